This is an optimization exercise on Yosys and OpenROAD, whose aim is small area and a short achievable clock period, not a production implementation. Function was checked by simulation only, so behaviour that the tests miss may differ from the original. The runs stand in the order in which they began. Some may have run side by side, so a run need not build on the results above it, and the first need not be the original design. Some runs may be left out. An edit can pass the tests and still lose a function that they never use.

`design.v`:
```
module programcounter(
    input reset,
    input select,
    input [4:0] jumpingaddress,
    output [4:0] nextaddress,
    input stall,
    input clk,
    output reg [4:0] currentaddress
);
reg [4:0] counter;
always @(posedge clk) begin
    if (reset) begin
        counter <= 0;
    end else if (!stall) begin
        counter <= nextaddress;
    end
end
always@(*)
begin
if(select)
  currentaddress=jumpingaddress;
else
  currentaddress=counter;
end
assign nextaddress[4:0]= (currentaddress[4:0] + 1) ;
endmodule
module instructionreg(input [4:0] currentaddin,nxtaddin,input [31:0] datain,input stall,input clk,input reset,input rst,output reg [31:0] dataout,output reg [4:0] currentadd,nxtadd);
always@(posedge clk or posedge reset)
begin
 if(reset)
  begin
   dataout<=32'd0;
  end
 else if(rst)
  begin
   dataout<=32'd0;
   currentadd<=5'd0;
   nxtadd<=5'd0;
  end
 else if(!stall)
  begin
   dataout<=datain;
   currentadd<=currentaddin;
   nxtadd<=nxtaddin;
  end
end
endmodule
module instructionfetch(
    input stall,
    input reset,
    input clk,
    input [4:0] branching,jumping,
    output [31:0] dataout,
    input  branch,jump,
    input clr,
    output [4:0] nextaddressoutput,
    output  [4:0] addressoutput,
    input  [31:0] datain,
    output [4:0] address
);
    wire [4:0] nextaddress,addressskip;
    wire decidejump;
    assign decidejump=branch|| jump;
    assign addressskip = branch ?  branching:jumping ;
    programcounter    programcounter_inst(.reset(reset),
                                          .select(decidejump),
                                          .jumpingaddress(addressskip),
                                          .nextaddress(nextaddress),
                                          .stall(stall),
                                          .clk(clk),
                                          .currentaddress(address));
    instructionreg instructionreg_inst(
        .currentaddin(address),
        .nxtaddin(nextaddress),
        .datain(datain),
        .stall(stall),
        .clk(clk),
        .reset(clr),
        .rst(reset),
        .dataout(dataout),
        .currentadd(addressoutput),
        .nxtadd(nextaddressoutput)
    );
endmodule
module GPR(clk,reset,Radd1,Radd2,RaddD,wen,Dwrite,Rs1,Rs2);
input clk,reset,wen;   
input [4:0]Radd1,Radd2,RaddD;  
input [31:0]Dwrite;
output  [31:0] Rs1,Rs2;
reg [31:0]Register[31:0];  
integer i;
always@(negedge clk)
begin
if(reset)
  begin
  for(i=0;i<32;i=i+1)
  Register[i]<=0;
  end
 else if(wen) 
     begin
	  Register[RaddD] <= Dwrite;
	  end
end
assign Rs1 = Register[Radd1];
assign  Rs2 = Register[Radd2];
endmodule
module maindec(
    input [6:0] op,
    output [1:0] ResultSrc,
    output MemWrite,
    output Branch,
    output ALUSrc,
    output RegWrite,
    output Jump,
    output [1:0] ImmSrc,
    output [1:0] ALUOp
);
    reg [10:0] controls;
    assign {RegWrite, ImmSrc, ALUSrc, MemWrite, ResultSrc, Branch, ALUOp, Jump} = controls;
    always @*
        case(op)
            7'b0000011: controls = 11'b1_00_1_0_01_0_00_0;  
            7'b0100011: controls = 11'b0_01_1_1_01_0_00_0;  
            7'b0110011: controls = 11'b1_00_0_0_00_0_10_0;  
            7'b1100011: controls = 11'b0_00_0_0_00_1_01_0;  
            7'b0010011: controls = 11'b1_10_1_0_00_0_10_0;  
            7'b1101111: controls = 11'b1_00_0_0_10_0_00_1;  
				7'b0110111: controls = 11'b1_00_0_0_11_0_00_0;  
            default: controls = 11'b0_00_0_0_00_0_00_0;  
        endcase
endmodule
module aludec(
    input opb5,opb4,
    input [2:0] funct3,
    input funct7b5,
    input [1:0] ALUOp,
    output reg [3:0] ALUControl
);
    wire RtypeSub;
    assign RtypeSub = funct7b5 & (opb5||opb4);  
    always @(* )begin
        case(ALUOp)
            2'b00: ALUControl = 4'b0000;  
            2'b01: ALUControl = 4'b0001;  
            default: begin  
                case(funct3)
                    3'b000: if (RtypeSub)
                                ALUControl = 4'b0001;  
                            else
                                ALUControl = 4'b0000;  
						  3'b100: ALUControl = 4'b0100;  
					     3'b101: if (RtypeSub)
						          ALUControl = 4'b0110; 
						          else
							       ALUControl = 4'b0111;	 
                    3'b010: ALUControl = 4'b0101;  
                    3'b110: ALUControl = 4'b0011;  
                    3'b111: ALUControl = 4'b0010;  
                    default: ALUControl = 4'b0000;  
                endcase
            end
        endcase
    end
endmodule
module controller(
    input [6:0] op,
    input [2:0] funct3,
    input funct7b5,
    output [1:0] ResultSrc,
    output MemWrite,
    output ALUSrc,
    output RegWrite,
    output Jump,
    output [1:0] ImmSrc,
    output [3:0] ALUControl,
	 output Branch
);
    wire [1:0] ALUOp;
    maindec md(op, ResultSrc, MemWrite, Branch, ALUSrc, RegWrite, Jump, ImmSrc, ALUOp);
    aludec ad(op[5],op[4], funct3, funct7b5, ALUOp, ALUControl);
endmodule
module extend(
    input [31:7] instr,
    input [1:0] immsrc,
    output reg [31:0] immext
);
    always @* begin
        case(immsrc)
            2'b00: immext = {{20{instr[31]}}, instr[31:20]};
            2'b01: immext = {{20{instr[31]}}, instr[31:25], instr[11:7]};
           2'b10: immext ={{22{instr[31]}}, instr[29:20]};
            default: immext = 32'd0;  
        endcase
    end
endmodule
module instructiondecode(
input clk,clrebranch,
                        input reset,stall,
       input [31:0] ins,
          input [4:0] currentaddress,nxtadd,
			  input [4:0] regadd,
			  input wen,
	 input [31:0] Dwrite,
	 output [1:0] ResultSrc,  
    output MemWrite,
    output ALUSrc,
    output RegWrite,
    output Jump,
    output [1:0] ImmSrc,
    output [3:0] ALUControl,
	 output [31:0] RD1E, RD2E,  
	 output [31:0] immext,
	output branch ,
	output [4:0] currentaddressout,nxtaddout,RS1E,RS2E,RDE,
	output [2:0] fun3o
	 );
	 wire [1:0] ResultSrcinp;  
    wire MemWriteinp;
    wire ALUSrcinp;
    wire RegWriteinp;
    wire [3:0] ALUControlinp;
	 wire [4:0]  Rs1ainp,Rs2ainp,Rsadinp;
	 wire [31:0] RD1, RD2;  
	 wire [31:0] immextinp ;
	  wire branchinp;
	   controller inst_controller (
        .op(ins[6:0]),
        .funct3(ins[14:12]),
        .funct7b5(ins[30]), 
        .ResultSrc(ResultSrcinp),
        .MemWrite(MemWriteinp),
        .ALUSrc(ALUSrcinp),
        .RegWrite(RegWriteinp),
        .Jump(Jump),
        .ImmSrc(ImmSrc),
        .ALUControl(ALUControlinp),
		.Branch(branchinp)
    );
	GPR m1 (
        .clk(clk),
        .reset(reset),
        .Radd1(ins[19:15]),
        .Radd2(ins[24:20]),
        .RaddD(regadd),
        .wen(wen),
        .Dwrite(Dwrite),
        .Rs1(RD1),
        .Rs2(RD2)
    );
			extend inst_extend (
        .instr(ins[31:7]),
        .immsrc(ImmSrc),
        .immext(immextinp)
    );
 instructionreg2 inst (
        .reset(clrebranch),
        .rst(reset),
        .clk(clk),
		  .stall(stall),
        .Rd1(RD1),
        .Rd2(RD2),
        .RS1d(ins[19:15]),
        .RS2d(ins[24:20]),
        .RDd(ins[11:7]),
        .ResultSrc(ResultSrcinp),
        .MemWrite(MemWriteinp),
        .ALUSrc(ALUSrcinp),
        .RegWrite(RegWriteinp),
        .branch(branchinp),
        .ImmSrc(ImmSrc),
        .ALUControl(ALUControlinp),
        .immExt(immextinp),
        .currentadd(currentaddress),
        .nxtadd(nxtadd),
        .ResultSrcE(ResultSrc),
        .MemWriteE(MemWrite),
        .ALUSrcE(ALUSrc),
        .RegWriteE(RegWrite),
        .branchE(branch),
        .ALUControlE(ALUControl),
        .RD1E(RD1E),
        .RD2E(RD2E),
        .immExtE(immext),
        .RS1E(RS1E),
        .RS2E(RS2E),
        .RDE(RDE),
        .currentaddE(currentaddressout),
        .nxtaddE(nxtaddout),
		  .fun3i(ins[14:12]),  
		  .fun3o(fun3o)
		  );
endmodule
module instructionreg2(
    input reset,
    input rst,
	 input clk,
	 input stall,
    input [31:0] Rd1,Rd2,
	 input [4:0] RS1d, RS2d, RDd,
	 input [1:0] ResultSrc,  
    input MemWrite,
    input ALUSrc,
    input RegWrite,
	 input branch,
    input [1:0] ImmSrc,
    input [3:0] ALUControl,
	 input [31:0] immExt,     
	 input [4:0] currentadd,nxtadd,
	 output reg [1:0] ResultSrcE,  
    output reg MemWriteE,
    output reg ALUSrcE,
    output reg RegWriteE,
	 output reg branchE,
    output reg  [1:0] ImmSrcE,
    output  reg [3:0] ALUControlE,
	 output reg [31:0] RD1E, RD2E,  
	 output  reg [31:0] immExtE,     
	 output  reg [4:0]  RS1E, RS2E, RDE,
output reg [4:0] currentaddE,nxtaddE,
input [2:0] fun3i,
output reg [2:0] fun3o
);
always@(posedge clk or posedge reset)
begin
 if(reset)
  begin
   ResultSrcE<=0;  
    MemWriteE<=0;
    ALUSrcE<=0;
    RegWriteE<=0;
	 branchE<=0;
     ImmSrcE<=0;
     ALUControlE<=0;
	  RD1E<=0;
	  RD2E<=0;  
	 immExtE<=0;
	 RS1E<=0; 
	 RS2E<=0; 
	 RDE<=0;
	currentaddE<=0;
	nxtaddE<=0;
	fun3o<=0;
  end
 else if(rst)
  begin
   ResultSrcE<=0;
   MemWriteE<=0;
   ALUSrcE<=0;
   RegWriteE<=0;
   branchE<=0;
   ImmSrcE<=0;
   ALUControlE<=0;
   RD1E<=0;
   RD2E<=0;
   immExtE<=0;
   RS1E<=0;
   RS2E<=0;
   RDE<=0;
   currentaddE<=0;
   nxtaddE<=0;
   fun3o<=0;
  end
 else if(!stall)
  begin
  currentaddE<=currentadd;
  nxtaddE<=nxtadd;
  ResultSrcE<=ResultSrc;  
  MemWriteE<=MemWrite;
  ALUSrcE<=ALUSrc;
  RegWriteE<=RegWrite;
  branchE<=branch;
  ImmSrcE<=ImmSrc;
  ALUControlE<=ALUControl;
  RD1E<=Rd1;
  RD2E<=Rd2;  
  immExtE<=immExt;
  RS1E<=RS1d; 
  RS2E<=RS2d; 
  RDE<=RDd;
  fun3o<=fun3i;
  end
end
endmodule
module execute(
input RegWrite,
input [1:0] ResultSrc,  
input MemWrite,
input Jump,
input branch ,
input [3:0] ALUControl,
input ALUSrc,
input [31:0] RD1E, RD2E,  
input [31:0] immext,
input [4:0] currentaddress,nxtadd,Rde,
input clk,reset,
input rst,
output branchchoice,
output regwitem,
output memwritem,
output [1:0] resultsrcm,
output [31:0] solm,regdatam,
output [4:0] nxtaddoutm,Rdm,jumping,
output [31:0] regdata,
output zero_flag, Neg_flag,
input [1:0] ForwardAE, ForwardBE,
input [31:0] Memoeyregvalue,Writeregvalue,
output [31:0] Bout,Aout
);
 wire [31:0] Bin,sol,solfinal;
 wire optionsel;
assign optionsel=ResultSrc[0]&ResultSrc[1];
mux2to1 m3(RD2E,immext,ALUSrc,Bin);
mux3to1  m4(RD1E,Memoeyregvalue,Writeregvalue,ForwardAE,Aout);
mux3to1  m5(Bin,Memoeyregvalue,Writeregvalue,ForwardBE,Bout);
ALU m6(ALUControl,Aout,Bout,sol,zero_flag, Neg_flag);
mux2to1 m9(sol,immext,optionsel,solfinal);
assign branchchoice= branch;
instructionreg3 m8(clk,reset,rst,
immext,
 RegWrite,
   ResultSrc,  
 MemWrite,
 Rde,nxtadd,
solfinal,RD2E,	 
 nxtaddoutm,Rdm,
 solm,regdatam,	 
 regwitem,
 resultsrcm,  
 memwritem,
 regdata);
endmodule
module mux3to1(
    input [31:0] A,
    input [31:0] B,
    input [31:0] C,
    input [1:0] choice,
    output reg [31:0] data
);
always @(*)
begin
    case (choice)
        2'b00: data = A;
        2'b01: data = B;
        2'b10: data = C;
        default: data = A;
    endcase
end
endmodule
module mux2to1(
    input [31:0] A,
    input [31:0] B,
    input choice,
    output reg [31:0] data
);
always @(*)
begin
    if (!choice)
        data = A;
    else
        data = B;
end
endmodule
module instructionreg3(
input clk,reset,
input rst,
input [31:0] immext,
input RegWrite,
 input [1:0] ResultSrc,  
 input MemWrite,
input [4:0] Rde,nxtadd,
input [31:0] sol,regdata,	 
output reg[4:0] nxtaddout,Rdm,
output reg [31:0] solm,regdatam,	 
output reg RegWritem,
 output reg [1:0] ResultSrcm,  
 output reg MemWritem,
 output reg [31:0] regdatawrite
);
always@(posedge clk or posedge reset)
begin
if (reset)
begin
nxtaddout<=0;
Rdm<=0;
solm<=0;
regdatam <=  0;
RegWritem <= 0;
ResultSrcm <= 0;
MemWritem <= 0;
regdatawrite<=0;
end
else if (rst)
begin
nxtaddout<=0;
Rdm<=0;
solm<=0;
regdatam <=  0;
RegWritem <= 0;
ResultSrcm <= 0;
MemWritem <= 0;
regdatawrite<=0;
end
else
begin
nxtaddout<=nxtadd;
Rdm<=Rde;
solm<=sol;
regdatam <=  regdata;
RegWritem <= RegWrite;
ResultSrcm <= ResultSrc;
MemWritem <= MemWrite;
regdatawrite<=immext;
end
end
endmodule
module ALU(
input [3:0] ALUcontrol,
input [31:0] A,B,
output reg [31:0] sol,
output reg zero_flag,Neg_flag
);
always@(*)
begin
case(ALUcontrol)
4'b0000:sol=A+B;
4'b0001:sol=A-B;
4'b0010:sol=A&B;
4'b0011:sol=A|B;
4'b0100:sol=A^B;
4'b0101:sol=A<B;
4'b0110:sol=A>>>B;
4'b0111:sol=A>>B;
default:sol=0;
endcase
zero_flag = (sol == 32'b00000000_00000000_00000000_00000000)?1:0;
Neg_flag = (sol[31]==1)?1:0;
end
endmodule
module ALUREG(
input [31:0] data,
input clk,
output reg [31:0] dataout
);
always@(posedge clk)
begin
dataout<=data;
end
endmodule
module programaddr(input [4:0] PC,input [31:0] exc,output [4:0] jumping);
wire [4:0] w;
assign w= exc[4:0];
assign jumping=w+PC;
endmodule
module storeStage(
input clk,
input reset,
input RegWrite,
input [1:0] ResultSrc,  
input MemWrite,
input [4:0] Rdm,nxtadd,
input [31:0] ALUResultm,regdata,	 
input [31:0] immext,
output  [4:0]nxtaddout,Rdw,
output  RegWritew,
output  [1:0] ResultSrcw,  
output [31:0] ResultW
);
wire [31:0]  readDataw;
wire MemWritew;
wire [31:0] ALUResultw;
wire [31:0] readData;
wire [31:0] immextw;
 DataMemory data_memory_inst (
        .clk(clk),                 
        .reset(reset),             
        .addr(ALUResultm),               
        .writeData(regdata),     
        .memWrite(MemWrite),       
        .readData(readData)        
    );
	 storeStagePipelineReg store_stage_pipeline_reg_inst (
        .clk(clk),                   
        .reset(reset),
        .RegWrite(RegWrite),         
        .ResultSrc(ResultSrc),       
        .MemWrite(MemWrite),         
        .Rdm(Rdm),                   
        .nxtadd(nxtadd),             
        .ALUResultm(ALUResultm),     
		  .readData(readData),
		  .immextm(immext), 
        .nxtaddout(nxtaddout),       
        .Rdw(Rdw),                   
        .ALUResultw(ALUResultw),     
        .RegWritew(RegWritew),       
        .ResultSrcw(ResultSrcw),     
        .MemWritew(MemWritew),
		  .readDataw(readDataw),
		  .immextw(immextw) 
    );
	 mux3choito1 mux1(.A(ALUResultw),
	                  .B (readDataw),
	                 .C(nxtaddout),
						  .D(immextw),
	                  .choice(ResultSrcw),
	                  .data(ResultW));
endmodule
module mux3choito1(
    input [31:0] A,
    input [31:0] B,
   input [4:0] C,
	input [31:0] D,
    input [1:0] choice,
    output reg [31:0] data
);
always @(*)
begin
    case (choice)
        2'b00: data = A;
        2'b01: data = B;
        2'b10:data = {27'd0, C};
		  default:data=D;
    endcase
end
endmodule
module DataMemory(
    input clk,             
    input reset,           
    input [31:0] addr,     
    input [31:0] writeData,  
    input memWrite,        
    output [31:0] readData  
);
parameter MEM_DEPTH = 32;  
parameter MEM_WIDTH = 32;  
integer i;
reg [31:0] memory [31:0];
wire inrange = (addr[31:5] == 27'd0);
always @(posedge clk) begin
    if (reset) begin
        for ( i = 0; i < 32; i = i + 1) begin
            memory[i] <= 0;
        end
    end
    else if (memWrite == 1 && inrange)
        begin
            memory[addr[4:0]] <= writeData;
        end
end
assign readData = inrange ? memory[addr[4:0]] : 32'd0;
endmodule
module storeStagePipelineReg(
input clk,
input reset,
input RegWrite,
input [1:0] ResultSrc,  
input MemWrite,
input [4:0] Rdm,nxtadd,
input [31:0] ALUResultm,regdata,	 
input [31:0]readData,
input [31:0] immextm,
output reg [31:0]nxtaddout,Rdw,
output reg [31:0] ALUResultw,	 
output reg RegWritew,
output reg [1:0] ResultSrcw,  
output reg MemWritew,
output reg [31:0]readDataw,
 output reg [31:0] immextw
);
always@(posedge clk)
begin
 if (reset)
 begin
	nxtaddout<=0;
	Rdw<=0;
	ALUResultw<=0;
	RegWritew<=0;
	ResultSrcw<=0;
	MemWritew<=0;
	readDataw<=0;
	immextw<=0;
 end
 else
 begin
	nxtaddout<=nxtadd;
	Rdw<=Rdm;
	ALUResultw<=ALUResultm;
	RegWritew<= RegWrite;
	ResultSrcw <= ResultSrc;
	MemWritew <= MemWrite;
	readDataw <= readData;
	immextw<=immextm;
 end
end
endmodule
module hazardunit( 
    input [4:0] Rs1E, Rs2E,
    input [4:0] RdE, RdM, RdW,
    input branch, RegWriteW,
    output reg [1:0] ForwardAE, ForwardBE
);
reg condition;
always @(*) 
begin
    ForwardAE = 2'b00;
    ForwardBE = 2'b00;
	 condition=RegWriteW|| branch;
    if ((Rs1E == RdM) & (condition) & (Rs1E != 0))  
        ForwardAE = 2'b01; 
    else if ((Rs1E == RdW) & (condition) & (Rs1E != 0))
        ForwardAE = 2'b10;  
    if ((Rs2E == RdM) & (condition) & (Rs2E != 0))
        ForwardBE = 2'b01;  
    else if ((Rs2E == RdW) & condition & (Rs2E != 0))
        ForwardBE = 2'b10;  
end
endmodule
module sevensegment (
input [3:0] a,
output reg [6:0] s
);
always @(*) 
case(a)
4'h0:s= 7'b1000000;
4'h1:s= 7'b1111001;
4'h2:s= 7'b0100100;
4'h3:s= 7'b0110000;
4'h4:s= 7'b0011001;
4'h5:s= 7'b0010010;
4'h6:s= 7'b0000010;
4'h7:s= 7'b1111000;
4'h8:s= 7'b0000000;
4'h9:s= 7'b0011000;
4'hA:s= 7'b0001000;
4'hB:s= 7'b0000011;
4'hC:s= 7'b1000110;
4'hD:s= 7'b0100001;
4'hE:s= 7'b0000110;
4'hF:s= 7'b0001110;
default:s=7'b0000000; 
endcase
endmodule
module or3gate(input a,b,c,output reg d);
always@(*)
begin
if((a==1) || (b==1) || (c==1))
begin
d=1;
end
else
begin
d=0;
end
end
endmodule
module branchpredictor(input [6:0] ins,
input clk,
input rst,
input [4:0]currentadd,
additionadd,
input branch,
input flag,
output reg reset,
output reg branchop,
output  [4:0] add,
output reg  [2:0] count,
output reg  [ 4:0] currentreg,addreg);
reg [6:0] instemp;
reg [7:0] branching;    
always@(negedge clk)
begin
if (rst)
begin
instemp<=0;
branchop<=0;
count<=0;
currentreg<=0;
addreg<=0;
end
else if(ins[6:0]!=7'b1100011)
begin
instemp<=ins;
branchop<=0;
end
else
begin
currentreg<=currentadd+additionadd;
addreg<=currentadd+1;
case(instemp)
7'b0000011:  begin 
branchop<=branching[0];
count<=0;
end
7'b0010011 :  begin 
branchop<=branching[1];
count<=1;
end
7'b0100011:  begin 
branchop<=branching[2];
count<=1;
end
7'b0110011:  begin 
branchop<=branching[3];
count<=2;
end
7'b0110111 :  begin 
branchop<=branching[4];
count<=3;
end
7'b1101111:  begin  
branchop<=branching[5];
count<=4;
end
default:
begin
branchop<=0;
count<=6;
end
endcase
end
end
always@(negedge clk)
begin
if (rst)
begin
branching<=8'hff;
reset<=0;
end
else if(branch)
begin
if(flag!=branching[count])
begin
branching[count]<=~branching[count];
reset<=1;
end
else
begin
reset<=0;
end
end
else
begin
reset<=0;
end
end
assign add=(branching[count])?(currentreg):(addreg);
endmodule
module RISCV_2(
input clk,
input reset,
input [31:0] instr,           
output [4:0] imem_addr,       
output [3:0] data4bitpart1,data4bitpart2,
output [6:0]sout_1,sout_2,
output wb_en,                 
output [4:0] wb_rd,
output [31:0] wb_data
);
    wire [4:0] addressoutput;
    wire [4:0] addressTowhichToBranch;
    wire [31:0] instuctionfetchdata32;
    wire [4:0] addressinsfetchcurrent;
    wire [2:0] count;
    wire branchoperand;
    wire [4:0] currentregbranch, addregbranch;
    wire flag, branchOrOut;
    wire [1:0] ForwardAE, ForwardBE;
    wire [31:0] Aout, Bout;
    wire [31:0] solm;
    wire [31:0] regdatam;
wire [31:0] dataout;
wire [3:0] ALUControl;
reg [31:0]ResultW;
wire  [31:0] RD1E,RD2E;
wire ALUSrc;
wire [4:0]nextaddressoutput;
wire [1:0]ResultSrc;
wire MemWrite;
wire RegWrite;
wire Jump;
wire [1:0]ImmSrc;
wire [31:0] immext;
wire branchout;
wire [4:0] currentaddressout,nxtaddout,RS1E,RS2E,RDE;
wire [31:0] Dwrite;
wire wen;
wire branchchoice;
wire regwitem;
wire memwritem;
wire [1:0] resultsrcm;
wire [4:0] nxtaddoutm,Rdm,jumpingout;
wire [4:0] Rdw;
wire [4:0] nxtaddoutw;
wire [31:0]regdata;
wire [2:0] fun3o;
wire zero_flag, Neg_flag;
wire branchReset;
assign instuctionfetchdata32 = instr;
assign imem_addr = addressinsfetchcurrent;
mux2to1Forbranch m1(zero_flag, Neg_flag, fun3o, flag);
 instructionfetch instructionfetch_inst (
        .stall(1'b0),
        .reset(reset),
        .clk(clk),
        .branching(addressTowhichToBranch),
        .jumping(dataout[24:20]),
        .dataout(dataout),
        .branch(branchOrOut),
        .jump(1'b0),
        .clr(branchReset),
        .nextaddressoutput(nextaddressoutput),
        .addressoutput(addressoutput),
        .datain(instuctionfetchdata32),
        .address(addressinsfetchcurrent)
    );
 instructiondecode instructiondecode_inst (  
        .clk(clk),
        .clrebranch(branchReset),
        .reset(reset),
        .stall(1'b0),
        .ins(dataout),
        .currentaddress(addressoutput),
        .nxtadd(nextaddressoutput),
        .regadd(Rdw),
        .wen(wen),
        .Dwrite(Dwrite),
        .ResultSrc(ResultSrc),
        .MemWrite(MemWrite),
        .ALUSrc(ALUSrc),
        .RegWrite(RegWrite),
        .Jump(Jump),
        .ImmSrc(ImmSrc),
        .ALUControl(ALUControl),
        .RD1E(RD1E),
        .RD2E(RD2E),
        .immext(immext),
        .branch(branchout),
        .currentaddressout(currentaddressout),
        .nxtaddout(nxtaddout),
        .RS1E(RS1E),
        .RS2E(RS2E),
        .RDE(RDE),
        .fun3o(fun3o)
    );
 execute execute_inst (  
        .RegWrite(RegWrite),
        .ResultSrc(ResultSrc),
        .MemWrite(MemWrite),
        .Jump(Jump),
        .branch(branchout),
        .ALUControl(ALUControl),
        .ALUSrc(ALUSrc),
        .RD1E(RD1E),
        .RD2E(RD2E),
        .immext(immext),
        .currentaddress(currentaddressout),
        .nxtadd(nxtaddout),
        .Rde(RDE),
        .clk(clk), .reset(branchReset), .rst(reset),
        .branchchoice(branchchoice),
        .regwitem(regwitem),
        .memwritem(memwritem),
        .resultsrcm(resultsrcm),
        .solm(solm),
        .regdatam(regdatam),
        .nxtaddoutm(nxtaddoutm),
        .Rdm(Rdm),
        .jumping(jumpingout),
        .regdata(regdata),
        .zero_flag(zero_flag),
        .Neg_flag(Neg_flag),
        .ForwardAE(ForwardAE),
        .ForwardBE(ForwardBE),
        .Memoeyregvalue(solm),
        .Writeregvalue(Dwrite),
        .Bout(Bout),
        .Aout(Aout)
    );
 storeStage storeStage_inst (  
        .clk(clk),
        .reset(reset),
        .RegWrite(regwitem),
        .ResultSrc(resultsrcm),
        .MemWrite(memwritem),
        .Rdm(Rdm),
        .nxtadd(nxtaddoutm),
        .ALUResultm(solm),
        .regdata(regdatam),
        .immext(regdata),
        .nxtaddout(nxtaddoutw),
        .Rdw(Rdw),
        .RegWritew(wen),
        .ResultW(Dwrite)
    );
 branchpredictor b1(.ins(dataout[6:0]),
        .clk(clk),
        .rst(reset),
        .currentadd(addressoutput),
        .additionadd(dataout[11:7]),
        .branch(branchchoice),
        .flag(flag),
        .reset(branchReset),
        .branchop(branchoperand),
        .add(addressTowhichToBranch),
        .count(count),
        .currentreg(currentregbranch),
        .addreg(addregbranch)
        );
 hazardunit uut (
        .Rs1E(RS1E),
        .Rs2E(RS2E),
        .RdE(RDE),
        .RdM(Rdm),
        .RdW(Rdw),
        .branch(branchout),
        .RegWriteW(RegWrite),
        .ForwardAE(ForwardAE),
        .ForwardBE(ForwardBE)
    );
 or3gate   grs(branchReset, Jump,branchoperand,branchOrOut);
 always@(posedge clk)
 begin
  if (reset)
   ResultW<=0;
  else
   ResultW<=Dwrite;
 end
assign data4bitpart1=RD1E[3:0];
assign data4bitpart2=RD2E[3:0];
assign wb_en=wen;
assign wb_rd=Rdw;
assign wb_data=Dwrite;
sevensegment sg(ResultW[3:0], sout_1[6:0]);
sevensegment sg_2(ResultW[7:4], sout_2[6:0]);
endmodule
module mux2to1Forbranch(
input A,  
input B,  
input [2:0]choice,
output reg data
);
always @(*)
begin
    if ((choice==3'b000))
        data = A;
    else if((choice==3'b001))
        data = ~A;
    else if((choice==3'b010))
        data = B;
    else if((choice==3'b011))
        data = ~B;
    else
        data = 1'b0;
end
endmodule
```
`run.sh`:
```
#!/bin/bash
# synth_recipe.tcl (not shown) runs the flow's synth.tcl, then flattens the netlist and writes it again
# the make line also repeats each setting of config.mk as NAME=value (left out here)
make -C /OpenROAD-flow-scripts/flow DESIGN_CONFIG=/design/flow/config.mk WORK_HOME=/design/flow/orfs CLKGATE_MAP_FILE= SYNTH_SCRIPT=/design/flow/synth_recipe.tcl finish
```
`config.mk`:
```
export PLATFORM = sky130hd
export DESIGN_NAME = RISCV_2
export DESIGN_NICKNAME = RISCV_2
export VERILOG_FILES = /design/flow/design.v
export SDC_FILE = /design/flow/constraint.sdc
export NUM_CORES = 4
export LEC_CHECK = 0
export CAP_MARGIN = 20
export CORE_MARGIN = 2
export CORE_UTILIZATION = 40
export SLEW_MARGIN = 20
```
`constraint.sdc`:
```
create_clock -name core_clock -period 16.0 [get_ports {clk}]
set_input_delay 3.2000 -clock core_clock [delete_from_list [all_inputs] [get_ports {clk}]]
set_output_delay 3.2000 -clock core_clock [all_outputs]
set_load 0.01 [all_outputs]
```
==> run_results.csv, run 1 <==
group,metric,value,unit
sta,fin_setup_tns,0,ns
synth,syn-num-nets,8848,
setup_path,crit_arrival,8.33,ns
synth,synth_top_family_by_area,"multiplexers",
final_layout,final_cells,13800,
detailed_routing,met2_length,211000,um
synth,synth-main-ff-cell,"edfxtp_1",
detailed_routing,viasPerCell,5.99,
setup_path,path_max_fanout,17,
detailed_routing,top_layer_used,"met5",
final_layout,utilization,46.5,%
synth,synth_top_area_cell,"edfxtp_1",
detailed_routing,routedWlPerCell,31.5,um
placement,gp_congestion,0.948,
global_route,grt_max_degree,143,
floorplan,dieArea,305000,um^2
synth,synth_edf_count,2058,
detailed_routing,drt-met1-wl,161000,um
global_route,grt_overflow,0,
final_layout,multiInputGateArea,46400,um^2
final_layout,layout-drive-gt1-share,19.3,%
synth,avgSynthCellArea,13.8,um^2
setup_path,endpoint_kind,"register",
detailed_routing,drtAntennaViolNets,0,
sta,hold_viol,0,
detailed_routing,vias,82800,
synth,synthAdderAreaFrac,1.29,%
synth,synth_xor_xnor_area_share,0.321,%
synth,synthMuxAreaShare,18.8,%
synth,ys_types,89,
floorplan,ios,99,
clock_tree,clk_path_buf_depth,4,
sta,worstMarginPinSlew,1.22,ns
final_layout,nNetsFinal,9800,
detailed_routing,drtIter0Drc,10700,
flow_run,cap_violations,0,
worst_hold_path,hold_path.class,"reg2reg",
clock_tree,cts_buffers,280,
sta,holdWs,0.448,ns
synth,yosysSeqAreaShare,58.6,%
sta,finalSetupViolations,0,
final_layout,regArea,70400,um^2
placement,io_buffers,98,
synth,yosysMostFrequentCell,"edfxtp_1",
final_layout,fillers,26600,
synth,async_reset_ff_share,9.48,%
clock_tree,cts_setup_buffers,0,
synth,synth_compound_area_share,4.73,%
placement,place_inst,12300,
sta,max_slew_margin,18.7,%
global_route,grt_pass1_wl,614000,um
synth,netlist_area,120000,um^2
placement,hpwl,269000,um
clock_tree,clock-sinks,2426,
clock_tree,cts_tree,"built",
clock_tree,clockRootBuffer,"clkbuf_16",
synth,yosys_warnings,22,
sta,rsz0062_at_grt,"no",
synth,synthSimpleGateAreaFrac,13.1,%
detailed_routing,drcViolationCount,0,
detailed_routing,routed_wl,436000,um
synth,ys_seq_elements,2426,
global_route,grt_pass1_vias,85300,
clock_tree,clk_pin_slew_worst_paths,0.06,ns
setup_path,ff2ff_setup_slack,0.45,ns
detailed_routing,firstDrtPassIters,6,
floorplan,die_h,552,um
floorplan,initial_core_util,40.1,%
synth,synth_common_cells,"edfxtp_1 (2058), nor2_1 (1337), and2_1 (1032)",
clock_tree,htreeDepth,5,
setup_path,start_kind,"register",
global_route,grt_usage,28.4,%
global_route,antenna_found_initial,20,
sta,fin_worst_skew,0.0588,ns
synth,synth_area_leaders,"edfxtp_1 (51%), mux4_2 (17%), and2_1 (5.4%)",
floorplan,die_w,552,um
setup_path,cp.required,8.78,ns
run_status,status,"timing/DRC/antenna clean",
detailed_routing,wl_met3,41200,um
floorplan,coreArea,299000,um^2
sta,drv_slew,0,
synth,yosysTopAreaCellShare,51.5,%
setup_path,crit_type,"reg2reg",
clock_tree,clock_latency,0.92,ns
final_layout,syn_to_final_growth,16.0,%
synth,synthCells,8692,
floorplan,rows,201,
## placed cells by master (no fill, tap or decap), types with 136 or more instances in the layout
| cell | Yosys | final |
|---|---|---|
| a21oi_1 | 194 | 194 |
| clkbuf_16 | 0 | 289 |
| dfrtp_1 | 230 | 211 |
| nand2_1 | 204 | 172 |
| mux2i_1 | 194 | 194 |
| dfxtp_1 | 138 | 136 |
| mux4_2 | 904 | 904 |
| inv_1 | 155 | 1228 |
| nor2b_1 | 189 | 189 |
| nor2_1 | 1337 | 1297 |
| buf_4 | 9 | 345 |
| and2_1 | 1032 | 1032 |
| edfxtp_1 | 2058 | 2058 |
## final cells by class
type | count | share of cell area, %
timing repair buffer | 460 | 2.80
tap | 3958 | 3.56
clock inverter | 1209 | 3.99
antenna | 7 | 0.0126
multi-input combinational | 5261 | 33.3
clock buffer | 339 | 5.40
sequential | 2426 | 50.5
inverter | 161 | 0.439
## registers in the layout, summed over array words and instances, names as in the netlist, 7 cells and up
name / flops
execute_inst.m8.solm: 32
sout_1: 7
storeStage_inst.data_memory_inst.memory: 1024
execute_inst.m8.regdatam: 32
instructiondecode_inst.m1.Register: 1024
instructionfetch_inst.instructionreg_inst.dataout: 32
sout_2: 7
storeStage_inst.store_stage_pipeline_reg_inst.immextw: 12
instructiondecode_inst.inst.RD2E: 32
instructiondecode_inst.inst.immExtE: 12
execute_inst.m8.regdatawrite: 12
instructiondecode_inst.inst.RD1E: 32
b1.branching: 8
b1.instemp: 7
storeStage_inst.store_stage_pipeline_reg_inst.ALUResultw: 32
storeStage_inst.store_stage_pipeline_reg_inst.readDataw: 32
## cells by family (layout without fill, tap and decap cells)
group,after synthesis,after routing
AND/OR/NAND/NOR,3144,3144
adder cells (fa/ha/maj),122,122
AO/OA/AOI/OAI,835,835
buffers and inverters,1005,2169
other,0,7
flip-flops,2426,2426
XOR/XNOR,44,44
multiplexers,1116,1116
## path summary, 6_finish.rpt
| kind | cells past startpoint | start | end |
|---|---|---|---|
| worst max-delay path | 27 | instructiondecode_inst.inst.RS2E[1] | b1.branching[0] |
| worst min-delay path | 1 | execute_inst.m8.ResultSrcm[0] | register |
| worst max register to register | 27 | instructiondecode_inst.inst.RS2E[1] | b1.branching[0] |
| worst min register to register | 1 | execute_inst.m8.ResultSrcm[0] | register |
| max in group asynchronous | 2 | b1.reset | asynchronous set/reset pin |
| min in group asynchronous | 1 | b1.reset | instructiondecode_inst.inst.ALUControlE[2] |
## stage by stage
stage                     worst slack, ns  area (um^2)
after global routing              0.00497       139000
after CTS                           0.236       139000
after floorplan                      1.13       120000
after global placement             0.0427       126000
final                               0.453       139000
after detailed placement            0.290       126000
## layer usage
layer / up-vias / GRT usage, %
met5: - / 0
met4: 10 / 14.5
met3: 939 / 6.25
met2: 4747 / 46.5
met1: 42800 / 35.5
li1: 34300 / -
## worst max-delay path, cell delays in order (launching register included)
cell and delay [ns]:
dfrtp_1 0.41, or4_4 0.56, o22a_1 0.30, and3_4 0.28, o31a_1 0.36, clkinv_1 0.10
ha_1 0.18, inv_1 0.07, fa_1 0.49, a211oi_1 0.34, o21ai_0 0.18, a21oi_1 0.35
o21ai_1 0.24, o21ai_1 0.30, o221ai_1 0.16, a221oi_1 0.40, o221ai_1 0.22, nor4b_1 0.32
nand4_1 0.12, nor4_1 0.21, buf_4 0.18, nand4_1 0.18, o41ai_4 0.45, buf_12 0.19
mux2_4 0.37, buf_4 0.18, o22ai_1 0.16, nand2b_1 0.07
## what timing repair did
item / 4_1_cts / 5_1_grt
gates resized for setup: 0 / 11
hold buffers: 0 / 0
endpoints found under the setup margin: 0 / 9
Power of run 1 is not shown: the default activity estimate is doubtful for this run.
==> run 2, diff against run 1 <==
==> design.v (replaced) <==
module RISCV_2(
input clk,
input reset,
input [31:0] instr,           
output [4:0] imem_addr,       
output [3:0] data4bitpart1,data4bitpart2,
output [6:0]sout_1,sout_2,
output wb_en,                 
output [4:0] wb_rd,
output [31:0] wb_data
);
    reg  [4:0]  pc;                      
    reg  [31:0] d_ins;                   
    reg  [4:0]  d_ca, d_na;
    reg         e_rw, e_mw, e_br, e_asrc, e_sub, e_ldu;    
    reg  [1:0]  e_rsrc;
    reg  [2:0]  e_op;                    
    reg  [31:0] e_rd1, e_rd2;
    reg  [11:0] e_imm;
    reg  [4:0]  e_rd, e_na;
    reg  [2:0]  e_f3;
    reg  [1:0]  e_fa, e_fb;              
    reg         m_rw, m_mw;              
    reg  [1:0]  m_rsrc;
    reg  [4:0]  m_rd, m_na;
    reg  [31:0] m_sol, m_sd;
    reg         w_en;                    
    reg  [4:0]  w_rd;
    reg  [31:0] w_data;
    reg  [7:0]  res_w;                   
    reg  [2:0]  bp_cls;                  
    reg  [2:0]  bp_cnt;                  
    reg  [4:0]  bp_cr, bp_ar;            
    reg  [4:0]  bp_b;                    
    reg         bp_b6;                   
    reg  [31:0] rf [0:31];
    reg  [31:0] rf_v;
    reg  [31:0] dm [0:31];
    reg  [31:0] dm_v;
    wire [6:0] op = d_ins[6:0];
    wire is_lw  = (op == 7'b0000011);
    wire is_sw  = (op == 7'b0100011);
    wire is_r   = (op == 7'b0110011);
    wire is_br  = (op == 7'b1100011);
    wire is_i   = (op == 7'b0010011);
    wire is_jal = (op == 7'b1101111);
    wire is_ldu = (op == 7'b0110111);
    wire [2:0] f3 = d_ins[14:12];
    wire [4:0] rs1 = d_ins[19:15];
    wire [4:0] rs2 = d_ins[24:20];
    wire dc_rw   = is_lw | is_r | is_i | is_jal | is_ldu;
    wire dc_asrc = is_lw | is_sw | is_i;
    wire [1:0] dc_rsrc = {is_jal | is_ldu, is_lw | is_sw | is_ldu};
    wire alu_f  = is_r | is_i;
    wire dc_sub = is_br | (alu_f & (f3 == 3'b000) & d_ins[30]);
    reg  [2:0] dc_op;
    always @(*) begin
        dc_op = 3'd0;
        if (alu_f)
            case (f3)
                3'b100: dc_op = 3'd3;
                3'b101: dc_op = 3'd5;
                3'b010: dc_op = 3'd4;
                3'b110: dc_op = 3'd2;
                3'b111: dc_op = 3'd1;
                default: dc_op = 3'd0;
            endcase
    end
    wire [11:0] dc_imm = is_sw ? {d_ins[31:25], d_ins[11:7]} :
                         is_i  ? {d_ins[31], d_ins[31], d_ins[29:20]} :
                                 d_ins[31:20];
    wire [31:0] rd1 = (w_en && w_rd == rs1) ? w_data : (rf_v[rs1] ? rf[rs1] : 32'd0);
    wire [31:0] rd2 = (w_en && w_rd == rs2) ? w_data : (rf_v[rs2] ? rf[rs2] : 32'd0);
    wire fwd_c = dc_rw | is_br;
    wire [1:0] dc_fa = (fwd_c && rs1 != 5'd0) ?
                       ((rs1 == e_rd) ? 2'b01 : (rs1 == m_rd) ? 2'b10 : 2'b00) : 2'b00;
    wire [1:0] dc_fb = (fwd_c && rs2 != 5'd0) ?
                       ((rs2 == e_rd) ? 2'b01 : (rs2 == m_rd) ? 2'b10 : 2'b00) : 2'b00;
    wire [31:0] immx = {{20{e_imm[11]}}, e_imm};
    wire [31:0] bin  = e_asrc ? immx : e_rd2;
    wire [31:0] A = e_fa[0] ? m_sol : e_fa[1] ? w_data : e_rd1;
    wire [31:0] B = e_fb[0] ? m_sol : e_fb[1] ? w_data : bin;
    wire [32:0] sum = {1'b0, A} + {1'b0, e_sub ? ~B : B} + {32'd0, e_sub};
    wire [31:0] diff = A - B;
    wire [31:0] srl = (|B[31:5]) ? 32'd0 : (A >> B[4:0]);
    reg  [31:0] sol;
    always @(*) begin
        case (e_op)
            3'd0: sol = sum[31:0];
            3'd1: sol = A & B;
            3'd2: sol = A | B;
            3'd3: sol = A ^ B;
            3'd4: sol = {31'd0, A < B};
            default: sol = srl;
        endcase
    end
    wire [31:0] solf = e_ldu ? immx : sol;
    wire eq = (A == B);
    reg  flag;
    always @(*) begin
        case (e_f3)
            3'b000: flag = eq;
            3'b001: flag = ~eq;
            3'b010: flag = diff[31];
            3'b011: flag = ~diff[31];
            default: flag = 1'b0;
        endcase
    end
    wire [7:0] bits = {1'b1, bp_b6, 1'b1, bp_b};
    wire pbit = bits[bp_cnt];
    wire mis  = ~reset & e_br & (flag ^ pbit);
    wire inr = (m_sol[31:5] == 27'd0);
    wire [4:0] ma = m_sol[4:0];
    wire [31:0] rdata = (inr & dm_v[ma]) ? dm[ma] : 32'd0;
    reg  [31:0] wb_next;
    always @(*) begin
        case (m_rsrc)
            2'b01: wb_next = rdata;
            2'b10: wb_next = {27'd0, m_na};
            default: wb_next = m_sol;
        endcase
    end
    reg [2:0] cls_of;        
    always @(*) begin
        case (op)
            7'b0000011: cls_of = 3'd0;
            7'b0010011: cls_of = 3'd1;
            7'b0100011: cls_of = 3'd2;
            7'b0110011: cls_of = 3'd3;
            7'b0110111: cls_of = 3'd4;
            7'b1101111: cls_of = 3'd5;
            default:    cls_of = 3'd6;
        endcase
    end
    reg [2:0] cnt_of;        
    reg       pred;          
    always @(*) begin
        case (bp_cls)
            3'd0: begin cnt_of = 3'd0; pred = bp_b[0]; end
            3'd1: begin cnt_of = 3'd1; pred = bp_b[1]; end
            3'd2: begin cnt_of = 3'd1; pred = bp_b[2]; end
            3'd3: begin cnt_of = 3'd2; pred = bp_b[3]; end
            3'd4: begin cnt_of = 3'd3; pred = bp_b[4]; end
            3'd5: begin cnt_of = 3'd4; pred = 1'b1;    end
            default: begin cnt_of = 3'd6; pred = 1'b0; end
        endcase
    end
    wire [2:0] cnt_n = reset ? 3'd0 : is_br ? cnt_of : bp_cnt;
    wire [4:0] cr_n  = reset ? 5'd0 : is_br ? d_ca + d_ins[11:7] : bp_cr;
    wire [4:0] ar_n  = reset ? 5'd0 : is_br ? d_ca + 5'd1 : bp_ar;
    wire [2:0] cls_n = reset ? 3'd6 : is_br ? bp_cls : cls_of;
    wire [7:0] bits_m = bits ^ (8'd1 << bp_cnt);
    wire sel_n = is_jal | (~reset & is_br & pred);
    wire [4:0] add_n = bits[cnt_n]   ? cr_n : ar_n;
    wire [4:0] add_m = bits_m[cnt_n] ? cr_n : ar_n;
    assign imem_addr = mis ? add_m : sel_n ? add_n : pc;
    integer i;
    always @(posedge clk) begin
        pc <= reset ? 5'd0 : imem_addr + 5'd1;
        if (mis) begin
            d_ins <= 32'd0;
        end else if (reset) begin
            d_ins <= 32'd0; d_ca <= 5'd0; d_na <= 5'd0;
        end else begin
            d_ins <= instr; d_ca <= imem_addr; d_na <= imem_addr + 5'd1;
        end
        if (reset | mis) begin
            e_rw <= 1'b0; e_mw <= 1'b0; e_br <= 1'b0; e_asrc <= 1'b0; e_sub <= 1'b0;
            e_ldu <= 1'b0; e_rsrc <= 2'd0; e_op <= 3'd0; e_rd1 <= 32'd0; e_rd2 <= 32'd0;
            e_imm <= 12'd0; e_rd <= 5'd0; e_na <= 5'd0; e_f3 <= 3'd0;
            e_fa <= 2'd0; e_fb <= 2'd0;
        end else begin
            e_rw <= dc_rw; e_mw <= is_sw; e_br <= is_br; e_asrc <= dc_asrc; e_sub <= dc_sub;
            e_ldu <= is_ldu; e_rsrc <= dc_rsrc; e_op <= dc_op; e_rd1 <= rd1; e_rd2 <= rd2;
            e_imm <= dc_imm; e_rd <= d_ins[11:7]; e_na <= d_na; e_f3 <= f3;
            e_fa <= dc_fa; e_fb <= dc_fb;
        end
        if (reset | mis) begin
            m_rw <= 1'b0; m_mw <= 1'b0; m_rsrc <= 2'd0; m_rd <= 5'd0; m_na <= 5'd0;
            m_sol <= 32'd0; m_sd <= 32'd0;
        end else begin
            m_rw <= e_rw; m_mw <= e_mw; m_rsrc <= e_rsrc; m_rd <= e_rd; m_na <= e_na;
            m_sol <= solf; m_sd <= e_rd2;
        end
        if (reset | mis) begin
            w_en <= 1'b0; w_rd <= 5'd0; w_data <= 32'd0;
        end else begin
            w_en <= m_rw; w_rd <= m_rd; w_data <= wb_next;
        end
        res_w <= reset ? 8'd0 : w_data[7:0];
        bp_cnt <= cnt_n;
        bp_cr  <= cr_n;
        bp_ar  <= ar_n;
        bp_cls <= cls_n;
        if (reset) begin
            bp_b <= 5'h1f; bp_b6 <= 1'b1;
        end else if (mis) begin
            bp_b <= bits_m[4:0]; bp_b6 <= bits_m[6];
        end
        if (reset)
            rf_v <= 32'd0;
        else if (w_en)
            rf_v[w_rd] <= 1'b1;
        if (reset)
            dm_v <= 32'd0;
        else if (m_mw & ~mis & inr)
            dm_v[ma] <= 1'b1;
    end
    always @(posedge clk) begin
        if (~reset & w_en)
            rf[w_rd] <= w_data;
        if (~reset & m_mw & ~mis & inr)
            dm[ma] <= m_sd;
    end
    assign data4bitpart1 = mis ? 4'd0 : e_rd1[3:0];
    assign data4bitpart2 = mis ? 4'd0 : e_rd2[3:0];
    assign wb_en   = w_en;
    assign wb_rd   = w_rd;
    assign wb_data = w_data;
    sevensegment sg  (res_w[3:0], sout_1);
    sevensegment sg_2(res_w[7:4], sout_2);
endmodule
module sevensegment (
input [3:0] a,
output reg [6:0] s
);
always @(*)
case(a)
4'h0:s= 7'b1000000;
4'h1:s= 7'b1111001;
4'h2:s= 7'b0100100;
4'h3:s= 7'b0110000;
4'h4:s= 7'b0011001;
4'h5:s= 7'b0010010;
4'h6:s= 7'b0000010;
4'h7:s= 7'b1111000;
4'h8:s= 7'b0000000;
4'h9:s= 7'b0011000;
4'hA:s= 7'b0001000;
4'hB:s= 7'b0000011;
4'hC:s= 7'b1000110;
4'hD:s= 7'b0100001;
4'hE:s= 7'b0000110;
4'hF:s= 7'b0001110;
default:s=7'b0000000;
endcase
endmodule
==> run 2 against run 1 <==
Net effect: non-clock buffer count down 174; area after synthesis is 10% lower; flip-flop and latch count decreased by 11; via count down 24%; global-route usage fell by 4.0 points; register-to-register slack gained 7.2 ns; critical path depth down 10; synthesized cell count is 28% lower; largest cell class unchanged; highest routed layer unchanged.
==> run_results.csv, run 2 <==
group,metric,value,unit
sta,rsz0062_at_grt,"no",
synth,syn-num-nets,6425,
global_route,grt_pass1_wl,476000,um
synth,synthCells,6236,
placement,hpwl,203000,um
flow_run,cap_violations,0,
global_route,grt_pass1_vias,62400,
setup_path,start_kind,"register",
final_layout,layout-drive-gt1-share,25.7,%
sta,hold_viol,0,
floorplan,rows,190,
final_layout,syn_to_final_growth,13.1,%
detailed_routing,routed_wl,337000,um
sta,fin_worst_skew,0.0611,ns
synth,ys_types,83,
setup_path,endpoint_kind,"output pin",
sta,timing.fmax,0.0925,GHz
setup_path,crit_type,"reg2out",
global_route,antenna_found_initial,16,
worst_hold_path,whs_path_depth,1,
synth,synth_top_area_cell,"edfxtp_1",
floorplan,coreArea,268000,um^2
final_layout,most-common-layout-cells,"edfxtp_1 (2058), mux4_2 (928), nor2_1 (404)",
setup_path,crit_arrival,7.61,ns
sta,max_slew_margin,19.9,%
clock_tree,clk_path_buf_depth,4,
synth,yosysSeqAreaShare,64.1,%
sta,fin_ws,5.19,ns
setup_path,path_max_fanout,35,
synth,synth_edf_count,2058,
setup_path,max_stage_delay,0.69,ns
synth,yosysMostFrequentCell,"edfxtp_1",
floorplan,initial_core_util,40.2,%
synth,async_reset_ff_share,0,%
floorplan,die_w,523,um
setup_path,path_cells,"nand2_1 > buf_4 > a21oi_1 > a21oi_1 > nor2_1 > a21oi_1 > ha_1 > nand4_1 > or2_2 > or4_1 > mux2i_1 > o211a_1 > nand3b_1 > mux2i_4 > buf_4 > nor2b_1 > clkdlybuf4s50_1",
clock_tree,cts_tree,"built",
final_layout,final_common_cell,"edfxtp_1",
global_route,grt_usage,24.4,%
clock_tree,cts_setup_buffers,0,
synth,avgSynthCellArea,17.3,um^2
floorplan,ios,99,
placement,place_inst,9645,
setup_path,crit_slowest_cell,"clkdlybuf4s50_1",
placement,io_buffers,98,
final_layout,reg_top3,"dm (1024), rf (1024)",
setup_path,ff2ff_setup_slack,7.65,ns
final_layout,final_cells,10100,
synth,netlist_area,108000,um^2
synth,synth-main-ff-cell,"edfxtp_1",
detailed_routing,drtIter0Drc,7887,
setup_path,r2r_start,"e_asrc",
synth,yosysTopAreaCellShare,57.4,%
detailed_routing,drcViolationCount,0,
detailed_routing,vias,62700,
setup_path,r2r-end,"dm[29][30]",
floorplan,dieArea,273000,um^2
worst_hold_path,min_to,"e_imm[9]",
clock_tree,clock_latency,0.92,ns
floorplan,die_h,523,um
clock_tree,clk_pin_slew_worst_paths,0.06,ns
detailed_routing,drtAntennaViolNets,0,
clock_tree,ctsResizeCount,0,
synth,yosys_warnings,2,
run_status,status,"timing/DRC/antenna clean",
clock_tree,clockRootBuffer,"clkbuf_16",
detailed_routing,routedWlPerCell,33.4,um
sta,fin_setup_tns,0,ns
detailed_routing,viasPerCell,6.20,
global_route,grt_overflow,0,
final_layout,fillers,22800,
clock_tree,htreeDepth,4,
synth,ys_seq_elements,2415,
worst_hold_path,hold_path.class,"reg2reg",
synth,synth_area_leaders,"edfxtp_1 (57%), mux4_2 (19%), dfxtp_1 (6.6%)",
final_layout,nNetsFinal,6532,
clock_tree,clock-sinks,2415,
placement,gp_congestion,0.930,
placement,dpl_worst_slack,5.65,ns
sta,finalSetupViolations,0,
setup_path,cp.required,12.80,ns
clock_tree,cts_hold_buf,0,
sta,worstMarginPinSlew,1.20,ns
worst_hold_path,holdCritStartpoint,"d_ins[29]",
sta,drv_slew,0,
detailed_routing,firstDrtPassIters,6,
global_route,grt_max_degree,125,
sta,fin_crit_sh,67.5,%
setup_path,crit_top_cell,"a21oi_1",
setup_path,reg2regPathDepth,19,
sta,period_minus_slack,10.81,ns
synth,synth_common_cells,"edfxtp_1 (2058), mux4_2 (928), nor2_1 (462)",
final_layout,utilization,45.4,%
clock_tree,cts_buffers,248,
[run 2: changes by cell type after synthesis, sizes merged, moves of 69 or more]
cell	delta
nor2	-875
dfxtp	+219
nand2	-69
dfrtp	-230
clkbuf	-416
nor2b	-159
a21oi	+122
and2	-919
[run 2: per-layer routing]
metal | vias to the layer above | track usage (%) | wire length, um
li1 | 25500 | - | -
met1 | 33700 | 34.9 | 140000
met2 | 3010 | 38.0 | 157000
met3 | 529 | 4.08 | 27600
met4 | 12 | 8.39 | 12300
met5 | - | 0 | 88
[run 2: worst max-delay path by stage]
stage | to | from
floorplan | imem_addr[0] | reset
global placement | imem_addr[0] | reset
detailed placement | imem_addr[0] | reset
CTS | data4bitpart2[0] | e_asrc
global route | data4bitpart2[0] | e_asrc
finish | data4bitpart2[0] | e_asrc
[run 2: kinds of logic after synthesis]
group                    share of synthesized area (%)
AO/OA/AOI/OAI                                     4.39
XOR/XNOR                                         0.863
adder cells (fa/ha/maj)                           1.82
buffers and inverters                             1.97
flip-flops                                        64.1
multiplexers                                      22.3
AND/OR/NAND/NOR                                   4.57
[run 2: cell type report]
type | instances | area (um^2) | area share, %
inverter | 113 | 424 | 0.348
antenna | 9 | 22.5 | 0.0185
clock inverter | 124 | 1340 | 1.10
multi-input combinational | 3279 | 37100 | 30.5
clock buffer | 329 | 6900 | 5.66
sequential | 2415 | 69000 | 56.7
timing repair buffer | 286 | 2440 | 2.00
tap | 3552 | 4440 | 3.65
[run 2: worst max-delay path: cells and delay by family (launching register included)]
family,cells,cell delay [ns]
AND/OR/NAND/NOR,7,2.56
buffers and inverters,3,1.34
AO/OA/AOI/OAI,4,1.32
multiplexers,2,0.60
flip-flops,1,0.58
adder cells (fa/ha/maj),1,0.27
[run 2: stage by stage]
step                hold WS [ns]  area, um^2
CTS                        0.424      122000
global placement           0.410      113000
finish                     0.423      122000
global route               0.443      122000
floorplan                  0.406      108000
detailed placement         0.410      113000
Power of run 2 is not shown: the default activity estimate is doubtful for this run.
==> run 3, diff against run 2 <==
==> design.v (replaced) <==
module RISCV_2(
input clk,
input reset,
input [31:0] instr,           
output [4:0] imem_addr,       
output [3:0] data4bitpart1,data4bitpart2,
output [6:0]sout_1,sout_2,
output wb_en,                 
output [4:0] wb_rd,
output [31:0] wb_data
);
    reg  [4:0]  pc;                      
    reg  [31:0] d_ins;                   
    reg  [4:0]  d_ca;
    reg         d_br, d_jal;             
    reg  [4:0]  d_cr;                    
    reg         e_rw, e_mw, e_sub, e_ldu;          
    reg  [1:0]  e_rsrc;
    reg  [2:0]  e_op;                    
    reg  [31:0] e_a, e_b;                
    reg  [4:0]  e_sh;                    
    reg         e_shz;                   
    reg  [3:0]  e_d1;                    
    reg  [31:0] e_rd2;                   
    reg  [4:0]  e_rd, e_na;
    reg         e_fl;                    
    reg         e_mis;                   
    reg         m_rw, m_mw;              
    reg  [1:0]  m_rsrc;
    reg  [4:0]  m_rd, m_na;
    reg  [31:0] m_sol, m_sd;
    reg  [31:0] m_sel;
    reg         w_en;                    
    reg  [4:0]  w_rd;
    reg  [31:0] w_data;
    reg  [7:0]  res_w;                   
    reg  [2:0]  bp_cls;                  
    reg  [2:0]  bp_cnt;                  
    reg  [4:0]  bp_cr, bp_ar;            
    reg  [4:0]  bp_b;                    
    reg         bp_b6;                   
    reg         q_of, q_ct, q_eq, q_pr;
    reg  [31:0] rf [0:31];
    reg  [31:0] rf_v;
    reg  [31:0] dm [0:31];
    reg  [31:0] dm_v;
    reg         rq;
    wire        mis;                     
    wire        flush = rq | e_mis;
    wire [6:0] op = d_ins[6:0];
    wire is_lw  = (op == 7'b0000011);
    wire is_sw  = (op == 7'b0100011);
    wire is_r   = (op == 7'b0110011);
    wire is_br  = (op == 7'b1100011);
    wire is_i   = (op == 7'b0010011);
    wire is_jal = (op == 7'b1101111);
    wire is_ldu = (op == 7'b0110111);
    wire [2:0] f3 = d_ins[14:12];
    wire [4:0] rs1 = d_ins[19:15];
    wire [4:0] rs2 = d_ins[24:20];
    wire dc_rw   = is_lw | is_r | is_i | is_jal | is_ldu;
    wire dc_asrc = is_lw | is_sw | is_i;
    wire [1:0] dc_rsrc = {is_jal | is_ldu, is_lw | is_sw | is_ldu};
    wire alu_f  = is_r | is_i;
    wire dc_sub = is_br | (alu_f & (f3 == 3'b010)) | (alu_f & (f3 == 3'b000) & d_ins[30]);
    reg  [2:0] dc_op;
    always @(*) begin
        dc_op = 3'd0;
        if (alu_f)
            case (f3)
                3'b100: dc_op = 3'd3;
                3'b101: dc_op = 3'd5;
                3'b010: dc_op = 3'd4;
                3'b110: dc_op = 3'd2;
                3'b111: dc_op = 3'd1;
                default: dc_op = 3'd0;
            endcase
    end
    wire [11:0] dc_imm = is_sw ? {d_ins[31:25], d_ins[11:7]} :
                         is_i  ? {d_ins[31], d_ins[31], d_ins[29:20]} :
                                 d_ins[31:20];
    wire [31:0] immx = {{20{dc_imm[11]}}, dc_imm};
    wire [31:0] sel1 = rf_v & (32'd1 << rs1);
    wire [31:0] sel2 = rf_v & (32'd1 << rs2);
    reg  [31:0] rd1, rd2;
    integer j;
    always @(*) begin
        rd1 = 32'd0;
        rd2 = 32'd0;
        for (j = 0; j < 32; j = j + 1) begin
            rd1 = rd1 | (rf[j] & {32{sel1[j]}});
            rd2 = rd2 | (rf[j] & {32{sel2[j]}});
        end
    end
    wire fwd_c = dc_rw | is_br;
    wire fa_m = fwd_c && rs1 != 5'd0 && rs1 == e_rd;
    wire fa_w = fwd_c && rs1 != 5'd0 && rs1 != e_rd && rs1 == m_rd;
    wire fb_m = fwd_c && rs2 != 5'd0 && rs2 == e_rd;
    wire fb_w = fwd_c && rs2 != 5'd0 && rs2 != e_rd && rs2 == m_rd;
    wire [32:0] sum = {1'b0, e_a} + {1'b0, e_b} + {32'd0, e_sub};
    wire [31:0] srl = e_shz ? 32'd0 : (e_a >> e_sh);
    reg  [31:0] sol;
    always @(*) begin
        case (e_op)
            3'd0: sol = sum[31:0];
            3'd1: sol = e_a & e_b;
            3'd2: sol = e_a | e_b;
            3'd3: sol = e_a ^ e_b;
            3'd4: sol = {31'd0, ~sum[32]};
            default: sol = srl;
        endcase
    end
    wire [31:0] solf = e_ldu ? e_b : sol;    
    wire [7:0] bits = {1'b1, bp_b6, 1'b1, bp_b};
    assign mis = ~reset & e_mis;
    wire [31:0] seld = dm_v & m_sel;
    reg  [31:0] rdata;
    integer k;
    always @(*) begin
        rdata = 32'd0;
        for (k = 0; k < 32; k = k + 1)
            rdata = rdata | (dm[k] & {32{seld[k]}});
    end
    reg  [31:0] wb_next;
    always @(*) begin
        case (m_rsrc)
            2'b01: wb_next = rdata;
            2'b10: wb_next = {27'd0, m_na};
            default: wb_next = m_sol;
        endcase
    end
    wire [31:0] a_next = fa_m ? solf : fa_w ? wb_next : rd1;
    wire [31:0] b_next = is_ldu ? immx : fb_m ? solf : fb_w ? wb_next :
                         dc_asrc ? immx : rd2;
    wire blt30, beq30;
    cmp31 bcmp(.a(a_next[30:0]), .b(b_next[30:0]), .lt(blt30), .eq(beq30));
    wire beq  = beq30 & ~(a_next[31] ^ b_next[31]);
    wire bneg = a_next[31] ^ b_next[31] ^ blt30;
    reg  bflag;
    always @(*) begin
        case (f3)
            3'b000: bflag = beq;
            3'b001: bflag = ~beq;
            3'b010: bflag = bneg;
            3'b011: bflag = ~bneg;
            default: bflag = 1'b0;
        endcase
    end
    reg [2:0] cls_of;        
    always @(*) begin
        case (op)
            7'b0000011: cls_of = 3'd0;
            7'b0010011: cls_of = 3'd1;
            7'b0100011: cls_of = 3'd2;
            7'b0110011: cls_of = 3'd3;
            7'b0110111: cls_of = 3'd4;
            7'b1101111: cls_of = 3'd5;
            default:    cls_of = 3'd6;
        endcase
    end
    function [3:0] cnt_pred(input [2:0] c, input [7:0] b);
        case (c)
            3'd0: cnt_pred = {3'd0, b[0]};
            3'd1: cnt_pred = {3'd1, b[1]};
            3'd2: cnt_pred = {3'd1, b[2]};
            3'd3: cnt_pred = {3'd2, b[3]};
            3'd4: cnt_pred = {3'd3, b[4]};
            3'd5: cnt_pred = {3'd4, 1'b1};
            default: cnt_pred = {3'd6, 1'b0};
        endcase
    endfunction
    wire [3:0] cp = cnt_pred(bp_cls, bits);
    wire [2:0] cnt_of = cp[3:1];
    wire [4:0] d_na  = pc;               
    wire [2:0] cnt_r = d_br ? cnt_of : bp_cnt;
    wire [4:0] cr_r  = d_br ? d_cr : bp_cr;
    wire [4:0] ar_r  = d_br ? d_na : bp_ar;
    wire [2:0] cls_r = is_br ? bp_cls : cls_of;
    wire [7:0] bits_m = bits ^ (8'd1 << bp_cnt);
    wire pn = d_br ? q_of : q_ct;                    
    wire pm = d_br ? q_of ^ q_eq : ~q_ct;            
    wire sel_r = d_jal | (d_br & q_pr);
    wire pb = e_mis ? pm : pn;                       
    wire take = e_mis | sel_r;
    wire [2:0] cls_x  = rq ? 3'd6 : cls_r;
    wire [2:0] cnt_x  = rq ? 3'd0 : cnt_r;
    wire [7:0] bits_x = rq ? 8'hff : e_mis ? bits_m : bits;
    wire [3:0] cp_x   = cnt_pred(cls_x, bits_x);
    wire [4:0] ia_r = take ? (pb ? cr_r : ar_r) : pc;
    wire pbit_nx = pb;
    imem_out io(.reset(reset), .rq(rq), .d_br(d_br), .d_jal(d_jal), .e_mis(e_mis),
                .q_of(q_of), .q_ct(q_ct), .q_eq(q_eq), .q_pr(q_pr),
                .d_cr(d_cr), .bp_cr(bp_cr), .pc(pc), .bp_ar(bp_ar), .imem_addr(imem_addr));
    always @(posedge clk) begin
        rq <= reset;
        pc <= rq ? 5'd1 : ia_r + 5'd1;
        d_ins <= (e_mis & ~rq) ? 32'd0 : instr;
        d_ca  <= rq ? 5'd0 : ia_r;
        d_cr  <= (rq ? 5'd0 : ia_r) + instr[11:7];
        d_br  <= ~(e_mis & ~rq) & (instr[6:0] == 7'b1100011);
        d_jal <= ~(e_mis & ~rq) & (instr[6:0] == 7'b1101111);
        if (flush) begin
            e_rw <= 1'b0; e_mw <= 1'b0; e_rsrc <= 2'd0;
            e_d1 <= 4'd0; e_rd2[3:0] <= 4'd0; e_rd <= 5'd0; e_fl <= 1'b1; e_mis <= 1'b0;
        end else begin
            e_rw <= dc_rw; e_mw <= is_sw; e_rsrc <= dc_rsrc;
            e_d1 <= rd1[3:0]; e_rd2[3:0] <= rd2[3:0]; e_rd <= d_ins[11:7]; e_fl <= 1'b0;
            e_mis <= is_br & (bflag ^ pbit_nx);
        end
        e_sub <= dc_sub; e_ldu <= is_ldu; e_op <= dc_op;
        e_a <= a_next; e_b <= b_next ^ {32{dc_sub}}; e_rd2[31:4] <= rd2[31:4];
        e_sh <= b_next[4:0]; e_shz <= |b_next[31:5];
        e_na <= d_na;
        if (flush | e_fl) begin
            m_rw <= 1'b0; m_mw <= 1'b0; m_rsrc <= 2'd0; m_rd <= 5'd0; m_sol <= 32'd0;
        end else begin
            m_rw <= e_rw; m_mw <= e_mw; m_rsrc <= e_rsrc; m_rd <= e_rd; m_sol <= solf;
        end
        m_na <= e_na;
        m_sd <= e_rd2;
        m_sel <= (solf[31:5] == 27'd0) ? (32'd1 << solf[4:0]) : 32'd0;
        if (flush) begin
            w_en <= 1'b0; w_rd <= 5'd0; w_data <= 32'd0;
        end else begin
            w_en <= m_rw; w_rd <= m_rd; w_data <= wb_next;
        end
        res_w <= rq ? 8'd0 : w_data[7:0];
        q_of <= bits_x[cp_x[3:1]];
        q_ct <= bits_x[cnt_x];
        q_eq <= (cp_x[3:1] == cnt_x);
        q_pr <= cp_x[0];
        if (rq) begin
            bp_cnt <= 3'd0; bp_cr <= 5'd0; bp_ar <= 5'd0; bp_cls <= 3'd6;
            bp_b <= 5'h1f; bp_b6 <= 1'b1;
        end else begin
            bp_cnt <= cnt_r; bp_cr <= cr_r; bp_ar <= ar_r; bp_cls <= cls_r;
            if (e_mis) begin
                bp_b <= bits_m[4:0]; bp_b6 <= bits_m[6];
            end
        end
        if (rq)
            rf_v <= 32'd0;
        else if (m_rw & ~e_mis)
            rf_v[m_rd] <= 1'b1;
        if (rq)
            dm_v <= 32'd0;
        else if (m_mw & ~e_mis)
            dm_v <= dm_v | m_sel;
    end
    integer i;
    always @(posedge clk) begin
        if (~e_mis & m_rw)
            rf[m_rd] <= wb_next;
        for (i = 0; i < 32; i = i + 1)
            if (~e_mis & m_mw & m_sel[i])
                dm[i] <= m_sd;
    end
    d4_out d4a(.reset(reset), .rq(rq), .mis(e_mis), .v(e_d1), .y(data4bitpart1));
    d4_out d4b(.reset(reset), .rq(rq), .mis(e_mis), .v(e_rd2[3:0]), .y(data4bitpart2));
    assign wb_en   = w_en & ~rq;
    assign wb_rd   = w_rd & {5{~rq}};
    assign wb_data = w_data & {32{~rq}};
    wire [7:0] res_o = res_w & {8{~rq}};
    sevensegment sg  (res_o[3:0], sout_1);
    sevensegment sg_2(res_o[7:4], sout_2);
endmodule
module sevensegment (
input [3:0] a,
output reg [6:0] s
);
always @(*)
case(a)
4'h0:s= 7'b1000000;
4'h1:s= 7'b1111001;
4'h2:s= 7'b0100100;
4'h3:s= 7'b0110000;
4'h4:s= 7'b0011001;
4'h5:s= 7'b0010010;
4'h6:s= 7'b0000010;
4'h7:s= 7'b1111000;
4'h8:s= 7'b0000000;
4'h9:s= 7'b0011000;
4'hA:s= 7'b0001000;
4'hB:s= 7'b0000011;
4'hC:s= 7'b1000110;
4'hD:s= 7'b0100001;
4'hE:s= 7'b0000110;
4'hF:s= 7'b0001110;
default:s=7'b0000000;
endcase
endmodule
module cmp31(
input [30:0] a, b,
output lt, eq
);
    wire [31:0] l0 = {1'b0, ~a & b};
    wire [31:0] e0 = {1'b1, ~(a ^ b)};
    wire [15:0] l1, e1;
    wire [7:0]  l2, e2;
    wire [3:0]  l3, e3;
    wire [1:0]  l4, e4;
    genvar i;
    generate
        for (i = 0; i < 16; i = i + 1) begin : g1
            assign l1[i] = l0[2*i+1] | (e0[2*i+1] & l0[2*i]);
            assign e1[i] = e0[2*i+1] & e0[2*i];
        end
        for (i = 0; i < 8; i = i + 1) begin : g2
            assign l2[i] = l1[2*i+1] | (e1[2*i+1] & l1[2*i]);
            assign e2[i] = e1[2*i+1] & e1[2*i];
        end
        for (i = 0; i < 4; i = i + 1) begin : g3
            assign l3[i] = l2[2*i+1] | (e2[2*i+1] & l2[2*i]);
            assign e3[i] = e2[2*i+1] & e2[2*i];
        end
        for (i = 0; i < 2; i = i + 1) begin : g4
            assign l4[i] = l3[2*i+1] | (e3[2*i+1] & l3[2*i]);
            assign e4[i] = e3[2*i+1] & e3[2*i];
        end
    endgenerate
    assign lt = l4[1] | (e4[1] & l4[0]);
    assign eq = e4[1] & e4[0];
endmodule
module imem_out(
input reset, rq, d_br, d_jal, e_mis,
input q_of, q_ct, q_eq, q_pr,
input [4:0] d_cr, bp_cr, pc, bp_ar,
output [4:0] imem_addr
);
    wire pn = d_br ? q_of : q_ct;
    wire pm = d_br ? q_of ^ q_eq : ~q_ct;
    wire pb = e_mis ? pm : pn;
    wire take = e_mis | d_jal | (d_br & q_pr);
    wire [4:0] cr = d_br ? d_cr : bp_cr;
    wire [4:0] ar = d_br ? pc : bp_ar;
    wire [4:0] ia = take ? (pb ? cr : ar) : pc;
    wire [4:0] ia_rst = (rq | d_jal) ? 5'd0 : pc;
    wire [4:0] ia_nr  = rq ? 5'd0 : ia;
    assign imem_addr = reset ? ia_rst : ia_nr;
endmodule
module d4_out(
input reset, rq, mis,
input [3:0] v,
output [3:0] y
);
    genvar i;
    generate
        for (i = 0; i < 4; i = i + 1) begin : b
            d4_bit u(.reset(reset), .a(v[i] & ~rq), .nmis(~mis), .y(y[i]));
        end
    endgenerate
endmodule
module d4_bit(
input reset, a, nmis,
output y
);
    assign y = a & (reset | nmis);
endmodule
==> flow/run.sh (new file) <==
#!/bin/bash
# The standard layout (standard.sh), with two changes to how it is made:
#  * the port buffers are buf_4 cells (buffer_ports otherwise picks the
#    slow clkdlybuf4s50_1 delay cell);
#  * clock tree: clkbuf_16 buffers over clusters of up to 30 sinks, and no
#    dummy loads.
set -o pipefail
export BUFFER_PORTS_ARGS="-buffer_cell sky130_fd_sc_hd__buf_4"
export CTS_ARGS="-sink_clustering_enable -repair_clock_nets -dont_use_dummy_load -buf_list sky130_fd_sc_hd__clkbuf_16 -sink_clustering_size 30 -sink_clustering_max_diameter 80"
bash standard.sh > standard.log 2>&1
==> standard.sh (new file) <==
#!/bin/bash
# synth_recipe.tcl (not shown) runs the flow's synth.tcl, then flattens the netlist and writes it again
# the make line also repeats each setting of config.mk as NAME=value (left out here)
make -C /OpenROAD-flow-scripts/flow DESIGN_CONFIG=/design/flow/config.mk WORK_HOME=/design/flow/orfs CLKGATE_MAP_FILE= SYNTH_SCRIPT=/design/flow/synth_recipe.tcl "${@:-finish}"
==> config.mk (replaced) <==
export PLATFORM = sky130hd
export DESIGN_NAME = RISCV_2
export DESIGN_NICKNAME = RISCV_2
export VERILOG_FILES = /design/flow/design.v
export SDC_FILE = /design/flow/constraint.sdc
export NUM_CORES = 4
export LEC_CHECK = 0
export CAP_MARGIN = 30
export CORE_MARGIN = 2
export CORE_UTILIZATION = 50
export SLEW_MARGIN = 30
export SYNTH_HIERARCHICAL = 1
export SYNTH_MINIMUM_KEEP_SIZE = 0
removed: run.sh
==> run 3 against run 2 <==
Net effect: critical endpoint is now e_mis; clock skew is 0.055 ns higher; setup slack better by 2.8 ns; critical path depth is 3 higher; synthesized cell count is 24% higher; via count is 32% higher; clock-buffer cell count is 210 lower; area after synthesis is 3.9% lower; non-clock buffer count is 143 higher; critical path type is now reg2reg; fmax is 36% higher; first-iteration DRC count is 130% higher; still clean on timing, DRC and antenna; design area is 8.1% lower.
==> run_results.csv, run 3 <==
group,metric,value,unit
run_status,status,"timing/DRC/antenna clean",
placement,hpwl,298000,um
synth,synth_edf_count,2048,
detailed_routing,drtIter0Drc,18100,
synth,synth-main-ff-cell,"edfxtp_1",
floorplan,ios,99,
global_route,antenna_found_initial,52,
setup_path,start_kind,"register",
worst_hold_path,whs_path_depth,0,
synth,synthAdderAreaFrac,1.48,%
sta,fin_crit_sh,49.8,%
floorplan,coreArea,205000,um^2
global_route,grt_pass1_vias,74600,
global_route,grt_max_degree,138,
global_route,grt_overflow,0,
setup_path,endpoint_kind,"register",
worst_hold_path,holdCritStartpoint,"e_na[1]",
floorplan,die_h,459,um
final_layout,utilization,54.5,%
clock_tree,htreeDepth,3,
synth,synth_top_family_by_area,"compound AO/OA/AOI/OAI gates",
synth,yosysSeqAreaShare,67.5,%
synth,ys_seq_elements,2466,
detailed_routing,firstDrtPassIters,10,
synth,synthMuxAreaShare,1.46,%
final_layout,nNetsFinal,7911,
sta,drv_slew,0,
synth,avgSynthCellArea,13.4,um^2
synth,yosysMostFrequentCell,"edfxtp_1",
synth,synthCells,7745,
setup_path,cp.required,16.75,ns
floorplan,rows,166,
final_layout,reg_top3,"dm (1024), rf (1024)",
setup_path,reg2regPathDepth,20,
detailed_routing,viasPerCell,7.84,
synth,ys_types,104,
clock_tree,cts_tree,"built",
final_layout,syn_to_final_growth,8.14,%
setup_path,crit_slowest_cell,"a22oi_1",
sta,worstMarginPinSlew,1.15,ns
sta,holdWs,0.283,ns
setup_path,path_max_fanout,22,
clock_tree,clockRootBuffer,"clkbuf_16",
floorplan,dieArea,211000,um^2
setup_path,r2r-end,"e_mis",
placement,gp_congestion,1.02,
final_layout,most-common-layout-cells,"edfxtp_1 (2048), a22oi_1 (866), buf_4 (415)",
sta,hold_viol,0,
synth,synth_compound_area_share,14.6,%
detailed_routing,routed_wl,490000,um
clock_tree,cts_setup_buffers,0,
synth,syn-num-nets,7900,
synth,synthSimpleGateAreaFrac,11.5,%
final_layout,final_cells,10500,
global_route,grt_pass1_wl,649000,um
setup_path,path_cells,"and2_2 > buf_4 > a22oi_1 > nand4_1 > or4_1 > a22oi_1 > inv_1 > o211ai_1 > o21ai_0 > inv_1 > ha_1 > a21oi_2 > o21ai_1 > a221o_1 > a2111oi_2 > o31ai_1 > or4b_2 > a21oi_1 > nand4b_1 > mux2i_1",
placement,place_inst,10300,
sta,fin_worst_skew,0.116,ns
worst_hold_path,min_to,"m_na[1]",
sta,timing.fmax,0.126,GHz
clock_tree,clk_path_buf_depth,3,
clock_tree,clk_pin_slew_worst_paths,0.11,ns
detailed_routing,drcViolationCount,0,
final_layout,final_common_cell,"edfxtp_1",
clock_tree,cts_buffers,119,
synth,yosys_warnings,9,
clock_tree,ctsResizeCount,0,
global_route,grt_usage,45.3,%
synth,synth_xor_xnor_area_share,0.676,%
placement,io_buffers,98,
synth,synth_top_area_cell,"edfxtp_1",
sta,period_minus_slack,7.96,ns
clock_tree,cts_hold_buf,0,
clock_tree,clock-sinks,2466,
setup_path,crit_type,"reg2reg",
floorplan,die_w,459,um
flow_run,cap_violations,0,
synth,synth_area_leaders,"edfxtp_1 (59%), dfxtp_1 (8.1%), a22oi_1 (6.3%)",
synth,netlist_area,103000,um^2
detailed_routing,routedWlPerCell,46.6,um
sta,rsz0062_at_grt,"no",
sta,fin_setup_tns,0,ns
detailed_routing,drtAntennaViolNets,0,
setup_path,max_stage_delay,0.87,ns
synth,async_reset_ff_share,0,%
final_layout,layout-drive-gt1-share,11.3,%
sta,finalSetupViolations,0,
setup_path,r2r_start,"m_sel[30]",
floorplan,initial_core_util,50.4,%
setup_path,ff2ff_setup_slack,8.04,ns
clock_tree,clock_latency,0.88,ns
synth,yosysTopAreaCellShare,59.4,%
setup_path,crit_arrival,8.71,ns
sta,max_slew_margin,21.7,%
synth,synth_common_cells,"edfxtp_1 (2048), a22oi_1 (866), dfxtp_1 (418)",
worst_hold_path,hold_path.class,"reg2reg",
detailed_routing,vias,82400,
[run 3: worst max-delay path by stage]
stage | start | endpoint | slack [ns]
2_1_floorplan | reset | imem_addr[3] | 9.11
3_3_place_gp | m_sel[10] | e_mis | 7.24
3_5_place_dp | m_sel[30] | e_mis | 8.30
4_1_cts | m_sel[30] | e_mis | 8.26
5_1_grt | d_ins[20] | e_mis | 8.08
6_report | m_sel[30] | e_mis | 8.04
[run 3: metrics by stage]
step | worst slack, ns | instance area, um^2
4_1_cts | 8.26 | 112000
2_1_floorplan | 9.11 | 103000
3_3_place_gp | 7.24 | 108000
5_1_grt | 8.08 | 112000
6_report | 8.04 | 112000
3_5_place_dp | 8.30 | 109000
[run 3: kinds of logic after synthesis]
kind of cell,after synthesis
buf+inv,717
simple gates,2240
compound gates,2005
flops,2466
fa+ha+maj,121
mux,117
xor+xnor,79
[run 3: cell type report]
type                            count  area [um^2]
Fill cell                       16900        93300
Antenna cell                       72          180
Clock buffer                      119         2980
Multi-Input combinational cell   4562        31400
Sequential cell                  2466        69900
Tap cell                         2688         3360
Timing Repair Buffer              429         3370
Inverter                          178          668
[run 3: critical path, delay by kind of cell, from the launching register on]
| kind | cells | cell delay, ns |
|---|---|---|
| buf+inv | 3 | 1.18 |
| flops | 1 | 0.35 |
| fa+ha+maj | 1 | 0.26 |
| compound gates | 10 | 3.75 |
| mux | 1 | 0.17 |
| simple gates | 5 | 2.09 |
[run 3: modules after synthesis, one instance, submodules excluded]
| module | times used | flip-flops and latches |
|---|---|---|
| d4_out | 2 | 0 |
| imem_out | 1 | 0 |
| d4_bit | 8 | 0 |
| sevensegment | 2 | 0 |
| RISCV_2 | 1 | 2466 |
| cmp31 | 1 | 0 |
[run 3: metal layers]
layer | track usage, % | up-vias | share of wire [%]
li1 | - | 30700 | -
met1 | 58.2 | 40700 | 35
met2 | 65.5 | 8503 | 42
met3 | 15.4 | 2432 | 15
met4 | 29.4 | 26 | 8.7
met5 | 0.367 | - | 0.075
Power of run 3 is not shown: the default activity estimate is doubtful for this run.
==> run 4, diff against run 3 <==
--- a/design.v
+++ b/design.v
@@ -14,6 +14,8 @@
     reg  [4:0]  d_ca;
     reg         d_br, d_jal;             
     reg  [4:0]  d_cr;                    
+    reg  [3:0]  d_r1h, d_r2h;            
+    reg  [7:0]  d_r1l, d_r2l;            
     reg         e_rw, e_mw, e_sub, e_ldu;          
     reg  [1:0]  e_rsrc;
     reg  [2:0]  e_op;                    
@@ -80,8 +82,14 @@
                          is_i  ? {d_ins[31], d_ins[31], d_ins[29:20]} :
                                  d_ins[31:20];
     wire [31:0] immx = {{20{dc_imm[11]}}, dc_imm};
-    wire [31:0] sel1 = rf_v & (32'd1 << rs1);
-    wire [31:0] sel2 = rf_v & (32'd1 << rs2);
+    wire [31:0] sel1, sel2;
+    genvar gi;
+    generate
+        for (gi = 0; gi < 32; gi = gi + 1) begin : rsel
+            assign sel1[gi] = rf_v[gi] & d_r1h[gi >> 3] & d_r1l[gi & 7];
+            assign sel2[gi] = rf_v[gi] & d_r2h[gi >> 3] & d_r2l[gi & 7];
+        end
+    endgenerate
     reg  [31:0] rd1, rd2;
     integer j;
     always @(*) begin
@@ -97,7 +105,8 @@
     wire fa_w = fwd_c && rs1 != 5'd0 && rs1 != e_rd && rs1 == m_rd;
     wire fb_m = fwd_c && rs2 != 5'd0 && rs2 == e_rd;
     wire fb_w = fwd_c && rs2 != 5'd0 && rs2 != e_rd && rs2 == m_rd;
-    wire [32:0] sum = {1'b0, e_a} + {1'b0, e_b} + {32'd0, e_sub};
+    wire [32:0] sum;
+    add33 alu_add(.a(e_a), .b(e_b), .cin(e_sub), .s(sum));
     wire [31:0] srl = e_shz ? 32'd0 : (e_a >> e_sh);
     reg  [31:0] sol;
     always @(*) begin
@@ -195,6 +204,10 @@
         rq <= reset;
         pc <= rq ? 5'd1 : ia_r + 5'd1;
         d_ins <= (e_mis & ~rq) ? 32'd0 : instr;
+        d_r1h <= (e_mis & ~rq) ? 4'd1 : (4'd1 << instr[19:18]);
+        d_r1l <= (e_mis & ~rq) ? 8'd1 : (8'd1 << instr[17:15]);
+        d_r2h <= (e_mis & ~rq) ? 4'd1 : (4'd1 << instr[24:23]);
+        d_r2l <= (e_mis & ~rq) ? 8'd1 : (8'd1 << instr[22:20]);
         d_ca  <= rq ? 5'd0 : ia_r;
         d_cr  <= (rq ? 5'd0 : ia_r) + instr[11:7];
         d_br  <= ~(e_mis & ~rq) & (instr[6:0] == 7'b1100011);
@@ -336,7 +349,18 @@
     wire [4:0] ia = take ? (pb ? cr : ar) : pc;
     wire [4:0] ia_rst = (rq | d_jal) ? 5'd0 : pc;
     wire [4:0] ia_nr  = rq ? 5'd0 : ia;
-    assign imem_addr = reset ? ia_rst : ia_nr;
+    genvar i;
+    generate
+        for (i = 0; i < 5; i = i + 1) begin : b
+            omux m(.s(reset), .a(ia_rst[i]), .b(ia_nr[i]), .y(imem_addr[i]));
+        end
+    endgenerate
+endmodule
+module omux(
+input s, a, b,
+output y
+);
+    assign y = s ? a : b;
 endmodule
 module d4_out(
 input reset, rq, mis,
@@ -356,3 +380,31 @@
 );
     assign y = a & (reset | nmis);
 endmodule
+module add33(
+input [31:0] a, b,
+input cin,
+output [32:0] s
+);
+    wire [31:0] p = a ^ b;
+    wire [31:0] g0 = a & b;
+    wire [31:0] g[0:5];
+    wire [31:0] q[0:5];
+    assign g[0] = {g0[31:1], g0[0] | (p[0] & cin)};
+    assign q[0] = p;
+    genvar l, i;
+    generate
+        for (l = 0; l < 5; l = l + 1) begin : lv
+            for (i = 0; i < 32; i = i + 1) begin : bt
+                if ((i >> l) & 1) begin : c
+                    assign g[l+1][i] = g[l][i] | (q[l][i] & g[l][((i >> l) << l) - 1]);
+                    assign q[l+1][i] = q[l][i] & q[l][((i >> l) << l) - 1];
+                end else begin : k
+                    assign g[l+1][i] = g[l][i];
+                    assign q[l+1][i] = q[l][i];
+                end
+            end
+        end
+    endgenerate
+    wire [32:0] c = {g[5], cin};       
+    assign s = {c[32], p ^ c[31:0]};
+endmodule
==> run 4 against run 3 <==
Net effect: area after synthesis decreased by 0.26%; final cell count decreased by 4.1%; routed wire length decreased by 6.0%; utilization decreased by 0.24 points; fmax increased by 11%; clock-buffer cell count increased by 2; via count decreased by 4.8%; design area decreased by 0.55%; worst hold slack got worse by 0.024 ns; synthesized cell count decreased by 4.7%; die area decreased by 0.25%.
==> run_results.csv, run 4 <==
group,metric,value,unit
synth,avgSynthCellArea,14.0,um^2
global_route,antenna_found_initial,30,
detailed_routing,routed_wl,460000,um
synth,ys_seq_elements,2490,
flow_run,cap_violations,0,
synth,netlist_area,103000,um^2
final_layout,syn_to_final_growth,7.83,%
detailed_routing,vias,78500,
synth,yosysSeqAreaShare,68.2,%
final_layout,layout-drive-gt1-share,11.5,%
global_route,grt_usage,42.6,%
worst_hold_path,whs_path_depth,0,
final_layout,reg_top3,"dm (1024), rf (1024)",
global_route,grt_pass1_wl,610000,um
clock_tree,cts_tree,"built",
clock_tree,clock-sinks,2490,
global_route,grt_max_degree,69,
sta,drv_slew,0,
clock_tree,clock_latency,0.89,ns
clock_tree,clk_path_buf_depth,3,
clock_tree,cts_setup_buffers,0,
final_layout,fillers,16700,
detailed_routing,firstDrtPassIters,8,
sta,rsz0062_at_grt,"no",
final_layout,most-common-layout-cells,"edfxtp_1 (2048), a22oi_1 (990), nand4_1 (419)",
setup_path,r2r-end,"e_mis",
placement,dpl_worst_slack,8.88,ns
setup_path,reg2regPathDepth,29,
setup_path,endpoint_kind,"register",
sta,period_minus_slack,7.17,ns
sta,fin_setup_tns,0,ns
synth,synth_common_cells,"edfxtp_1 (2048), a22oi_1 (991), dfxtp_1 (442)",
synth,synth-main-ff-cell,"edfxtp_1",
clock_tree,cts_hold_buf,0,
floorplan,die_h,458,um
clock_tree,cts_buffers,121,
setup_path,crit_buf_inv,2,
synth,synthCells,7380,
final_layout,nNetsFinal,7553,
floorplan,dieArea,210000,um^2
sta,fin_ws,8.83,ns
setup_path,crit_type,"reg2reg",
sta,fin_crit_sh,44.8,%
synth,ys_types,102,
global_route,grt_overflow,0,
final_layout,final_common_cell,"edfxtp_1",
synth,synth_edf_count,2048,
sta,hold_viol,0,
detailed_routing,drcViolationCount,0,
detailed_routing,viasPerCell,7.79,
synth,yosys_warnings,10,
global_route,grt_pass1_vias,71300,
detailed_routing,drtIter0Drc,17200,
synth,synth_top_area_cell,"edfxtp_1",
sta,worstMarginPinSlew,1.20,ns
sta,max_slew_margin,19.8,%
floorplan,initial_core_util,50.4,%
setup_path,path_max_fanout,8,
setup_path,crit_slowest_cell,"mux2i_1",
floorplan,rows,166,
clock_tree,htreeDepth,3,
synth,async_reset_ff_share,0,%
placement,gp_congestion,0.999,
worst_hold_path,holdCritStartpoint,"e_rd2[20]",
placement,hpwl,267000,um
final_layout,final_cell_area,111000,um^2
synth,syn-num-nets,7569,
run_status,status,"timing/DRC/antenna clean",
setup_path,start_kind,"register",
clock_tree,clk_pin_slew_worst_paths,0.10,ns
setup_path,ff2ff_setup_slack,8.83,ns
worst_hold_path,min_to,"m_sd[20]",
synth,yosysTopAreaCellShare,59.6,%
setup_path,cp.required,16.68,ns
floorplan,ios,99,
setup_path,r2r_start,"e_a[0]",
clock_tree,ctsResizeCount,0,
sta,finalSetupViolations,0,
setup_path,cpLargestDelayFamily,"compound AO/OA/AOI/OAI gates",
detailed_routing,drtAntennaViolNets,0,
clock_tree,clockRootBuffer,"clkbuf_16",
setup_path,max_stage_delay,0.69,ns
placement,io_buffers,98,
worst_hold_path,hold_path.class,"reg2reg",
detailed_routing,routedWlPerCell,45.7,um
floorplan,die_w,458,um
synth,synth_area_leaders,"edfxtp_1 (60%), dfxtp_1 (8.6%), a22oi_1 (7.2%)",
placement,dpl_cell_area,108000,um^2
synth,yosysMostFrequentCell,"edfxtp_1",
setup_path,crit_arrival,7.85,ns
floorplan,coreArea,205000,um^2
sta,fin_worst_skew,0.179,ns
sta,timing.fmax,0.140,GHz
[run 4: cell types whose count changed after synthesis, moves of 91 or more]
cell / previous run / this run
a222oi_1: 91 / 0
a22oi_1: 866 / 991
and3_1: 288 / 188
nand2_1: 365 / 180
nand3_1: 365 / 154
nand4_1: 267 / 419
[run 4: cells by family (layout without fill, tap and decap cells)]
| logic type | Yosys count | count (layout) | synth area share, % |
|---|---|---|---|
| DFF | 2490 | 2490 | 68.2 |
| AOI/OAI and AO/OA | 1953 | 1953 | 14.5 |
| and+or+nand+nor | 1834 | 1834 | 9.82 |
| buffers and inverters | 713 | 695 | 2.74 |
| adders and majority gates | 155 | 155 | 1.93 |
| muxes | 141 | 141 | 2.10 |
| xor gates and xnor gates | 94 | 94 | 0.798 |
| other | 0 | 33 | 0 |
[run 4: per-stage QoR]
step	utilization (%)	hold WS, ns	std cells
global placement	52.6	0.313	9915
CTS	54.2	0.260	10100
floorplan	-	0.310	7380
detailed placement	52.7	0.312	9929
global route	54.3	0.277	10100
finish	54.3	0.259	10100
[run 4: how the worst max path moves through the flow]
stage,start,cells after the start,end,slack [ns]
final,e_a[0],29,e_mis,8.83
after global routing,e_a[0],29,e_mis,8.48
after CTS,reset,3,imem_addr[0],8.88
after detailed placement,reset,3,imem_addr[0],8.88
after global placement,reset,3,imem_addr[4],8.90
after floorplan,reset,1,imem_addr[0],9.31
[run 4: cell type report]
cell class | count | area [um^2] | share of cell area, %
multi-input combinational | 4177 | 30700 | 27.6
timing repair buffer | 375 | 3000 | 2.69
sequential | 2490 | 70400 | 63.3
inverter | 199 | 749 | 0.673
clock buffer | 121 | 3030 | 2.72
tap | 2688 | 3360 | 3.02
antenna | 33 | 82.6 | 0.0742
[run 4: layer usage]
layer	share of wire (%)	up-vias	wire length (um)	global-route usage (%)
met5	0.19	-	879	3.10
met4	8.3	26	38400	26.4
met3	16	1999	74700	17.6
met2	41	7996	188000	59.5
met1	34	39000	159000	54.6
li1	-	29500	-	-
[run 4: worst reg2reg max path: cells and delay by family (launching register included)]
kind / cells / cell delay [ns]
AND/OR/NAND/NOR: 3 / 0.46
adder cells (fa/ha/maj): 3 / 0.92
buffers and inverters: 2 / 0.18
multiplexers: 2 / 0.90
flip-flops: 1 / 0.41
AO/OA/AOI/OAI: 19 / 4.26
[run 4: Yosys stat by module (local to each module, per instance)]
module        times used  area, um^2  flip-flops and latches
RISCV_2                1      100000                    2490
d4_out                 2        28.8                       0
imem_out               1         324                       0
d4_bit                 8        7.51                       0
cmp31                  1         781                       0
sevensegment           2         263                       0
add33                  1        1370                       0
omux                   5        15.0                       0
Power of run 4 is not shown: the default activity estimate is doubtful for this run.
==> run 5, diff against run 4 <==
==> flow/run.sh (replaced) <==
#!/bin/bash
# The standard layout (standard.sh), with two changes to how it is made:
#  * the port buffers are buf_4 cells (buffer_ports otherwise picks the
#    slow clkdlybuf4s50_1 delay cell);
#  * clock tree: clkbuf_16 buffers over clusters of up to 25 sinks, and no
#    dummy loads.
set -o pipefail
export BUFFER_PORTS_ARGS="-buffer_cell sky130_fd_sc_hd__buf_4"
export CTS_ARGS="-sink_clustering_enable -repair_clock_nets -dont_use_dummy_load -buf_list sky130_fd_sc_hd__clkbuf_16 -sink_clustering_size 25 -sink_clustering_max_diameter 70"
bash standard.sh > standard.log 2>&1
--- a/config.mk
+++ b/config.mk
@@ -7,7 +7,7 @@
 export LEC_CHECK = 0
 export CAP_MARGIN = 30
 export CORE_MARGIN = 2
-export CORE_UTILIZATION = 50
+export CORE_UTILIZATION = 60
 export SLEW_MARGIN = 30
 export SYNTH_HIERARCHICAL = 1
 export SYNTH_MINIMUM_KEEP_SIZE = 0
==> run 5 against run 4 <==
Net effect: fmax increased by 0.57%; synthesized cell count unchanged; design area about the same; sequential share of layout area about the same; non-clock buffer count decreased by 7; clock-buffer cell count increased by 21; utilization increased by 11 points; flip-flop and latch count unchanged; worst hold slack improved by 0.034 ns; global-route usage increased by 8.5 points; area after synthesis unchanged; critical path type is now in2out; largest cell class unchanged.
==> run_results.csv, run 5 <==
group,metric,value,unit
run_status,status,"timing/DRC/antenna clean",
sta,worstMarginPinSlew,1.15,ns
setup_path,max_stage_delay,0.33,ns
setup_path,crit_arrival,3.92,ns
global_route,grt_usage,51.0,%
sta,period_minus_slack,7.12,ns
sta,rsz0062_at_grt,"no",
clock_tree,clk_path_buf_depth,3,
setup_path,crit_top_cell,"buf_4",
floorplan,dieArea,175000,um^2
sta,fin_crit_sh,44.5,%
sta,finalSetupViolations,0,
detailed_routing,drtAntennaViolNets,0,
synth,synth_common_cells,"edfxtp_1 (2048), a22oi_1 (991), dfxtp_1 (442)",
setup_path,endpoint_kind,"output pin",
final_layout,multiInputGateArea,30700,um^2
detailed_routing,drcViolationCount,0,
synth,yosysSeqAreaShare,68.2,%
worst_hold_path,whs_path_depth,0,
global_route,antenna_found_initial,40,
sta,max_slew_margin,23.0,%
detailed_routing,routed_wl,454000,um
detailed_routing,firstDrtPassIters,13,
setup_path,cp_num_cells,3,
synth,synth_top_area_cell,"edfxtp_1",
worst_hold_path,hold_path.class,"reg2reg",
synth,ys_seq_elements,2490,
global_route,grt_max_degree,90,
setup_path,cp.required,12.80,ns
setup_path,crit_slowest_cell,"mux2_4",
placement,io_buffers,98,
setup_path,start_kind,"input pin",
setup_path,reg2regPathDepth,26,
floorplan,initial_core_util,60.2,%
synth,avgSynthCellArea,14.0,um^2
flow_run,cap_violations,0,
setup_path,path_cells,"buf_4 > mux2_4 > buf_4",
clock_tree,clock_latency,0.89,ns
synth,synth_edf_count,2048,
final_layout,regArea,70400,um^2
floorplan,ios,99,
sta,timing.fmax,0.140,GHz
final_layout,fillers,12400,
setup_path,crit_type,"in2out",
synth,yosysTopAreaCellShare,59.6,%
floorplan,coreArea,171000,um^2
floorplan,rows,152,
synth,synth_area_leaders,"edfxtp_1 (60%), dfxtp_1 (8.6%), a22oi_1 (7.2%)",
synth,yosys_warnings,10,
sta,fin_setup_tns,0,ns
clock_tree,ctsResizeCount,0,
placement,hpwl,263000,um
clock_tree,cts_buffers,142,
clock_tree,cts_setup_buffers,0,
global_route,grt_pass1_wl,605000,um
clock_tree,clockRootBuffer,"clkbuf_16",
sta,fin_worst_skew,0.107,ns
setup_path,crit_buf_inv,2,
synth,synth-main-ff-cell,"edfxtp_1",
final_layout,syn_to_final_growth,7.80,%
global_route,grt_overflow,0,
synth,yosysMostFrequentCell,"edfxtp_1",
detailed_routing,drtIter0Drc,17900,
synth,synthCells,7380,
sta,hold_viol,0,
synth,netlist_area,103000,um^2
detailed_routing,viasPerCell,8.22,
setup_path,cpLargestDelayFamily,"buffers and inverters",
synth,async_reset_ff_share,0,%
setup_path,path_max_fanout,14,
synth,ys_types,102,
synth,syn-num-nets,7569,
final_layout,most-common-layout-cells,"edfxtp_1 (2048), a22oi_1 (990), nand4_1 (419)",
clock_tree,cts_tree,"built",
sta,drv_slew,0,
floorplan,die_w,419,um
final_layout,layout-drive-gt1-share,11.7,%
final_layout,final_common_cell,"edfxtp_1",
detailed_routing,routedWlPerCell,46.6,um
clock_tree,cts_hold_buf,0,
placement,gp_congestion,1.03,
clock_tree,clk_pin_slew_worst_paths,0.09,ns
clock_tree,htreeDepth,4,
final_layout,nNetsFinal,7567,
final_layout,reg_top3,"dm (1024), rf (1024)",
global_route,grt_pass1_vias,72700,
detailed_routing,vias,80000,
floorplan,die_h,419,um
clock_tree,clock-sinks,2490,
## run 5: cell types whose count changed in the layout (fill, tap and decap cells not counted), sizes merged
cell,delta
inv,+3
clkinv,-3
buf,-7
diode,+17
clkbuf,+21
## run 5: cell families (layout without fill, tap and decap cells)
group	Yosys count	in the layout	share of synthesized area, %
AO/OA/AOI/OAI	1953	1953	14.5
multiplexers	141	141	2.10
flip-flops	2490	2490	68.2
XOR/XNOR	94	94	0.798
other	0	50	0
buffers and inverters	713	709	2.74
AND/OR/NAND/NOR	1834	1834	9.82
adder cells (fa/ha/maj)	155	155	1.93
## run 5: through the flow
step,setup WS [ns],hold WS [ns],cells,util [%],area (um^2)
global placement,8.90,0.311,9538,62.6,107000
CTS,8.88,0.292,9684,64.8,111000
global route,8.73,0.302,9698,64.9,111000
detailed placement,8.88,0.312,9542,62.7,107000
finish,8.88,0.293,9736,64.9,111000
floorplan,9.31,0.310,7380,-,103000
## run 5: path summary, 6_finish.rpt
check | start | endpoint | slack (ns)
max | reset | imem_addr[1] | 8.88
min | e_rd2[17] | m_sd[17] | 0.29
max reg2reg | e_a[0] | e_mis | 8.95
min reg2reg | e_rd2[17] | m_sd[17] | 0.29
## run 5: per-module statistics from Yosys (local to each module, per instance), a selection
module	area (um^2)	copies in the design	cells	flops+latches
imem_out	324	1	36	0
d4_out	28.8	2	5	0
add33	1370	1	171	0
sevensegment	263	2	35	0
RISCV_2	100000	1	6972	2490
d4_bit	7.51	8	1	0
cmp31	781	1	108	0
## run 5: worst register-to-register path: cells and delay by family, from the launching register on
| family | cells | cell delay (ns) |
|---|---|---|
| compound gates | 13 | 3.76 |
| simple gates | 6 | 1.08 |
| fa+ha+maj | 3 | 0.93 |
| mux | 2 | 0.73 |
| buf+inv | 2 | 0.15 |
| flops | 1 | 0.36 |
## run 5: layer usage
layer | part of all wire [%] | track usage [%] | vias up
li1 | - | - | 29500
met1 | 32 | 62.9 | 38800
met2 | 40 | 70.4 | 8961
met3 | 17 | 23.4 | 2651
met4 | 10 | 37.1 | 48
met5 | 0.19 | 2.36 | -
## run 5: layout make-up
class / instances / share of cell area (%)
sequential: 2490 / 63.3
multi-input combinational: 4177 / 27.6
clock buffer: 142 / 3.19
tap: 2310 / 2.60
timing repair buffer: 368 / 2.54
inverter: 199 / 0.671
antenna: 50 / 0.112
Power of run 5 is not shown: the default activity estimate is doubtful for this run.
==> run 6, diff against run 5 <==
--- a/design.v
+++ b/design.v
@@ -16,9 +16,9 @@
     reg  [4:0]  d_cr;                    
     reg  [3:0]  d_r1h, d_r2h;            
     reg  [7:0]  d_r1l, d_r2l;            
-    reg         e_rw, e_mw, e_sub, e_ldu;          
+    reg         e_rw, e_mw, e_sub;                 
     reg  [1:0]  e_rsrc;
-    reg  [2:0]  e_op;                    
+    reg  [6:0]  e_op;                    
     reg  [31:0] e_a, e_b;                
     reg  [4:0]  e_sh;                    
     reg         e_shz;                   
@@ -65,17 +65,19 @@
     wire [1:0] dc_rsrc = {is_jal | is_ldu, is_lw | is_sw | is_ldu};
     wire alu_f  = is_r | is_i;
     wire dc_sub = is_br | (alu_f & (f3 == 3'b010)) | (alu_f & (f3 == 3'b000) & d_ins[30]);
-    reg  [2:0] dc_op;
+    reg  [6:0] dc_op;
     always @(*) begin
-        dc_op = 3'd0;
-        if (alu_f)
+        dc_op = 7'b0000001;
+        if (is_ldu)
+            dc_op = 7'b1000000;
+        else if (alu_f)
             case (f3)
-                3'b100: dc_op = 3'd3;
-                3'b101: dc_op = 3'd5;
-                3'b010: dc_op = 3'd4;
-                3'b110: dc_op = 3'd2;
-                3'b111: dc_op = 3'd1;
-                default: dc_op = 3'd0;
+                3'b100: dc_op = 7'b0001000;
+                3'b101: dc_op = 7'b0100000;
+                3'b010: dc_op = 7'b0010000;
+                3'b110: dc_op = 7'b0000100;
+                3'b111: dc_op = 7'b0000010;
+                default: dc_op = 7'b0000001;
             endcase
     end
     wire [11:0] dc_imm = is_sw ? {d_ins[31:25], d_ins[11:7]} :
@@ -108,18 +110,13 @@
     wire [32:0] sum;
     add33 alu_add(.a(e_a), .b(e_b), .cin(e_sub), .s(sum));
     wire [31:0] srl = e_shz ? 32'd0 : (e_a >> e_sh);
-    reg  [31:0] sol;
-    always @(*) begin
-        case (e_op)
-            3'd0: sol = sum[31:0];
-            3'd1: sol = e_a & e_b;
-            3'd2: sol = e_a | e_b;
-            3'd3: sol = e_a ^ e_b;
-            3'd4: sol = {31'd0, ~sum[32]};
-            default: sol = srl;
-        endcase
-    end
-    wire [31:0] solf = e_ldu ? e_b : sol;    
+    wire [31:0] solf = ({32{e_op[0]}} & sum[31:0]) |
+                       ({32{e_op[1]}} & (e_a & e_b)) |
+                       ({32{e_op[2]}} & (e_a | e_b)) |
+                       ({32{e_op[3]}} & (e_a ^ e_b)) |
+                       {31'd0, e_op[4] & ~sum[32]} |
+                       ({32{e_op[5]}} & srl) |
+                       ({32{e_op[6]}} & e_b);
     wire [7:0] bits = {1'b1, bp_b6, 1'b1, bp_b};
     assign mis = ~reset & e_mis;
     wire [31:0] seld = dm_v & m_sel;
@@ -145,16 +142,8 @@
     cmp31 bcmp(.a(a_next[30:0]), .b(b_next[30:0]), .lt(blt30), .eq(beq30));
     wire beq  = beq30 & ~(a_next[31] ^ b_next[31]);
     wire bneg = a_next[31] ^ b_next[31] ^ blt30;
-    reg  bflag;
-    always @(*) begin
-        case (f3)
-            3'b000: bflag = beq;
-            3'b001: bflag = ~beq;
-            3'b010: bflag = bneg;
-            3'b011: bflag = ~bneg;
-            default: bflag = 1'b0;
-        endcase
-    end
+    wire bx = pbit_nx ^ f3[0];
+    wire bmis = f3[2] ? pbit_nx : f3[1] ? (bneg ^ bx) : (beq ^ bx);
     reg [2:0] cls_of;        
     always @(*) begin
         case (op)
@@ -218,9 +207,9 @@
         end else begin
             e_rw <= dc_rw; e_mw <= is_sw; e_rsrc <= dc_rsrc;
             e_d1 <= rd1[3:0]; e_rd2[3:0] <= rd2[3:0]; e_rd <= d_ins[11:7]; e_fl <= 1'b0;
-            e_mis <= is_br & (bflag ^ pbit_nx);
+            e_mis <= is_br & bmis;
         end
-        e_sub <= dc_sub; e_ldu <= is_ldu; e_op <= dc_op;
+        e_sub <= dc_sub; e_op <= dc_op;
         e_a <= a_next; e_b <= b_next ^ {32{dc_sub}}; e_rd2[31:4] <= rd2[31:4];
         e_sh <= b_next[4:0]; e_shz <= |b_next[31:5];
         e_na <= d_na;
==> flow/run.sh (replaced) <==
#!/bin/bash
# The standard layout (standard.sh), with these changes to how it is made:
#  * the port buffers are buf_4 cells (buffer_ports otherwise picks the
#    slow clkdlybuf4s50_1 delay cell);
#  * clock tree: clkbuf_16 buffers over clusters of up to 25 sinks, and no
#    dummy loads;
#  * the timing repair steps aim for 9.2 ns of setup slack (the design's
#    constraints and clock period are unchanged).
set -o pipefail
export BUFFER_PORTS_ARGS="-buffer_cell sky130_fd_sc_hd__buf_4"
export CTS_ARGS="-sink_clustering_enable -repair_clock_nets -dont_use_dummy_load -buf_list sky130_fd_sc_hd__clkbuf_16 -sink_clustering_size 25 -sink_clustering_max_diameter 70"
export SETUP_SLACK_MARGIN=9.2
bash standard.sh > standard.log 2>&1
==> run 6 against run 5 <==
Net effect: design area is 0.16% higher; critical endpoint is now e_mis; clock skew hardly changed; synthesized cell count is 0.91% higher; worst hold slack worse by 0.027 ns; global-route usage is 0.31 points higher; register-to-register slack worse by 0.06 ns; non-clock buffer count is 28 higher; highest routed layer unchanged; die area is 0.23% lower; utilization is 0.25 points higher; routed wire length is 0.72% higher; critical path type is now reg2reg; via count hardly changed; final cell count is 0.23% higher.
==> run_results.csv, run 6 <==
group,metric,value,unit
final_layout,regArea,70500,um^2
synth,avgSynthCellArea,13.8,um^2
sta,hold_viol,0,
worst_hold_path,min_to,"m_sd[23]",
synth,yosys_warnings,10,
clock_tree,htreeDepth,4,
floorplan,dieArea,175000,um^2
detailed_routing,firstDrtPassIters,14,
setup_path,path_cells,"and3_2 > buf_4 > a22o_1 > a221oi_1 > nand4_1 > nor4_2 > a21oi_1 > mux2_2 > inv_1 > ha_1 > and4_1 > a221o_1 > a2111oi_4 > o31ai_2 > nand2b_1 > nand2_1 > nor2_1 > a2111oi_2 > nand4_1 > mux2_2",
global_route,grt_max_degree,73,
placement,gp_congestion,1.04,
detailed_routing,routed_wl,457000,um
setup_path,max_stage_delay,0.98,ns
floorplan,initial_core_util,60.2,%
synth,synth_edf_count,2048,
final_layout,multiInputGateArea,30600,um^2
synth,yosysTopAreaCellShare,59.7,%
flow_run,cap_violations,0,
clock_tree,cts_tree,"built",
setup_path,reg2regPathDepth,20,
setup_path,ff2ff_setup_slack,8.89,ns
sta,finalSetupViolations,0,
clock_tree,clk_pin_slew_worst_paths,0.10,ns
sta,max_slew_margin,16.8,%
synth,yosysSeqAreaShare,68.4,%
floorplan,die_w,418,um
detailed_routing,drtAntennaViolNets,0,
setup_path,r2r-end,"e_mis",
clock_tree,clock-sinks,2493,
detailed_routing,vias,80100,
sta,fin_crit_sh,44.4,%
sta,timing.fmax,0.141,GHz
placement,io_buffers,98,
setup_path,crit_type,"reg2reg",
sta,drv_slew,0,
setup_path,path_max_fanout,17,
floorplan,coreArea,171000,um^2
clock_tree,clk_path_buf_depth,3,
setup_path,cp.required,16.72,ns
detailed_routing,drtIter0Drc,18100,
setup_path,endpoint_kind,"register",
sta,period_minus_slack,7.11,ns
sta,fin_setup_tns,0,ns
synth,yosysMostFrequentCell,"edfxtp_1",
clock_tree,clockRootBuffer,"clkbuf_16",
floorplan,ios,99,
synth,ys_types,101,
synth,syn-num-nets,7636,
synth,synth_area_leaders,"edfxtp_1 (60%), dfxtp_1 (8.7%), a22oi_1 (7.2%)",
final_layout,final_cell_area,111000,um^2
final_layout,fillers,12600,
synth,ys_seq_elements,2493,
floorplan,rows,152,
worst_hold_path,whs_path_depth,0,
synth,netlist_area,103000,um^2
synth,synth-main-ff-cell,"edfxtp_1",
floorplan,die_h,418,um
final_layout,final_common_cell,"edfxtp_1",
final_layout,syn_to_final_growth,8.23,%
global_route,grt_overflow,0,
setup_path,crit_slowest_cell,"nor4_2",
detailed_routing,drcViolationCount,0,
sta,rsz0062_at_grt,"yes",
global_route,grt_pass1_vias,73400,
placement,hpwl,271000,um
final_layout,most-common-layout-cells,"edfxtp_1 (2048), a22oi_1 (986), nand4_1 (495)",
clock_tree,cts_buffers,143,
setup_path,start_kind,"register",
sta,fin_worst_skew,0.107,ns
setup_path,crit_arrival,7.83,ns
final_layout,reg_top3,"dm (1024), rf (1024)",
synth,async_reset_ff_share,0,%
detailed_routing,routedWlPerCell,46.8,um
global_route,grt_usage,51.3,%
synth,synth_common_cells,"edfxtp_1 (2048), a22oi_1 (990), nand4_1 (495)",
global_route,antenna_found_initial,48,
synth,synthCells,7447,
clock_tree,cts_hold_buf,0,
clock_tree,clock_latency,0.87,ns
run_status,status,"timing/DRC/antenna clean",
final_layout,nNetsFinal,7658,
sta,worstMarginPinSlew,1.25,ns
global_route,grt_pass1_wl,609000,um
placement,dpl_cell_area,107000,um^2
synth,synth_top_area_cell,"edfxtp_1",
final_layout,layout-drive-gt1-share,12.1,%
detailed_routing,viasPerCell,8.21,
worst_hold_path,hold_path.class,"reg2reg",
setup_path,r2r_start,"rf_v[2]",
worst_hold_path,holdCritStartpoint,"e_rd2[23]",
run 6: cell types whose count changed in the layout (fill, tap and decap cells not counted), sizes merged, moves of 19 or more:
cell,change
buf,+27
nand4,+76
xnor2,-28
and3,+37
a222oi,+25
mux4,-22
a221oi,-43
xor2,+30
nor3,+19
run 6: cells by family (layout without fill, tap and decap cells):
logic type	count (synthesis)	count (layout)	synth area share (%)
XOR/XNOR	96	96	0.817
AO/OA/AOI/OAI	1892	1892	13.9
adder cells (fa/ha/maj)	155	155	1.93
multiplexers	121	121	1.61
other	0	58	0
flip-flops	2493	2493	68.4
buffers and inverters	714	734	2.69
AND/OR/NAND/NOR	1976	1976	10.6
run 6: per-layer routing:
metal  GRT usage [%]  up-vias  wire length (um)
met5           0.250        -               223
met4            37.7       28             44800
met3            22.6     2589             78900
met2            70.9     8675            185000
met1            63.9    38900            148000
li1                -    29800                 -
run 6: worst max path at each step:
| stage | to | cells after the start | slack [ns] | from |
|---|---|---|---|---|
| 2_1_floorplan | imem_addr[0] | 1 | 9.31 | reset |
| 3_3_place_gp | e_mis | 21 | 8.00 | m_sel[10] |
| 3_5_place_dp | e_mis | 30 | 8.86 | e_a[0] |
| 4_1_cts | imem_addr[4] | 3 | 9.06 | reset |
| 5_1_grt | e_mis | 31 | 9.01 | e_a[0] |
| 6_report | e_mis | 20 | 8.89 | rf_v[2] |
run 6: critical path: cells and delay by family (launching register included):
| kind | cells | cell delay (ns) |
|---|---|---|
| adder cells (fa/ha/maj) | 1 | 0.23 |
| buffers and inverters | 2 | 0.53 |
| AO/OA/AOI/OAI | 7 | 2.20 |
| multiplexers | 2 | 0.69 |
| flip-flops | 1 | 0.74 |
| AND/OR/NAND/NOR | 8 | 2.57 |
run 6: final cells by class:
cell class / count / share of cell area [%]
diodes: 58 / 0.130
multi-input cells: 4240 / 27.4
flip-flops and latches: 2493 / 63.2
inverters: 195 / 0.657
repair buffers: 396 / 2.85
well taps: 2233 / 2.51
clock buffers: 143 / 3.21
run 6: per-stage QoR:
stage,utilization [%],setup WS [ns],hold slack [ns],std cells
2_1_floorplan,-,9.31,0.310,7447
3_3_place_gp,62.6,8.00,0.311,9534
3_5_place_dp,62.7,8.86,0.312,9537
4_1_cts,64.9,9.06,0.278,9681
5_1_grt,65.2,9.01,0.283,9737
6_report,65.2,8.89,0.266,9758
run 6: repair_timing:
action	in CTS	in global routing
hold endpoints to repair	0	0
resized for setup	31	26
cloned	1	0
pin swaps	2	12
setup buffers	0	13
endpoints found under the setup margin	14	19
run 6: Yosys stat by module, one instance, submodules excluded, a selection:
module | cells | copies in the design | cell area, um^2
RISCV_2 | 7039 | 1 | 99800
add33 | 171 | 1 | 1370
cmp31 | 108 | 1 | 781
imem_out | 36 | 1 | 324
sevensegment | 35 | 2 | 263
d4_out | 5 | 2 | 28.8
d4_bit | 1 | 8 | 7.51
Power of run 6 is not shown: the default activity estimate is doubtful for this run.
==> run 7, diff against run 6 <==
--- a/config.mk
+++ b/config.mk
@@ -7,7 +7,7 @@
 export LEC_CHECK = 0
 export CAP_MARGIN = 30
 export CORE_MARGIN = 2
-export CORE_UTILIZATION = 60
+export CORE_UTILIZATION = 65
 export SLEW_MARGIN = 30
 export SYNTH_HIERARCHICAL = 1
 export SYNTH_MINIMUM_KEEP_SIZE = 0
==> run 7 against run 6 <==
Net effect: final cell count shrank 1.7%; register-to-register slack gained 0.04 ns; routed wire length shrank 1.1%; critical endpoint unchanged; largest cell class unchanged.
==> run_results.csv, run 7 <==
group,metric,value,unit
run_status,status,"timing/DRC/antenna clean",
synth,async_reset_ff_share,0,%
detailed_routing,drtAntennaViolNets,0,
final_layout,nNetsFinal,7670,
detailed_routing,vias,81400,
clock_tree,clk_path_buf_depth,3,
detailed_routing,firstDrtPassIters,13,
synth,yosysTopAreaCellShare,59.7,%
setup_path,crit_arrival,7.74,ns
floorplan,dieArea,162000,um^2
sta,worstMarginPinSlew,1.28,ns
clock_tree,clk_pin_slew_worst_paths,0.09,ns
clock_tree,cts_tree,"built",
sta,fin_crit_sh,44.2,%
final_layout,final_cell_area,111000,um^2
clock_tree,htreeDepth,4,
final_layout,syn_to_final_growth,8.08,%
clock_tree,clockRootBuffer,"clkbuf_16",
floorplan,coreArea,158000,um^2
clock_tree,cts_buffers,141,
placement,gp_congestion,1.05,
detailed_routing,drtIter0Drc,19400,
setup_path,cp.required,16.67,ns
detailed_routing,routed_wl,452000,um
floorplan,initial_core_util,65.2,%
sta,timing.fmax,0.141,GHz
placement,dpl_cell_area,107000,um^2
synth,synth_edf_count,2048,
global_route,grt_pass1_wl,606000,um
global_route,grt_usage,54.9,%
synth,synth_top_area_cell,"edfxtp_1",
global_route,antenna_found_initial,45,
clock_tree,clock-sinks,2493,
sta,period_minus_slack,7.07,ns
final_layout,regArea,70400,um^2
floorplan,rows,146,
clock_tree,clock_latency,0.86,ns
final_layout,final_common_cell,"edfxtp_1",
synth,ys_types,101,
detailed_routing,routedWlPerCell,47.1,um
synth,yosysSeqAreaShare,68.4,%
synth,synth_common_cells,"edfxtp_1 (2048), a22oi_1 (990), nand4_1 (495)",
detailed_routing,viasPerCell,8.49,
synth,yosys_warnings,10,
final_layout,multiInputGateArea,30600,um^2
sta,finalSetupViolations,0,
final_layout,most-common-layout-cells,"edfxtp_1 (2048), a22oi_1 (988), nand4_1 (495)",
worst_hold_path,hold_path.class,"reg2reg",
placement,hpwl,266000,um
sta,rsz0062_at_grt,"yes",
detailed_routing,drcViolationCount,0,
flow_run,cap_violations,0,
sta,fin_setup_tns,0,ns
setup_path,reg2regPathDepth,25,
setup_path,path_max_fanout,35,
sta,hold_viol,0,
global_route,grt_overflow,0,
synth,ys_seq_elements,2493,
sta,max_slew_margin,14.8,%
floorplan,die_w,402,um
floorplan,die_h,402,um
final_layout,fillers,10500,
sta,fin_worst_skew,0.129,ns
placement,io_buffers,98,
synth,yosysMostFrequentCell,"edfxtp_1",
synth,synthCells,7447,
sta,drv_slew,0,
synth,synth_area_leaders,"edfxtp_1 (60%), dfxtp_1 (8.7%), a22oi_1 (7.2%)",
synth,avgSynthCellArea,13.8,um^2
final_layout,layout-drive-gt1-share,12.1,%
global_route,grt_pass1_vias,75100,
synth,netlist_area,103000,um^2
global_route,grt_max_degree,67,
setup_path,endpoint_kind,"register",
floorplan,ios,99,
worst_hold_path,whs_path_depth,0,
final_layout,reg_top3,"dm (1024), rf (1024)",
synth,syn-num-nets,7636,
setup_path,start_kind,"register",
setup_path,crit_type,"reg2reg",
synth,synth-main-ff-cell,"edfxtp_1",
-- run 7: final timing paths --
check	from	to	slack (ns)
hold / removal	e_rd2[17]	m_sd[17]	0.32
setup / recovery	d_r2h[1]	e_mis	8.93
hold reg to reg	e_rd2[17]	m_sd[17]	0.32
setup reg to reg	d_r2h[1]	e_mis	8.93
-- run 7: timing repair --
action | CTS | global route
gates cloned | 1 | 0
setup buffers | 0 | 6
pin swaps | 3 | 11
endpoints found under the setup margin | 14 | 14
resized for setup | 18 | 39
hold buffers | 0 | 0
-- run 7: worst max-delay path, cell delays in order (launching register included) --
cell and delay (ns):
dfxtp_2 0.32, buf_4 0.40, buf_4 0.52, and3_2 0.74, buf_4 0.57, a22o_1 0.21, a221oi_1 0.06, nand4_1 0.13
or3_1 0.61, nor2_1 0.13, or3_1 0.34, o211ai_1 0.10, a22oi_1 0.18, inv_1 0.10, ha_1 0.24, and4_1 0.22
a221oi_2 0.36, o221a_2 0.25, o31ai_1 0.09, nand2b_1 0.19, nor3_2 0.22, inv_1 0.08, nor3b_2 0.21, a2111oi_2 0.08
nand4_1 0.14, mux2_2 0.34
-- run 7: Yosys stat by module, one instance, submodules excluded --
| module | cells inside | times used |
|---|---|---|
| d4_out | 5 | 2 |
| cmp31 | 108 | 1 |
| imem_out | 36 | 1 |
| add33 | 171 | 1 |
| d4_bit | 1 | 8 |
| omux | 1 | 5 |
| sevensegment | 35 | 2 |
| RISCV_2 | 7039 | 1 |
-- run 7: kinds of logic (layout without fill, tap and decap cells) --
group,Yosys count,after routing,share of synthesized area (%)
multiplexers,121,121,1.61
flip-flops,2493,2493,68.4
adder cells (fa/ha/maj),155,155,1.93
XOR/XNOR,96,96,0.817
other,0,41,0
AND/OR/NAND/NOR,1976,1976,10.6
AO/OA/AOI/OAI,1892,1892,13.9
buffers and inverters,714,746,2.69
-- run 7: layer usage --
metal | share of wire [%] | vias up | track usage (%) | wire, um
met5 | 0.15 | - | 2.62 | 696
met4 | 11 | 38 | 44.0 | 50500
met3 | 19 | 3122 | 26.9 | 86500
met2 | 39 | 9864 | 74.7 | 178000
met1 | 30 | 38600 | 66.0 | 136000
li1 | - | 29800 | - | -
-- run 7: stage by stage --
step           worst slack [ns]  hold slack [ns]  utilization (%)  instances
2_1_floorplan              9.31            0.310                -       7447
3_3_place_gp               8.69            0.310             67.8       9389
3_5_place_dp               8.81            0.312             67.9       9398
4_1_cts                    9.06            0.319             70.2       9540
5_1_grt                    9.02            0.313             70.5       9562
6_report                   8.93            0.318             70.5       9592
-- run 7: final cells by class --
type,count,area share [%]
sequential,2493,63.3
multi-input combinational,4240,27.5
clock buffer,141,3.17
timing repair buffer,410,2.97
tap,2072,2.33
inverter,195,0.658
antenna,41,0.0922
Power of run 7 is not shown: the default activity estimate is doubtful for this run.

## afterwards: timing with drivers on the ports
The flow's constraints put no driver on any port. The routed layouts listed below were extracted and timed again, unchanged, in two steps. Step 1 (the two cells are an assumption about what drives the block):
set clk [get_ports {clk}]
set_driving_cell -lib_cell sky130_fd_sc_hd__clkbuf_16 $clk
set_driving_cell -lib_cell sky130_fd_sc_hd__buf_2 [delete_from_list [all_inputs] $clk]
Step 2 times the ports against the registers' clock, not the clock port: input delays grow and output delays shrink by t, the midpoint of the rising clock arrivals with the driver on. Three values: ideal, step 1, step 2; two values: the first two.
run	shift t [ns]	setup slack, ns	hold slack, ns	pins driven straight from the clock port
run 2	0.992	5.192 / 5.091 / 5.577	0.423 / 0.423 / 0.423	1
run 3	0.909	8.037 / 8.037 / 8.037	0.283 / 0.283 / 0.283	1
run 4	0.895	8.834 / 8.834 / 8.834	0.259 / 0.259 / 0.259	1
run 5	0.928	8.875 / 8.851 / 8.851	0.293 / 0.293 / 0.293	1
run 6	0.911	8.891 / 8.891 / 8.891	0.266 / 0.266 / 0.266	1
run 7	0.887	8.929 / 8.929 / 8.929	0.318 / 0.318 / 0.318	1
After both steps every run listed still meets setup and hold. The setup slack of run 5, which loses most, moves by -0.024 ns with the drivers and by -0.024 ns with both steps.
